Context: an optimization exercise on an open-source flow, tuned for small area and a short achievable clock period. The choices shown serve that exercise and are no tape-out recipe.
Function was checked by simulation only, so behaviour that the tests miss may differ from the original.
Runs are listed by start time; runs that overlapped did not see each other's results, and the first one shown may already differ from the original design.
Not every run is shown, and edits may drop behaviour that the tests do not exercise.
No activity file was given, so power comes from the tool's default toggle rates.

==> flow/design.v <==
parameter NUM_OF_CORES = 4;
parameter NUM_OF_LANES = 4;
parameter NUM_OF_PORT = 8;
parameter NUM_OF_WB = 3;
parameter MEM_REQ_PER_CORE = 2;
parameter VECTOR_REG_DEPTH = 64; 
parameter VECTOR_REG_WIDTH = 32;
parameter SCALAR_REG_DEPTH = 32; 
parameter SCALAR_REG_WIDTH = 64;
parameter NUM_OF_VECTOR_REG = 8;
parameter PIPELINE_OPCODE_WIDTH = 32;
typedef bit [PIPELINE_OPCODE_WIDTH-1:0] opcode_t;
parameter LOAD_STORE_BUFFER_DEPTH = 64;
parameter REQUEST_COUNTER_WIDTH = 8;
parameter REQUEST_LENGHT_WIDTH = 8;
parameter TAG_BIT_WIDTH = 5; 
parameter SET_BIT_WIDTH = 5; 
parameter CACHE_BLOCK_SIZE = 8;
parameter MAX_ASSOCIATIVITY = 32;
parameter CACHE_SIZE = 2048;
typedef enum { ONE_WAY_ASSOCIATIVITY = 0,
               TWO_WAY_ASSOCIATIVITY = 1,
               FOUR_WAY_ASSOCIATIVITY = 2,
               EIGHT_WAY_ASSOCIATIVITY = 3,
               SIXTEEN_WAY_ASSOCIATIVITY = 4,
               THIRTYTWO_WAY_ASSOCIATIVITY = 5 } associativity_t;
parameter BYTE = 8;
parameter ADDR_FIELD_WIDTH = 16;
parameter DATA_FIELD_WIDTH = 64;
parameter ACCESS_ID_WIDTH = 8;
parameter CORE_ID_WIDTH = 4;
typedef enum { NULL_ACCESS, READ_REQ, WRITE_REQ, READ_RSP, WRITE_RSP, THREAD_ACTIVATE, THREAD_HALT} access_type_t;
typedef enum { NON_STRIDE, STRIDE, INDEX} stride_type_t;
typedef struct packed {
    bit vld;
    access_type_t access_type;
    bit [REQUEST_LENGHT_WIDTH-1:0] access_length;
    bit [ACCESS_ID_WIDTH-1:0] access_id;
    bit [CORE_ID_WIDTH-1:0] core_id;
    bit [ADDR_FIELD_WIDTH-1:0] addr;
    bit [(DATA_FIELD_WIDTH/BYTE)-1:0] byte_en;
    bit [VECTOR_REG_DEPTH-1:0] data;
} request_t;
typedef struct packed {
    bit vld;
    access_type_t access_type;
    bit [REQUEST_LENGHT_WIDTH-1:0] access_length;
    stride_type_t stride_type;
    bit [$clog2(NUM_OF_VECTOR_REG)-1:0] vec_reg_ptr;
    bit [ADDR_FIELD_WIDTH-1:0] addr;
    bit [VECTOR_REG_DEPTH-1:0] data;
} cntrl_req_t;
typedef enum bit [7:0] {
   NO_OP = 0,
   ADDVVD = 1, ADDVSD = 2,
   SUBVVD = 3, SUBVSD = 4, SUBSVD = 5, 
   MULVVD = 6, MULVSD = 7,
   DIVVVD = 8, DIVVSD = 9, DIVSVD = 10,
   LV = 11, LVI = 12, LVWS = 13, 
   SV = 14, SVI = 15, SVWS = 16,
   SEQVVD = 17, SNEVVD = 18, SGTVVD = 19, SLTVVD = 20, SGEVVD = 21, SLEVVD = 22,
   SEQVSD = 23, SNEVSD = 24, SGTVSD = 25, SLTVSD = 26, SGEVSD = 27, SLEVSD = 28,
   POP = 29, 
   CVM = 30, 
   MTC1 = 31, MFC1 = 32,
   MVTM = 33, MVFM = 34,
   PIPE_ACTIVATE =35, PIPE_HALT = 36, 
   MOV_IMM = 37, MOV_IMM_DATA = 38
 } vopcode_t;
 typedef enum {SADD, SSUB, SMUL, SDIV, 
               FADD, FSUB, FMUL, FDIV} function_opcode_t;
 typedef enum bit [7:0] { R0,  R1,  R2,  R3,  R4,  R5,  R6,  R7,
                          R8,  R9,  R10, R11, R12, R13, R14, R15,
                          R16, R17, R18, R19, R20, R21, R22, R23,
                          R24, R25, R26, R27, R28, R29, R30, R31 } s_register_t;
 typedef enum bit [7:0] { F0,  F1,  F2,  F3,  F4,  F5,  F6,  F7,
                          F8,  F9,  F10, F11, F12, F13, F14, F15,
                          F16, F17, F18, F19, F20, F21, F22, F23,
                          F24, F25, F26, F27, F28, F29, F30, F31 } f_register_t;
 typedef enum bit [7:0] { V0, V1, V2, V3, V4, V5, V6, V7, VLR, VM} v_register_t;
module arbiter_p #(parameter VECTOR_IN = 8)
                 (input clk,
                  input [VECTOR_IN-1:0] request_vector,
                  output reg [VECTOR_IN-1:0] grant
                 );
   logic found;
   always_comb begin
       grant = 0;
       found = 0;
       for(int i = 0; i < VECTOR_IN; i++) begin
          if((request_vector[i] == 1'b1) && !found) begin
             grant[i] = 1;
             found = 1;
          end
       end
   end
endmodule
module weight_logic # (parameter VECTOR_IN = 8)
                    (input clk, 
                     input reset,
                     input [VECTOR_IN-1:0] request_vector,
                     input [VECTOR_IN-1:0][VECTOR_IN-1:0] weight,
                     output reg [VECTOR_IN-1:0] grant
                    );
   logic [VECTOR_IN-1:0] num_of_grants;
   always_ff @(posedge clk or negedge reset) begin
      if(!reset) begin
         num_of_grants <= 0;
         grant <= 0;
      end
      else begin
         for(int i = 0; i<VECTOR_IN; i++) begin
            if(request_vector[i] && (weight[i] != num_of_grants+1)) begin
               num_of_grants <= num_of_grants+1;
            end
            else if(request_vector[i] && (weight[i] == num_of_grants+1)) begin
               num_of_grants <= 0;
               for(int i = 1; i < VECTOR_IN; i++) begin
                  grant[i] <= request_vector[i-1] | grant[i-1];
               end
            end
         end
      end
   end
endmodule
module warbiter_rr # (parameter VECTOR_IN = 8)
                   (input clk,
                    input reset,
                    input [VECTOR_IN-1:0] request_vector,
                    input [VECTOR_IN-1:0][VECTOR_IN-1:0] weight,
                    output reg [VECTOR_IN-1:0] grant
                   );
   logic [VECTOR_IN-1:0] request_vector_comb, masked_request_vector,
                         unmasked_grant, unmasked_grant_ff, masked_grant, next_mask_vector;
   logic masked;
   weight_logic # (.VECTOR_IN(VECTOR_IN))
                next_mask_generator (.clk(clk),
                                     .reset(reset),
                                     .request_vector(grant),
                                     .weight(weight),
                                     .grant(next_mask_vector)
                                    );
   always_comb begin
      request_vector_comb = 0;
      for(int i=0; i<VECTOR_IN; i++) begin
         if(weight[i] != 0)
            request_vector_comb[i] = request_vector[i];
      end
   end
    always_comb begin
       masked_request_vector = request_vector & next_mask_vector;
    end
   arbiter_p # (.VECTOR_IN(VECTOR_IN))
             masked_request_grant (.clk(clk),
                                   .request_vector(masked_request_vector),
                                   .grant(masked_grant)
                                  );
   arbiter_p # (.VECTOR_IN(VECTOR_IN))
             unmasked_request_grant (.clk(clk),
                                     .request_vector(request_vector_comb),
                                     .grant(unmasked_grant)
                                    );
    always_comb begin
       masked = (masked_grant == 4'h0) ? 0 : 1;
    end
always_ff@(posedge clk or negedge reset)
begin
   if(!reset)
      unmasked_grant_ff <= 0;
   else
      unmasked_grant_ff <= unmasked_grant;
end
    always_comb begin
       if(masked)
          grant = masked_grant;
       else
          grant = unmasked_grant_ff;
    end
endmodule
module crossbar_switch (input clk,
                        input reset,
                        input [NUM_OF_PORT-1:0] req_vld,
                        input [NUM_OF_PORT-1:0] req_write,
                        input [NUM_OF_PORT-1:0][REQUEST_LENGHT_WIDTH-1:0] req_length,
                        input [NUM_OF_PORT-1:0][$clog2(NUM_OF_VECTOR_REG)-1:0] req_vec_reg_ptr,
                        input [NUM_OF_PORT-1:0][ADDR_FIELD_WIDTH-1:0] req_addr,
                        input [NUM_OF_PORT-1:0][VECTOR_REG_WIDTH-1:0] req_data,
                        output reg [NUM_OF_VECTOR_REG-1:0][$clog2(VECTOR_REG_DEPTH)-1:0] vector_read_addr_port,
                        output reg [NUM_OF_VECTOR_REG-1:0] vector_write_port,
                        output reg [NUM_OF_VECTOR_REG-1:0][$clog2(VECTOR_REG_DEPTH)-1:0] vector_write_addr_port,
                        output reg [NUM_OF_VECTOR_REG-1:0][VECTOR_REG_WIDTH-1:0] write_data,
                        output reg [NUM_OF_PORT-1:0] reg_req_grant,
                        output reg [NUM_OF_PORT-1:0] rsp_vld,
                        output reg [NUM_OF_VECTOR_REG-1:0][$clog2(VECTOR_REG_DEPTH)-1:0] rsp_addr_port                    
                       );
    logic [NUM_OF_VECTOR_REG-1:0][NUM_OF_PORT-1:0] request, grant;
    logic [NUM_OF_VECTOR_REG-1:0][NUM_OF_PORT-1:0][NUM_OF_PORT-1:0] weight;
    logic [NUM_OF_VECTOR_REG-1:0][NUM_OF_PORT-1:0] grant_rev;
    logic [NUM_OF_PORT-1:0] rsp_vld_comb;
    logic [NUM_OF_PORT-1:0][$clog2(VECTOR_REG_DEPTH)-1:0] rsp_addr_port_ff;
    always_comb begin
        for(int i = 0; i<NUM_OF_PORT; i++) begin
           for(int j = 0; j<NUM_OF_VECTOR_REG; j++) begin
              if(req_vld[i] && (req_vec_reg_ptr[i] == j)) begin
                 request[j][i] = 1;
                 weight[j][i] = req_length[i];
              end
              else begin
                 request[j][i] = 0 ;
                 weight[j][i] = 0;
              end
           end
        end
    end
    generate for(genvar i=0; i<NUM_OF_VECTOR_REG; i++) begin : xbar_arbiter
    warbiter_rr #(.VECTOR_IN(NUM_OF_PORT))
                arb (.clk(clk),
                     .reset(reset),
                     .request_vector(request[i]),
                     .weight(weight[i]),
                     .grant(grant[i])
                    );
    end endgenerate
    always_comb begin
       for(int i=0; i<NUM_OF_VECTOR_REG; i++) begin
          for(int j=0; j<NUM_OF_PORT; j++) begin
             grant_rev[i][j] = grant[j][i];
          end
       end
    end
    always_comb begin
       for(int i = 0; i<NUM_OF_PORT; i++) begin
             reg_req_grant[i] =  |grant_rev[i];
             rsp_vld_comb[i] =  req_vld[i] && |grant_rev[i];
       end
    end
    always_ff@(posedge clk or negedge reset) begin
       if(!reset) begin
          for(int i = 0; i<NUM_OF_PORT; i++) begin
             rsp_vld[i] <= 0;
             rsp_addr_port_ff[i] <= 0;
          end
       end
       else begin
          rsp_vld <= rsp_vld_comb;
          for(int i=0; i<NUM_OF_VECTOR_REG; i++) begin
             for(int j=0; j<NUM_OF_PORT; j++) begin
                if(grant[i][j]) begin
                   rsp_addr_port_ff[j] <= i;
                end
             end
          end
       end
    end
    generate for(genvar i=0; i<NUM_OF_PORT; i++) begin
always_ff@(posedge clk or negedge reset)
begin
   if(!reset)
      rsp_addr_port[i] <= 0;
   else
      rsp_addr_port[i] <= rsp_addr_port_ff[i];
end
    end endgenerate
    always_ff @(posedge clk or negedge reset) begin
       if(!reset) begin
          for(int i = 0; i<NUM_OF_VECTOR_REG; i++) begin
             vector_read_addr_port[i] <= 0;
             vector_write_port[i] <= NO_OP;
             vector_write_addr_port[i] <= 0;
             write_data[i] <= 0;
          end
       end
       else begin
          for(int i = 0; i<NUM_OF_VECTOR_REG; i++) begin
             if(|grant[i]) begin
                vector_write_port[i] <= 0;
                for(int j = 0; j<NUM_OF_PORT; j++) begin
                   if(grant[i][j] && req_vld[j] && (req_vec_reg_ptr[j] == i)) begin
                      vector_read_addr_port[i] <= req_addr[j];
                      vector_write_port[i] <= req_write[j] ? 1 : 0;
                      vector_write_addr_port[i] <= req_addr[j];
                      write_data[i] <= req_data[j];
                   end
                end
             end
             else begin
                vector_write_port[i] <= 0;   
             end
          end
       end
    end
endmodule
module vreg_xbar (input clk,
                  input reset,
                  input [7:0] req_vld,
                  input [7:0] req_write,
                  input [63:0] req_len,
                  input [23:0] req_ptr,
                  input [47:0] req_addr,
                  input [NUM_OF_PORT*VECTOR_REG_WIDTH-1:0] req_data,
                  output [47:0] rd_addr,
                  output [7:0] wr_en,
                  output [47:0] wr_addr,
                  output [NUM_OF_VECTOR_REG*VECTOR_REG_WIDTH-1:0] wr_data,
                  output [7:0] grant,
                  output [7:0] rsp_vld,
                  output [23:0] rsp_reg
                 );
   logic [NUM_OF_PORT-1:0][ADDR_FIELD_WIDTH-1:0] req_addr_w;
   logic [NUM_OF_VECTOR_REG-1:0][$clog2(VECTOR_REG_DEPTH)-1:0] vector_read_addr_port, vector_write_addr_port;
   logic [NUM_OF_VECTOR_REG-1:0] vector_write_port;
   logic [NUM_OF_VECTOR_REG-1:0][VECTOR_REG_WIDTH-1:0] write_data;
   logic [NUM_OF_PORT-1:0] reg_req_grant, rsp_vld_w;
   logic [NUM_OF_VECTOR_REG-1:0][$clog2(VECTOR_REG_DEPTH)-1:0] rsp_addr_port;
   generate for(genvar p = 0; p < NUM_OF_PORT; p++) begin : port
      assign req_addr_w[p] = {10'h0, req_addr[p*6 +: 6]};
   end endgenerate
   crossbar_switch xbar (.clk(clk),
                         .reset(reset),
                         .req_vld(req_vld),
                         .req_write(req_write),
                         .req_length(req_len),
                         .req_vec_reg_ptr(req_ptr),
                         .req_addr(req_addr_w),
                         .req_data(req_data),
                         .vector_read_addr_port(vector_read_addr_port),
                         .vector_write_port(vector_write_port),
                         .vector_write_addr_port(vector_write_addr_port),
                         .write_data(write_data),
                         .reg_req_grant(reg_req_grant),
                         .rsp_vld(rsp_vld_w),
                         .rsp_addr_port(rsp_addr_port)
                        );
   generate for(genvar r = 0; r < 8; r++) begin : flat
      assign rd_addr[r*6 +: 6] = vector_read_addr_port[r];
      assign wr_addr[r*6 +: 6] = vector_write_addr_port[r];
      assign wr_data[r*VECTOR_REG_WIDTH +: VECTOR_REG_WIDTH] = write_data[r];
      assign rsp_reg[r*3 +: 3] = rsp_addr_port[r][2:0];
   end endgenerate
   assign wr_en = vector_write_port;
   assign grant = reg_req_grant;
   assign rsp_vld = rsp_vld_w;
endmodule
==> flow/run.sh <==
#!/bin/bash
# synth_recipe.tcl (not shown) runs the flow's synth.tcl, then flattens the netlist and writes it again
# the make line also repeats each setting of config.mk as NAME=value (left out here)
make -C /OpenROAD-flow-scripts/flow DESIGN_CONFIG=/design/flow/config.mk WORK_HOME=/design/flow/orfs CLKGATE_MAP_FILE= SYNTH_SCRIPT=/design/flow/synth_recipe.tcl finish
==> flow/config.mk <==
export PLATFORM = sky130hd
export DESIGN_NAME = vreg_xbar
export DESIGN_NICKNAME = vreg_xbar
export VERILOG_FILES = /design/flow/design.v
export SDC_FILE = /design/flow/constraint.sdc
export NUM_CORES = 4
export LEC_CHECK = 0
export CAP_MARGIN = 30
export CORE_MARGIN = 2
export CORE_UTILIZATION = 15
export PLACE_DENSITY = 0.3
export SETUP_SLACK_MARGIN = 0.3
export SLEW_MARGIN = 20
==> flow/constraint.sdc <==
create_clock -name core_clock -period 8.0 [get_ports {clk}]
set_input_delay 1.6000 -clock core_clock [delete_from_list [all_inputs] [get_ports {clk}]]
set_output_delay 1.6000 -clock core_clock [all_outputs]
set_load 0.01 [all_outputs]
==> results of run 1 <==
synth_stat cells (39+ instances only):
library cell / n
buf_1: 120
xnor3_1: 51
nand3_1: 190
nor2b_1: 53
a221oi_1: 89
o22a_1: 43
a221o_1: 49
clkbuf_1: 767
nor4_1: 78
dfrtp_1: 552
nor2_1: 1002
buf_4: 62
buf_2: 174
nand4b_1: 42
a21oi_1: 611
o21ai_0: 520
o221ai_1: 161
a21o_1: 39
a32oi_1: 55
o221a_2: 40
inv_1: 76
o22ai_1: 101
a211o_1: 74
o211ai_1: 153
nand4_1: 111
a22oi_1: 122
xor2_1: 48
xnor2_1: 175
or3_1: 66
and2_1: 67
a31oi_1: 124
o31ai_1: 64
a211oi_1: 338
and3_1: 96
mux2i_1: 336
nor3_1: 202
nand2_1: 654
nand2b_1: 47
per-layer routing:
layer / part of all wire / global-route usage / vias to the layer above
met5: 0.00039 / 0 / -
met2: 0.43 / 0.418 / 5104
met4: 0.066 / 0.163 / 34
met3: 0.085 / 0.0615 / 1124
met1: 0.42 / 0.363 / 40000
li1: - / - / 31600
layout by cell type, fill, tap and decap left out, drive strengths merged, types with 40 or more instances in the layout:
master,netlist,final
nand3,191,191
diode,0,106
nor3,207,207
and2,68,68
a221o,49,49
o21ai,534,534
xor2,49,49
a211o,74,74
nand2b,47,47
nor4,80,80
o22a,43,43
clkdlybuf4s50,0,763
o221ai,161,161
and3,96,96
nor2,1007,1007
a221oi,90,90
xnor3,51,51
o221a,40,40
inv,76,79
xnor2,176,176
nand4,112,112
o22ai,102,102
or3,66,66
clkbuf,771,132
nand2,654,654
a31oi,126,126
buf,368,533
a211oi,349,349
nor2b,53,53
o211ai,153,153
a22oi,123,123
mux2i,336,336
a32oi,56,56
dfrtp,552,552
a21oi,614,614
nand4b,43,43
o31ai,64,64
area by class of cell:
cell class	instances	area (µm²)	share of cell area
clock inverters	31	342	0.00437
flip-flops and latches	552	13800	0.177
multi-input cells	6450	42100	0.538
repair buffers	1300	12200	0.156
inverters	85	319	0.00408
clock buffers	130	2670	0.0341
diodes	106	265	0.00339
well taps	5265	6590	0.0842
worst max-delay path, cell delays in order:
cell             delay (ns)
clkdlybuf4s50_1        0.99
and4_1                 0.68
a22oi_1                0.35
and3_1                 0.37
a21o_1                 0.27
nor4_1                 0.79
nand2_1                0.42
clkdlybuf4s50_1        0.59
final timing paths:
path	endpoint	slack (ns)	cells past startpoint
max in group asynchronous	xbar.rsp_addr_port[8]$_DFF_PN0_	5.84	3
worst min-delay path	xbar.rsp_addr_port[0]$_DFF_PN0_	0.38	0
worst max-delay path	grant[2]	0.30	8
min in group asynchronous	async pin	0.73	1
worst min register to register	xbar.rsp_addr_port[0]$_DFF_PN0_	0.38	0
worst max register to register	flop	2.50	12
state kept, by name, indices dropped and copies added (netlist names):
name / cells
xbar.xbar_arbiter.arb.next_mask_generator.num_of_grants: 64
xbar.vector_write_addr_port: 30
xbar.xbar_arbiter.arb.unmasked_grant_ff: 64
xbar.vector_write_port: 8
xbar.vector_read_addr_port: 18
xbar.write_data: 256
xbar.rsp_vld: 8
xbar.rsp_addr_port: 24
xbar.rsp_addr_port_ff: 24
xbar.xbar_arbiter.arb.next_mask_generator.grant: 56
repair_timing:
action / in CTS / in global routing
pin swaps: 1 / 0
gates resized for setup: 0 / 2
setup endpoints to repair: 1 / 1
buffers inserted: 2 / 0
cell families after synthesis:
| group | Yosys count |
|---|---|
| compound gates | 2953 |
| simple gates | 2855 |
| buf+inv | 1224 |
| flops | 552 |
| mux | 352 |
| xor+xnor | 282 |
| fa+ha+maj | 8 |
where the power goes:
part	switching, mW	leakage (nW)	internal (mW)
clock network	1.90	1.47	2.48
logic	6.59	20.2	4.65
registers	1.66	6.74	3.92
total	10.1	28.4	11.0
per-stage QoR:
step | instance area, µm² | total power [mW] | hold WS [ns] | cells
global route | 78100 | 21.9 | 0.396 | 13900
detailed placement | 74900 | 16.6 | 0.365 | 13600
finish | 78200 | 21.2 | 0.377 | 13900
global placement | 74300 | 16.6 | 0.370 | 13600
floorplan | 60300 | 10.3 | 0.349 | 8226
CTS | 77900 | 21.1 | 0.377 | 13800
==> notes.md, run 1 <==
xor/xnor share of the synthesized area 0.0543; global-route total usage across every layer 0.278; clock buffer depth 4; Worst Clk Skew 0.127 ns; DIE AREA 0.407 mm²; first-pass GRT wire length 759000 µm; Slew @ Worst Pin 1.17 ns; vias in the first global route 71500; CTS Buf Count 94; Synth-to-Final Area Change 29.7%; crit path kind in2out; Buffers on Ports 809; Pins Over Slew Limit 0; post-layout util 0.196; HP Start xbar.rsp_addr_port_ff[0]$_DFFE_PN0N_; I/O pins slightly above 800; CP max FO 15; Clock Sink Count ~550; period utilization 0.962; Synth Register Bits 552; max_slew headroom 0.220; Via density between 5 and 6; Post-CTS Hold Fix Bufs 0; Netlist cell types 118; routed vias ~78000; Max-Cap Viols 0; Setup WS post-layout 0.302 ns; routability cong. 0.991; fillcell total about 45000; WL final approximately 600000 µm; status no timing/DRC/antenna violations; yosys warns 4; top cell type's share of synthesized area 0.229; pin count of the biggest net entering global routing around 100; pre-CTS setup slack between 0.15 and 0.2 ns; post-route ant nets 0; Crit path required time 6.40 ns; CP startpoint kind input port; initial core utilization 0.151; Hold Crit Class reg2reg; ys flop type dfrtp_1; Critical Path Sink Type primary output; Core ar. 0.400 mm²; leakage 28.4 nW; grt ovf 0; dpl hpwl 441000 µm; Peak Freq 130 MHz; endpoints failing hold 0; clk latency of the worst-skew pair 0.93 ns; post-synthesis sequential area ratio 0.229; fin crit period 7.70 ns; drt first pass iters 9; die height 638 µm; Post-route DRC 0; top cells by area, synth dfrtp_1, nor2_1, mux2i_1; Final TNS setup 0 ns; Die Width 638 µm; VDD IR max 0.000159 V; Arrival @ worst endpoint 6.10 ns; CTS root buf clkbuf_16; post-DR wirelength/cell 42.8 µm; Simple-Gate Fraction of Synth Area 0.232; area leader, netlist dfrtp_1; CTS tree done; Mapped Area between 0.06 and 0.07 mm²; Syn Inst Count a little over 8000; number of flops mapped to enable cells by yosys 0; # nets final 8901; P per Cell Area around 270 mW/mm²; CTS HTree Levels 3; crit path from req_ptr[23]; clock-pin slew on the worst setup and hold paths 0.05 ns; initial antenna violation count 191; RSZ-0062 raised after global routing false; post-synthesis mux area share 0.0587; Synth Area in Adders 0.00166; Mean Syn Cell Area ~7.3 µm²; Async S/R FF share, synth 1.00; layout cells sized above 1 0.110; syn_nets 8644; setup violators final 0; number of core rows 232; largest family of logic cells by synthesized area compound AO/OA/AOI/OAI gates; Compound-Gate Fraction of Synth Area 0.339; Starting DRT DRC Count ~11000
==> run 2: changes to the inputs <==
==> flow/design.v (replaced) <==
module vreg_xbar (input clk,
                  input reset,
                  input [7:0] req_vld,
                  input [7:0] req_write,
                  input [63:0] req_len,
                  input [23:0] req_ptr,
                  input [47:0] req_addr,
                  input [255:0] req_data,
                  output [47:0] rd_addr,
                  output [7:0] wr_en,
                  output [47:0] wr_addr,
                  output [255:0] wr_data,
                  output [7:0] grant,
                  output [7:0] rsp_vld,
                  output [23:0] rsp_reg
                 );
   wire [63:0] g;                 
   reg  [7:0]  gp;                
   generate for (genvar r = 0; r < 8; r++) begin : arb
      reg  [7:0] req, reqc, mreq, mg, ugff, gr, sel, len_sel;
      reg        anym, hit, anyg, match, pre;
      reg  [6:0] nm;              
      reg  [7:0] num;             
      reg  [2:0] ug_idx;          
      reg        ug_v;
      reg  [2:0] ug_idx_d;
      reg  [5:0] addr_q;
      reg        wen_q;
      reg  [31:0] data_q;
      always_comb begin
         for (int p = 0; p < 8; p++) begin
            req[p]  = req_vld[p] && (req_ptr[p*3 +: 3] == r);
            reqc[p] = req[p] && (req_len[p*8 +: 8] != 0);
            ugff[p] = ug_v && (ug_idx == p);
         end
         mreq = req & {nm, 1'b0};
         anym = |mreq;
         pre = 1'b0;
         for (int p = 0; p < 8; p++) begin
            mg[p] = mreq[p] & ~pre;
            pre = pre | mreq[p];
         end
         gr   = anym ? mg : ugff;
         sel  = anym ? mg : (ugff & req);
         hit  = |sel;
         anyg = anym | ug_v;
         len_sel = 0;
         for (int p = 0; p < 8; p++)
            len_sel = len_sel | ({8{sel[p]}} & req_len[p*8 +: 8]);
         match = hit && (num != 8'hff) && (len_sel == num + 8'd1);
         ug_idx_d = 0;
         for (int p = 7; p >= 0; p--)
            if (reqc[p]) ug_idx_d = p;
      end
      assign g[r*8 +: 8] = gr;
      always_ff @(posedge clk or negedge reset) begin
         if (!reset) begin
            nm <= 0;
            num <= 0;
            ug_idx <= 0;
            ug_v <= 0;
         end else begin
            ug_v <= |reqc;
            ug_idx <= ug_idx_d;
            if (anyg) begin
               if (match) begin
                  num <= 0;
                  nm <= {nm[5:0], 1'b0} | (anym ? 7'd0 : ugff[6:0]);
               end else
                  num <= num + 8'd1;
            end
         end
      end
      reg [5:0]  addr_d;
      reg [31:0] data_d;
      always_comb begin
         addr_d = {6{~hit}} & addr_q;
         data_d = {32{~hit}} & data_q;
         for (int p = 0; p < 8; p++) begin
            addr_d = addr_d | ({6{sel[p]}} & req_addr[p*6 +: 6]);
            data_d = data_d | ({32{sel[p]}} & req_data[p*32 +: 32]);
         end
      end
      always_ff @(posedge clk or negedge reset) begin
         if (!reset) begin
            addr_q <= 0;
            wen_q <= 0;
            data_q <= 0;
         end else begin
            wen_q <= |(sel & req_write);
            addr_q <= addr_d;
            data_q <= data_d;
         end
      end
      assign rd_addr[r*6 +: 6] = addr_q;
      assign wr_addr[r*6 +: 6] = addr_q;
      assign wr_en[r] = wen_q;
      assign wr_data[r*32 +: 32] = data_q;
   end endgenerate
   always_comb begin
      for (int p = 0; p < 8; p++) begin
         gp[p] = 0;
         for (int r = 0; r < 8; r++) gp[p] = gp[p] | g[r*8+p];
      end
   end
   assign grant = gp;
   reg [7:0]  rspv_q;
   reg [23:0] rsp_ff, rsp_q;
   always_ff @(posedge clk or negedge reset) begin
      if (!reset) begin
         rspv_q <= 0;
         rsp_ff <= 0;
         rsp_q <= 0;
      end else begin
         rspv_q <= req_vld & gp;
         rsp_q <= rsp_ff;
         for (int p = 0; p < 8; p++)
            for (int r = 0; r < 8; r++)
               if (g[r*8+p]) rsp_ff[p*3 +: 3] <= r;
      end
   end
   assign rsp_vld = rspv_q;
   assign rsp_reg = rsp_q;
endmodule
==> notes.md, run 2 <==
status no timing/DRC/antenna violations; top cells by area, synth dfrtp_1, a222oi_1, a22oi_1; Critical Path, Cell by Cell clkdlybuf4s50_1 -> and4_1 -> a22o_1 -> nor3_1 -> nand2_1 -> nor2_1 -> a21boi_0 -> nor3b_1 -> nand2_1 -> clkdlybuf4s50_1; leakage 21.5 nW; total chip power approximately 14 mW; first-pass GRT wire length 524000 µm; Reg-to-Reg End arb[2].nm[0]$_DFFE_PN0P_; Via density roughly 6; Final TNS setup 0 ns; post-DR wirelength/cell 43.9 µm; hold_ws between 0.3 and 0.4 ns; CP max FO 14; I/O pins 810; top cell type's share of synthesized area 0.311; placed cell count approximately 9000; WL final roughly 400000 µm; Pins Over Slew Limit 0; most frequent cells in the layout clkdlybuf4s50_1, a222oi_1, dfrtp_1; Non-Filler Instances 9171; grt ovf 0; clock-pin slew on the worst setup and hold paths 0.06 ns; max reg flops 256; Reg2Reg Launch Point arb[2].ug_v$_DFF_PN0_; global-route total usage across every layer 0.271; Worst setup endpoint grant[4]; Peak Freq approximately 130 MHz; Buffers on Ports about 810; yosys warns 1; synth cell count leaders clkbuf_1, a222oi_1, dfrtp_1, nand2_1, a22oi_1; DIE AREA 0.283 mm²; fin crit period roughly 7.5 ns; CTS tree done; cts repair resizes 0; routability cong. 0.947; die height 532 µm; setup violators final 0; # nets final 5764; layout cells sized above 1 0.0980; P per Cell Area 245 mW/mm²; largest stage delay on the critical path roughly 0.92 ns; initial antenna violation count 108; Mean Syn Cell Area 8.26 µm²; Slew @ Worst Pin 1.17 ns; Mapped Area 0.0418 mm²; period utilization 0.934; most common cell after layout, fill and taps aside clkdlybuf4s50_1; Hold Crit Class reg2reg; clk latency of the worst-skew pair 0.75 ns; Core ar. 0.277 mm²; Post-CTS Hold Fix Bufs 0; Async S/R FF share, synth 1.00; Netlist cell types 98; routed vias around 54000; clock buffer depth 3; Worst Clk Skew 0.0554 ns; dpl hpwl 282000 µm; number of flops mapped to enable cells by yosys 0; endpoints failing hold 0; pin count of the biggest net entering global routing 121; crit path from req_ptr[7]; area leader, netlist dfrtp_1; CTS Buf Count 81; drt first pass iters 14; Arrival @ worst endpoint 5.87 ns; Post-route DRC 0; Max-Cap Viols 0; Largest regs arb.data_q: 256 flops, arb.num: 64 flops, arb.nm: 56 flops; post-route ant nets 0; Worst path slowest cell clkdlybuf4s50_1; Clock Sink Count 520; CTS HTree Levels 3; Crit path max-delay family simple AND/OR/NAND/NOR gates; post-synthesis sequential area ratio 0.311; RSZ-0062 raised after global routing false; vias in the first global route 50800; Worst Path Buf+Inv 2; Levels on crit path 10; Synth Register Bits 520; CTS root buf clkbuf_16; crit path kind in2out; VDD IR max 0.000147 V; syn_nets approximately 5500; Syn Inst Count 5058; Reg with most FFs arb.data_q; max_slew headroom 0.217; Starting DRT DRC Count 11300; Crit path required time 6.40 ns; Synth-to-Final Area Change 35.1%; CP startpoint kind input port; number of core rows between 150 and 200; R2R Setup Slk 3.02 ns; Setup WS post-layout 0.529 ns; pre-CTS setup slack 0.626 ns; initial core utilization 0.151; Reg2Reg Depth 12; hold path depth 0; Critical Path Sink Type primary output; most frequent cell after synthesis clkbuf_1; buffer count from post-CTS setup fixing 0; Die Width around 530 µm; ys flop type dfrtp_1
==> run 2: changes by cell type after synthesis, sizes merged, moves of 174 or more <==
cell and delta:
o21ai -439, clkbuf -241, nand3 +193, a222oi +513
a21oi -443, mux2i -320, nor2 -823, a211oi -334
a22oi +305, nand2 -174
==> run 2: logic make-up after synthesis <==
family          Yosys count  synth area share
xor+xnor                 72            0.0151
compound gates         1848             0.365
fa+ha+maj                 8           0.00239
flops                   520             0.311
simple gates           1661             0.208
buf+inv                 913            0.0890
mux                      36           0.00922
==> run 2: worst min-delay path by stage <==
stage	start	endpoint	slack (ns)
after floorplan	rsp_ff[15]$_DFFE_PN0P_	rsp_q[15]$_DFF_PN0_	0.35
after global placement	rsp_ff[9]$_DFFE_PN0P_	rsp_q[9]$_DFF_PN0_	0.37
after detailed placement	rsp_ff[9]$_DFFE_PN0P_	rsp_q[9]$_DFF_PN0_	0.36
after CTS	rsp_ff[9]$_DFFE_PN0P_	rsp_q[9]$_DFF_PN0_	0.38
after global routing	rsp_ff[17]$_DFFE_PN0P_	rsp_q[17]$_DFF_PN0_	0.39
final	rsp_ff[17]$_DFFE_PN0P_	rsp_q[17]$_DFF_PN0_	0.37
==> run 2: final cells by class <==
type,instances,area (µm²)
multi-input cells,3625,25600
clock inverters,33,383
diodes,58,145
clock buffers,112,2350
repair buffers,1050,10100
flip-flops and latches,520,13000
inverters,68,255
well taps,3705,4640
fillers,30700,220000
==> run 2: metrics by stage <==
step	instance area, µm²	util
5_1_grt	56400	0.204
6_report	56500	0.204
2_1_floorplan	41800	-
3_3_place_gp	53400	0.193
4_1_cts	56300	0.203
3_5_place_dp	53500	0.193
==> run 2: worst reg2reg max path, stage by stage (launching register included) <==
cell and delay [ns]:
dfrtp_1 0.54, nand3_1 0.21, nor3_1 0.70, nand4_1 0.43
a21oi_4 0.24, buf_4 0.30, buf_4 0.77, a22oi_1 0.21
nand4_1 0.18, mux2i_1 0.21, o2111a_1 0.41, buf_4 0.29
mux2_2 0.36
==> run 2: power breakdown <==
part	switching (mW)	total, mW	internal (mW)	leakage, nW
registers	1.10	4.54	3.43	6.36
clock network	1.65	3.90	2.24	1.34
logic	3.03	5.42	2.40	13.8
total	5.78	13.9	8.08	21.5
==> run 2: layer usage <==
| layer | wire length, µm | GRT usage | vias to the layer above |
|---|---|---|---|
| li1 | - | - | 20900 |
| met1 | 162000 | 0.343 | 27700 |
| met2 | 180000 | 0.423 | 4315 |
| met3 | 41300 | 0.0794 | 863 |
| met4 | 19800 | 0.119 | 36 |
| met5 | 273 | 0.00101 | - |
==> run 3: changes to the inputs <==
--- a/flow/design.v
+++ b/flow/design.v
@@ -14,11 +14,37 @@
                   output [7:0] rsp_vld,
                   output [23:0] rsp_reg
                  );
+   wire [63:0] mask;              
+   wire [63:0] ugff;              
+   reg  [63:0] t, nt_pre;         
+   reg  [7:0]  nanym;             
+   reg  [7:0]  win, ugw;
+   reg  [63:0] dec;               
+   always_comb begin
+      for (int r = 0; r < 8; r++) begin
+         for (int q = 0; q < 8; q++) begin
+            dec[r*8+q] = req_vld[q] && (req_ptr[q*3 +: 3] == r);
+            t[r*8+q] = dec[r*8+q] && mask[r*8+q];
+         end
+         nt_pre[r*8] = 1'b1;
+         for (int q = 1; q < 8; q++)
+            nt_pre[r*8+q] = nt_pre[r*8+q-1] && !t[r*8+q-1];
+         nanym[r] = nt_pre[r*8+7] && !t[r*8+7];
+      end
+      for (int p = 0; p < 8; p++) begin
+         win[p] = 1'b0;
+         ugw[p] = 1'b0;
+         for (int r = 0; r < 8; r++) begin
+            win[p] = win[p] | (t[r*8+p] && nt_pre[r*8+p]);
+            ugw[p] = ugw[p] | (ugff[r*8+p] && nanym[r]);
+         end
+      end
+   end
+   assign grant = win | ugw;
    wire [63:0] g;                 
-   reg  [7:0]  gp;                
    generate for (genvar r = 0; r < 8; r++) begin : arb
-      reg  [7:0] req, reqc, mreq, mg, ugff, gr, sel, len_sel;
-      reg        anym, hit, anyg, match, pre;
+      reg  [7:0] req, reqc, mg, uf, sel, len_sel;
+      reg        hit, anyg, match;
       reg  [6:0] nm;              
       reg  [7:0] num;             
       reg  [2:0] ug_idx;          
@@ -27,23 +53,17 @@
       reg  [5:0] addr_q;
       reg        wen_q;
       reg  [31:0] data_q;
+      assign mask[r*8 +: 8] = {nm, 1'b0};
       always_comb begin
          for (int p = 0; p < 8; p++) begin
-            req[p]  = req_vld[p] && (req_ptr[p*3 +: 3] == r);
+            req[p]  = dec[r*8+p];
             reqc[p] = req[p] && (req_len[p*8 +: 8] != 0);
-            ugff[p] = ug_v && (ug_idx == p);
+            uf[p]   = ug_v && (ug_idx == p);
+            mg[p]   = t[r*8+p] && nt_pre[r*8+p];
          end
-         mreq = req & {nm, 1'b0};
-         anym = |mreq;
-         pre = 1'b0;
-         for (int p = 0; p < 8; p++) begin
-            mg[p] = mreq[p] & ~pre;
-            pre = pre | mreq[p];
-         end
-         gr   = anym ? mg : ugff;
-         sel  = anym ? mg : (ugff & req);
+         sel  = !nanym[r] ? mg : (uf & req);
          hit  = |sel;
-         anyg = anym | ug_v;
+         anyg = !nanym[r] | ug_v;
          len_sel = 0;
          for (int p = 0; p < 8; p++)
             len_sel = len_sel | ({8{sel[p]}} & req_len[p*8 +: 8]);
@@ -52,7 +72,8 @@
          for (int p = 7; p >= 0; p--)
             if (reqc[p]) ug_idx_d = p;
       end
-      assign g[r*8 +: 8] = gr;
+      assign ugff[r*8 +: 8] = uf;
+      assign g[r*8 +: 8] = !nanym[r] ? mg : uf;
       always_ff @(posedge clk or negedge reset) begin
          if (!reset) begin
             nm <= 0;
@@ -65,7 +86,7 @@
             if (anyg) begin
                if (match) begin
                   num <= 0;
-                  nm <= {nm[5:0], 1'b0} | (anym ? 7'd0 : ugff[6:0]);
+                  nm <= {nm[5:0], 1'b0} | (!nanym[r] ? 7'd0 : uf[6:0]);
                end else
                   num <= num + 8'd1;
             end
@@ -97,13 +118,6 @@
       assign wr_en[r] = wen_q;
       assign wr_data[r*32 +: 32] = data_q;
    end endgenerate
-   always_comb begin
-      for (int p = 0; p < 8; p++) begin
-         gp[p] = 0;
-         for (int r = 0; r < 8; r++) gp[p] = gp[p] | g[r*8+p];
-      end
-   end
-   assign grant = gp;
    reg [7:0]  rspv_q;
    reg [23:0] rsp_ff, rsp_q;
    always_ff @(posedge clk or negedge reset) begin
@@ -112,7 +126,7 @@
          rsp_ff <= 0;
          rsp_q <= 0;
       end else begin
-         rspv_q <= req_vld & gp;
+         rspv_q <= req_vld & grant;
          rsp_q <= rsp_ff;
          for (int p = 0; p < 8; p++)
             for (int r = 0; r < 8; r++)
==> flow/flow/run.sh (new file) <==
#!/bin/bash
# Own layout flow: the standard ORFS flow (standard synthesis unchanged), with the
# port buffers made from the smallest buffer cell instead of the resizer's default pick.
set -euo pipefail
export BUFFER_PORTS_ARGS="-buffer_cell sky130_fd_sc_hd__buf_1"
bash standard.sh > standard_flow.log 2>&1
==> flow/standard.sh (new file) <==
#!/bin/bash
# synth_recipe.tcl (not shown) runs the flow's synth.tcl, then flattens the netlist and writes it again
# the make line also repeats each setting of config.mk as NAME=value (left out here)
make -C /OpenROAD-flow-scripts/flow DESIGN_CONFIG=/design/flow/config.mk WORK_HOME=/design/flow/orfs CLKGATE_MAP_FILE= SYNTH_SCRIPT=/design/flow/synth_recipe.tcl "${@:-finish}"
--- a/flow/config.mk
+++ b/flow/config.mk
@@ -6,8 +6,11 @@
 export NUM_CORES = 4
 export LEC_CHECK = 0
 export CAP_MARGIN = 30
+export CELL_PAD_IN_SITES_DETAIL_PLACEMENT = 1
+export CELL_PAD_IN_SITES_GLOBAL_PLACEMENT = 2
 export CORE_MARGIN = 2
-export CORE_UTILIZATION = 15
-export PLACE_DENSITY = 0.3
-export SETUP_SLACK_MARGIN = 0.3
+export CORE_UTILIZATION = 25
+export CTS_BUF_LIST = sky130_fd_sc_hd__clkbuf_8
+export PLACE_DENSITY = 0.35
+export SETUP_SLACK_MARGIN = 3.5
 export SLEW_MARGIN = 20
removed: flow/run.sh
==> notes.md, run 3 <==
Arrival @ worst endpoint 3.79 ns; Pins Over Slew Limit 0; fillcell total 20000; Largest regs arb.data_q: 256 flops, arb.num: 64 flops, arb.nm: 56 flops; number of flops mapped to enable cells by yosys 0; pin count of the biggest net entering global routing 128; routability cong. between 0.9 and 1; Design Area, Final between 0.05 and 0.06 mm²; post-route ant nets 0; Buffers on Ports 809; Critical Path Sink Type primary output; I/O pins ~800; Via density about 7; Slew @ Worst Pin 1.16 ns; endpoints failing hold 0; hold_ws 0.376 ns; CTS HTree Levels 3; status no timing/DRC/antenna violations; CTS tree done; Crit path required time 6.40 ns; HP Start rsp_ff[0]$_DFFE_PN0P_; top cells by area, synth dfrtp_1, a222oi_1, nand2_1; Non-Filler Instances 8233; fin crit period 5.39 ns; post-synthesis sequential area ratio 0.306; global-route total usage across every layer 0.411; Starting DRT DRC Count 10400; CP startpoint kind input port; initial antenna violation count 78; setup violators final 0; max reg flops 256; drt first pass iters 12; # nets final 6282; RSZ-0062 raised after global routing true; leakage roughly 22 nW; CTS Buf Count 114; routed vias roughly 57000; placed cell count 7664; Reg2Reg Launch Point arb[7].ug_v$_DFF_PN0_; synth cell count leaders nand2_1, dfrtp_1, a222oi_1, clkbuf_1, nand3_1; Post-CTS Hold Fix Bufs 0; syn_nets between 5000 and 6000; grt ovf 0; Final TNS setup 0 ns; crit path from req_vld[2]; ys flop type dfrtp_1; clock-pin slew on the worst setup and hold paths 0.06 ns; Max-Cap Viols 0; yosys warns 1; top cell type's share of synthesized area 0.306; Synth Register Bits 520; VDD IR max 0.000141 V; dpl hpwl approximately 250000 µm; post-DR wirelength/cell 45.9 µm; CP max FO 6; Netlist cell types between 100 and 150; layout cells sized above 1 0.183; most common cell after layout, fill and taps aside nand2_1; Syn Inst Count around 5300; Reg with most FFs arb.data_q; most frequent cell after synthesis nand2_1; Worst Clk Skew 0.0820 ns; Die Width 417 µm; Mean Syn Cell Area between 8 and 9 µm²; Mapped Area about 0.043 mm²; DIE AREA approximately 0.17 mm²; Core ar. 0.169 mm²; Synth-to-Final Area Change 27.5%; period utilization 0.674; most frequent cells in the layout nand2_1, buf_1, dfrtp_1; first-pass GRT wire length 498000 µm; Hold Crit Class reg2reg; clock buffer depth 3; area leader, netlist dfrtp_1; Clock Sink Count 520; Async S/R FF share, synth 1.00; WL final approximately 380000 µm; P per Cell Area around 240 mW/mm²; clk latency of the worst-skew pair around 0.96 ns; initial core utilization 0.251; Peak Freq 185 MHz; CTS root buf clkbuf_8; die height about 420 µm; crit path kind in2out; dpl cell area 0.0472 mm²; number of core rows 151; Post-route DRC 0; max_slew headroom 0.229; vias in the first global route 56100
==> run 3: cell types whose count changed in the layout (fill, tap and decap cells not counted), sizes merged, moves of 24 or more <==
cell / before / now
buf: 242 / 1260
a221oi: 34 / 82
a21o: 145 / 26
clkbuf: 112 / 196
nand4: 129 / 210
o21ai: 95 / 127
nand2: 480 / 829
inv: 70 / 115
nand3: 384 / 302
a22oi: 428 / 288
clkdlybuf4s50: 807 / 0
a21oi: 171 / 195
==> run 3: cells by family (layout without fill, tap and decap cells) <==
group / after synthesis / after routing / synth area share
muxes: 32 / 32 / 0.00803
buffers and inverters: 936 / 1597 / 0.0963
adders and majority gates: 8 / 8 / 0.00235
xor gates and xnor gates: 80 / 80 / 0.0168
AOI/OAI and AO/OA: 1686 / 1689 / 0.330
other: 0 / 56 / 0
DFF: 520 / 520 / 0.306
and+or+nand+nor: 2030 / 2033 / 0.241
==> run 3: final timing paths <==
path / cells past startpoint / slack, ns / end
worst max-delay path: 12 / 2.61 / grant[1]
worst min-delay path: 0 / 0.38 / rsp_q[0]$_DFF_PN0_
worst max register to register: 11 / 3.21 / arb[7].nm[3]$_DFFE_PN0P_
worst min register to register: 0 / 0.38 / rsp_q[0]$_DFF_PN0_
max in group asynchronous: 3 / 5.60 / arb[1].data_q[7]$_DFF_PN0_
min in group asynchronous: 1 / 0.74 / arb[5].ug_idx[0]$_DFF_PN0_
==> run 3: routing by layer <==
| metal | wire, µm | vias up | GRT usage |
|---|---|---|---|
| met1 | 147000 | 29400 | 0.520 |
| met5 | 152 | - | 0 |
| met2 | 164000 | 4185 | 0.621 |
| met4 | 25500 | 24 | 0.236 |
| li1 | - | 22000 | - |
| met3 | 41400 | 1148 | 0.119 |
==> run 3: where the power goes <==
group | leakage, nW | switching [mW] | internal, mW
sequential | 6.38 | 1.11 | 3.51
combinational | 13.8 | 3.13 | 1.68
clock | 1.43 | 1.60 | 1.93
total | 21.6 | 5.84 | 7.13
==> run 3: timing repair <==
item                       CTS  global route
buffers inserted           188            89
setup endpoints to repair  398           201
pin swaps                  104            84
resized for setup          308           139
cloned                       6            16
==> run 3: worst max-delay path, stage by stage <==
cell	delay, ns
buf_12	0.12
nand4b_1	0.22
buf_4	0.17
or2_4	0.13
nand4_1	0.23
nor2_4	0.22
nand2_2	0.08
or4_4	0.50
nor3b_4	0.17
and3_4	0.19
inv_4	0.06
buf_6	0.09
==> run 3: metrics by stage <==
step	util	power [mW]	setup slack [ns]
2_1_floorplan	-	6.72	2.98
3_3_place_gp	0.278	8.97	1.17
3_5_place_dp	0.279	8.96	1.18
4_1_cts	0.310	12.8	2.69
5_1_grt	0.320	13.5	2.61
6_report	0.320	13.0	2.61
==> run 3: final cells by class <==
class                   count  area (µm²)  area share
inverters                  83         314     0.00579
diodes                     56         140     0.00258
repair buffers           1303        7850       0.145
well taps                2218        2780      0.0512
flip-flops and latches    520       13000       0.240
clock buffers             153        2110      0.0388
multi-input cells        3842       27600       0.508
clock inverters            58         468     0.00863
==> run 4: changes to the inputs <==
--- a/flow/design.v
+++ b/flow/design.v
@@ -46,7 +46,7 @@
       reg  [7:0] req, reqc, mg, uf, sel, len_sel;
       reg        hit, anyg, match;
       reg  [6:0] nm;              
-      reg  [7:0] num;             
+      reg  [7:0] c;               
       reg  [2:0] ug_idx;          
       reg        ug_v;
       reg  [2:0] ug_idx_d;
@@ -67,7 +67,7 @@
          len_sel = 0;
          for (int p = 0; p < 8; p++)
             len_sel = len_sel | ({8{sel[p]}} & req_len[p*8 +: 8]);
-         match = hit && (num != 8'hff) && (len_sel == num + 8'd1);
+         match = hit && (c != 8'd0) && (len_sel == c);
          ug_idx_d = 0;
          for (int p = 7; p >= 0; p--)
             if (reqc[p]) ug_idx_d = p;
@@ -77,7 +77,7 @@
       always_ff @(posedge clk or negedge reset) begin
          if (!reset) begin
             nm <= 0;
-            num <= 0;
+            c <= 8'd1;
             ug_idx <= 0;
             ug_v <= 0;
          end else begin
@@ -85,10 +85,10 @@
             ug_idx <= ug_idx_d;
             if (anyg) begin
                if (match) begin
-                  num <= 0;
+                  c <= 8'd1;
                   nm <= {nm[5:0], 1'b0} | (!nanym[r] ? 7'd0 : uf[6:0]);
                end else
-                  num <= num + 8'd1;
+                  c <= c + 8'd1;
             end
          end
       end
--- a/flow/config.mk
+++ b/flow/config.mk
@@ -12,5 +12,6 @@
 export CORE_UTILIZATION = 25
 export CTS_BUF_LIST = sky130_fd_sc_hd__clkbuf_8
 export PLACE_DENSITY = 0.35
-export SETUP_SLACK_MARGIN = 3.5
+export SETUP_SLACK_MARGIN = 4.0
 export SLEW_MARGIN = 20
+export TNS_END_PERCENT = 0
==> notes.md, run 4 <==
Post-route DRC 0; Hold Crit Class reg2reg; Via density 6.82; Crit path required time 6.40 ns; Synth-to-Final Area Change 23.6%; Async S/R FF share, synth 1.00; CTS tree done; HP Start rsp_ff[6]$_DFFE_PN0P_; fillcell total 19500; Peak Freq 188 MHz; Worst path slowest cell a31oi_4; area leader, netlist dfrtp_1; I/O pins between 800 and 900; syn_nets 5527; CP max FO 10; total chip power 12.4 mW; CTS Buf Count 113; first-pass GRT wire length 469000 µm; dpl hpwl 247000 µm; vias in the first global route about 53000; CP startpoint kind input port; CTS root buf clkbuf_8; Mean Syn Cell Area 8.14 µm²; drt first pass iters 12; Worst Clk Skew between 0.06 and 0.07 ns; Reg-to-Reg End arb[6].nm[1]$_DFFE_PN0P_; CTS HTree Levels 3; most frequent cell after synthesis nand2_1; ys flop type dfrtp_1; GRT met2 Usage 0.611; VDD IR max 0.000127 V; most common cell after layout, fill and taps aside buf_1; most frequent cells in the layout buf_1, nand2_1, dfrtp_1; Critical Path, Cell by Cell buf_6 -> buf_6 -> and4b_4 -> a32o_2 -> nor3_4 -> buf_4 -> and3_2 -> a31oi_4 -> nand2_2 -> nor2_4 -> nand2_4 -> buf_2; number of flops mapped to enable cells by yosys 0; number of core rows 149; Critical Path Sink Type primary output; grt ovf 0; crit path kind in2out; Syn Inst Count 5101; post-route ant nets 0; R2R Setup Slk 3.04 ns; largest family of logic cells by synthesized area compound AO/OA/AOI/OAI gates; pin count of the biggest net entering global routing 111; GR peak layer met2; Die Width 412 µm; placed cell count 7487; post-layout util 0.311; Simple-Gate Fraction of Synth Area 0.223; initial core utilization 0.252; clock buffer depth 3; Slew @ Worst Pin approximately 1.1 ns; Non-Filler Instances 7863; top cell type's share of synthesized area 0.308; layout cells sized above 1 0.165; CP dominant cell by count buf_6; # nets final 5967; M3 GR Usage 0.107; leakage just over 20 nW; met1 usage 0.511; WL final 349000 µm; Post-CTS Hold Fix Bufs 0; clock-pin slew on the worst setup and hold paths 0.06 ns; synth cell count leaders nand2_1, dfrtp_1, a222oi_1, clkbuf_1, a22oi_1; Reg2Reg Depth 10; Reg2Reg Launch Point arb[6].ug_idx[0]$_DFF_PN0_; xor/xnor share of the synthesized area 0.0171; period utilization 0.664; hold_ws 0.377 ns; largest stage delay on the critical path 0.35 ns; Pins Over Slew Limit 0; Compound-Gate Fraction of Synth Area 0.335; max_slew headroom 0.249; post-DR wirelength/cell between 40 and 50 µm; die height 412 µm; Arrival @ worst endpoint roughly 3.7 ns; Clock Sink Count 520; Core ar. 0.165 mm²; Starting DRT DRC Count 9632; Synth Area in Adders 0.00482; yosys warns 1; Largest regs arb.data_q: 256 flops, arb.c: 64 flops, arb.nm: 56 flops; DIE AREA 0.169 mm²; max reg flops between 200 and 300; Buffers on Ports 809; Synth Register Bits 520; P per Cell Area around 240 mW/mm²; post-synthesis mux area share 0.0161; top cells by area, synth dfrtp_1, a222oi_1, a22oi_1; setup violators final 0; Netlist cell types 102; Final TNS setup 0 ns; WHS Endpoint rsp_q[6]$_DFF_PN0_; initial antenna violation count a little over 80; RSZ-0062 raised after global routing true; post-synthesis sequential area ratio 0.314; hold path depth 0; clk latency of the worst-skew pair 0.95 ns; endpoints failing hold 0; Max-Cap Viols 0; routed vias 53600; Mapped Area around 0.042 mm²; global-route total usage across every layer 0.395; status no timing/DRC/antenna violations; routability cong. 0.997; fin crit period roughly 5.3 ns; Reg with most FFs arb.data_q
run 4: cell count changes after synthesis, sizes merged, moves of 24 or more:
| cell | delta |
|---|---|
| nand4 | -60 |
| a22oi | +113 |
| nand3 | +26 |
| a21o | +30 |
| a221oi | +24 |
| o21ai | -53 |
| a222oi | -25 |
| nand2 | -151 |
| a221o | -72 |
| clkbuf | -26 |
| and2 | +26 |
run 4: cells by family (layout without fill, tap and decap cells):
group | Yosys count | count (layout)
other cells | 0 | 38
mux | 62 | 62
flops | 520 | 520
simple gates | 1814 | 1814
buf+inv | 913 | 1448
fa+ha+maj | 16 | 16
xor+xnor | 81 | 81
compound gates | 1695 | 1695
run 4: through the flow:
| stage | setup slack, ns | area [µm²] |
|---|---|---|
| 2_1_floorplan | 3.13 | 41900 |
| 3_3_place_gp | 1.25 | 46300 |
| 3_5_place_dp | 1.20 | 46400 |
| 4_1_cts | 2.75 | 51100 |
| 5_1_grt | 2.67 | 51300 |
| 6_report | 2.69 | 51300 |
run 4: how the worst max path moves through the flow:
stage	from	endpoint	slack, ns	cells past startpoint
after global routing	req_ptr[12]	grant[4]	2.67	11
after floorplan	req_ptr[12]	arb[1].nm[0]$_DFFE_PN0P_	3.13	15
after global placement	req_vld[1]	grant[1]	1.25	10
final	req_ptr[7]	grant[4]	2.69	12
after detailed placement	req_ptr[5]	arb[0].nm[3]$_DFFE_PN0P_	1.20	11
after CTS	req_ptr[17]	grant[1]	2.75	11
run 4: final cells by class:
type                       instances  area (µm²)  share of cell area
tap                             2189        2740              0.0534
antenna                           38        95.1             0.00185
clock buffer                     155        2130              0.0416
sequential                       520       13000               0.254
clock inverter                    55         345             0.00673
inverter                          78         293             0.00570
multi-input combinational       3668       26500               0.517
timing repair buffer            1160        6170               0.120
run 4: what timing repair did:
item                       CTS  global route
cloned                       1             0
buffers inserted           115            10
setup endpoints to repair  451           425
resized for setup          323            22
pin swaps                   67            13
run 4: power breakdown:
| group | internal [mW] | leakage, nW | total [mW] | switching [mW] |
|---|---|---|---|---|
| logic | 1.50 | 12.7 | 4.34 | 2.84 |
| clock network | 1.81 | 1.38 | 3.39 | 1.58 |
| registers | 3.56 | 6.44 | 4.70 | 1.14 |
run 4: worst max-delay path: cells and delay by family:
family | cells | cell delay (ns)
buffers and inverters | 4 | 0.60
AND/OR/NAND/NOR | 6 | 0.95
AO/OA/AOI/OAI | 2 | 0.54
run 4: layer usage:
layer  part of all wire  vias up  routed length [µm]
li1                   -    21000                   -
met2               0.44     3747              153000
met4              0.052       64               18200
met5             0.0012        -                 424
met3               0.10      905               35100
met1               0.41    27900              142000
==> run 5: changes to the inputs <==
==> flow/flow/run.sh (replaced) <==
#!/bin/bash
# Own layout flow: the standard ORFS flow (standard synthesis unchanged), with
#  - port buffers made from the smallest buffer cell instead of the resizer's default pick,
#  - clock tree built from clkbuf_8 in larger sink clusters, without dummy balancing loads.
set -euo pipefail
export BUFFER_PORTS_ARGS="-buffer_cell sky130_fd_sc_hd__buf_1"
export CTS_ARGS="-sink_clustering_enable -repair_clock_nets -sink_clustering_size 12 -sink_clustering_max_diameter 60 -buf_list sky130_fd_sc_hd__clkbuf_8 -dont_use_dummy_load"
bash standard.sh > standard_flow.log 2>&1
==> notes.md, run 5 <==
Async S/R FF share, synth 1.00; post-route ant nets 0; routed vias 53200; global-route total usage across every layer 0.394; status no timing/DRC/antenna violations; yosys warns 1; hold path depth 0; synth cell count leaders nand2_1, dfrtp_1, a222oi_1, clkbuf_1, a22oi_1; # nets final 5968; dpl cell area 0.0464 mm²; Post-route DRC 0; Peak Freq 189 MHz; most common cell after layout, fill and taps aside buf_1; die height about 400 µm; fin crit period 5.30 ns; Design Area, Final 0.0504 mm²; clk latency of the worst-skew pair 0.89 ns; post-DR wirelength/cell 45.0 µm; vias in the first global route around 53000; drt first pass iters 14; WL final about 350000 µm; syn_nets 5527; top cells by area, synth dfrtp_1, a222oi_1, a22oi_1; most frequent cell after synthesis nand2_1; Syn Inst Count about 5100; CP startpoint kind input port; Largest regs arb.data_q: 256 flops, arb.c: 64 flops, arb.nm: 56 flops; pin count of the biggest net entering global routing roughly 110; Synth Area in Adders 0.00482; I/O pins slightly above 800; first-pass GRT wire length 468000 µm; CTS Buf Count 96; CTS root buf clkbuf_8; Clock Sink Count 520; largest family of logic cells by synthesized area compound AO/OA/AOI/OAI gates; Synth Register Bits 520; clock buffer depth 3; Synth-to-Final Area Change 21.3%; pre-CTS setup slack 1.20 ns; period utilization 0.663; grt ovf 0; Reg2Reg Depth 10; Buffers on Ports 809; Non-Filler Instances 7765; setup violators final 0; Mean Syn Cell Area 8.14 µm²; ys flop type dfrtp_1; Mapped Area 0.0415 mm²; area leader, netlist dfrtp_1; clock-pin slew on the worst setup and hold paths about 0.060 ns; routability cong. 0.997; Max-Cap Viols 0; number of core rows about 150; max_slew headroom 0.255; Die Width between 400 and 500 µm; Arrival @ worst endpoint 3.70 ns; Worst Clk Skew 0.100 ns; RSZ-0062 raised after global routing true; Via density about 7; post-synthesis mux area share 0.0161; Starting DRT DRC Count 9707; post-synthesis sequential area ratio 0.314; Pins Over Slew Limit 0; crit path kind in2out; VDD IR max 0.000125 V; CTS HTree Levels 3; layout cells sized above 1 0.157; Core ar. 0.165 mm²; top cell type's share of synthesized area 0.308; number of flops mapped to enable cells by yosys 0; placed cell count 7487; Netlist cell types between 100 and 150; xor/xnor share of the synthesized area 0.0171; endpoints failing hold 0; Reg with most FFs arb.data_q; Compound-Gate Fraction of Synth Area 0.335; hold_ws 0.374 ns; DIE AREA 0.169 mm²; Final TNS setup 0 ns; max reg flops ~260; total chip power between 10 and 15 mW; Setup WS post-layout 2.70 ns; initial antenna violation count 84; Critical Path Sink Type primary output; CP max FO 9; dpl hpwl around 250000 µm; post-layout util 0.305; initial core utilization 0.252; Slew @ Worst Pin between 1 and 1.5 ns; Hold Crit Class reg2reg; most frequent cells in the layout buf_1, nand2_1, dfrtp_1; Simple-Gate Fraction of Synth Area 0.223; Crit path required time 6.40 ns; CTS tree done; Post-CTS Hold Fix Bufs 0; leakage 20.0 nW; P per Cell Area around 230 mW/mm²
[run 5: timing repair]
item                                    4_1_cts  5_1_grt
gates cloned                                  1        1
resized for setup                           315       42
buffers inserted                            118       23
pin swaps                                    63       30
endpoints found under the setup margin      453      435
[run 5: routing by layer]
layer / track usage / up-vias / share of wire
li1: - / 20900 / -
met1: 0.510 / 27700 / 0.40
met2: 0.612 / 3669 / 0.44
met3: 0.105 / 813 / 0.10
met4: 0.175 / 68 / 0.050
met5: 0 / - / 0.0012
[run 5: power breakdown]
group	internal [mW]	switching [mW]
Clock	1.04	1.29
Sequential	3.56	1.15
Combinational	1.51	2.86
[run 5: cell type report]
cell class	instances	area (µm²)
fill	19500	115000
multi-input combinational	3669	26600
sequential	520	13000
timing repair buffer	1177	6300
tap	2189	2740
clock buffer	96	1320
inverter	78	293
antenna	36	90.1
[run 5: final timing paths]
path                                                 start                           to  slack (ns)
worst max-delay path                           req_ptr[21]                     grant[1]        2.70
worst min register to register       rsp_ff[6]$_DFFE_PN0P_           rsp_q[6]$_DFF_PN0_        0.37
worst max register to register  arb[6].ug_idx[1]$_DFF_PN0_     arb[6].nm[1]$_DFFE_PN0P_        3.12
min in group asynchronous                            reset        rsp_ff[3]$_DFFE_PN0P_        0.78
max in group asynchronous                            reset  arb[4].data_q[27]$_DFF_PN0_        5.58
worst min-delay path                 rsp_ff[6]$_DFFE_PN0P_           rsp_q[6]$_DFF_PN0_        0.37
[run 5: cell families (layout without fill, tap and decap cells)]
logic type	count (synthesis)	after routing
compound gates	1695	1695
xor+xnor	81	81
fa+ha+maj	16	16
buf+inv	913	1351
flops	520	520
mux	62	62
other cells	0	36
simple gates	1814	1815
[run 5: worst max-delay path: stages]
cell and delay (ns):
buf_1 0.08, buf_6 0.14, buf_12 0.13, nor4b_4 0.23, buf_4 0.19, a22oi_2 0.12
and3_4 0.21, nand2_2 0.10, nor3_4 0.07, nor4b_4 0.48, nand2_2 0.17, buf_6 0.16
==> run 6: changes to the inputs <==
--- a/flow/design.v
+++ b/flow/design.v
@@ -46,7 +46,7 @@
       reg  [7:0] req, reqc, mg, uf, sel, len_sel;
       reg        hit, anyg, match;
       reg  [6:0] nm;              
-      reg  [7:0] c;               
+      reg  [7:0] num;             
       reg  [2:0] ug_idx;          
       reg        ug_v;
       reg  [2:0] ug_idx_d;
@@ -67,7 +67,7 @@
          len_sel = 0;
          for (int p = 0; p < 8; p++)
             len_sel = len_sel | ({8{sel[p]}} & req_len[p*8 +: 8]);
-         match = hit && (c != 8'd0) && (len_sel == c);
+         match = hit && (num != 8'hff) && (len_sel == num + 8'd1);
          ug_idx_d = 0;
          for (int p = 7; p >= 0; p--)
             if (reqc[p]) ug_idx_d = p;
@@ -77,7 +77,7 @@
       always_ff @(posedge clk or negedge reset) begin
          if (!reset) begin
             nm <= 0;
-            c <= 8'd1;
+            num <= 0;
             ug_idx <= 0;
             ug_v <= 0;
          end else begin
@@ -85,10 +85,10 @@
             ug_idx <= ug_idx_d;
             if (anyg) begin
                if (match) begin
-                  c <= 8'd1;
+                  num <= 0;
                   nm <= {nm[5:0], 1'b0} | (!nanym[r] ? 7'd0 : uf[6:0]);
                end else
-                  c <= c + 8'd1;
+                  num <= num + 8'd1;
             end
          end
       end
==> flow/flow/run.sh (replaced) <==
#!/bin/bash
# Own layout flow: the standard ORFS flow (standard synthesis unchanged), with
#  - port buffers made from the smallest buffer cell instead of the resizer's default pick,
#  - clock tree built from clkbuf_8 in 12-sink clusters, without dummy balancing loads.
set -euo pipefail
export BUFFER_PORTS_ARGS="-buffer_cell sky130_fd_sc_hd__buf_1"
export CTS_ARGS="-sink_clustering_enable -repair_clock_nets -sink_clustering_size 12 -sink_clustering_max_diameter 60 -buf_list sky130_fd_sc_hd__clkbuf_8 -dont_use_dummy_load"
bash standard.sh > standard_flow.log 2>&1
==> notes.md, run 6 <==
CTS tree done; Worst path slowest cell or4_4; RSZ-0062 raised after global routing true; I/O pins roughly 800; Post-route DRC 0; CP dominant cell by count buf_6; crit path kind in2out; Seq. cell area 0.0130 mm²; Reg2Reg Launch Point arb[7].ug_idx[2]$_DFF_PN0_; post-DR wirelength/cell 45.4 µm; fillcell total 20100; Mean Syn Cell Area 8.04 µm²; Arrival @ worst endpoint 3.76 ns; Largest regs arb.data_q: 256 flops, arb.num: 64 flops, arb.nm: 56 flops; Clock Sink Count 520; Buffers on Ports 809; layout cells sized above 1 0.142; Non-Filler Instances 7992; first-pass GRT wire length just under 500000 µm; VDD IR max 0.000127 V; hold path depth 0; # nets final 6130; area leader, netlist dfrtp_1; routed vias about 55000; synth cell count leaders nand2_1, dfrtp_1, a222oi_1, clkbuf_1, nand3_1; Die Width around 420 µm; WHS Endpoint rsp_q[15]$_DFF_PN0_; Netlist cell types 116; number of flops mapped to enable cells by yosys 0; R2R Setup Slk 3.39 ns; leakage roughly 20 nW; max reg flops 256; Peak Freq roughly 190 MHz; global-route total usage across every layer 0.399; CTS root buf clkbuf_8; CP max FO 7; Critical Path, Cell by Cell buf_8 -> buf_8 -> nand4b_1 -> buf_6 -> buf_6 -> or2_4 -> nand4_1 -> nor2_4 -> nand2_2 -> or4_4 -> nor3b_4 -> and3_4 -> inv_4 -> buf_6; Design Area, Final 0.0508 mm²; Crit path max-delay family simple AND/OR/NAND/NOR gates; syn_nets 5710; Via density between 6 and 7; DIE AREA 0.174 mm²; routability cong. 0.977; Max-Cap Viols 0; CP startpoint kind input port; clk latency of the worst-skew pair 0.92 ns; grt ovf 0; Reg with most FFs arb.data_q; Mapped Area 0.0425 mm²; die height 417 µm; P per Cell Area 227 mW/mm²; post-synthesis sequential area ratio 0.306; pre-CTS setup slack 1.26 ns; max_slew headroom 0.224; clock buffer depth 3; status no timing/DRC/antenna violations; hold_ws 0.344 ns; endpoints failing hold 0; vias in the first global route 54900; Final TNS setup 0 ns; number of core rows 151; initial antenna violation count 87; yosys warns 1; placed cell count 7684; pin count of the biggest net entering global routing 117; area of the multi-input gates 0.0270 mm²; Synth Register Bits 520; most frequent cells in the layout nand2_1, buf_1, dfrtp_1; Hold Crit Class reg2reg; WL final between 300000 and 400000 µm; clock-pin slew on the worst setup and hold paths 0.07 ns; Synth-to-Final Area Change 19.4%; Crit path required time 6.40 ns; post-route ant nets 0; dpl cell area 0.0469 mm²; Pins Over Slew Limit 0; most common cell after layout, fill and taps aside nand2_1; dpl hpwl 243000 µm; Reg2Reg Depth 11; Syn Inst Count 5292; Reg-to-Reg End arb[7].nm[3]$_DFFE_PN0P_; period utilization 0.670; Worst Path Buf+Inv 6; Critical Path Sink Type primary output; top cell type's share of synthesized area 0.306; initial core utilization 0.251; Setup WS post-layout 2.64 ns; top cells by area, synth dfrtp_1, a222oi_1, nand2_1; Starting DRT DRC Count 9326; crit path from req_ptr[6]; Worst Clk Skew 0.128 ns; Slew @ Worst Pin 1.16 ns; fin crit period ~5.4 ns; ys flop type dfrtp_1; drt first pass iters 13; Core ar. 0.169 mm²; most frequent cell after synthesis nand2_1; largest stage delay on the critical path 0.49 ns; CTS HTree Levels 3; setup violators final 0; HP Start rsp_ff[15]$_DFFE_PN0P_; CTS Buf Count 96; Async S/R FF share, synth 1.00
## run 6: cell types whose count changed after synthesis, moves of 25 or more
cell | before | now
a21o_1 | 56 | 26
a22oi_1 | 400 | 285
nand2_1 | 678 | 828
buf_4 | 61 | 90
nand4_1 | 147 | 206
nand3_1 | 327 | 299
and2_1 | 78 | 53
a221oi_1 | 106 | 79
a222oi_1 | 482 | 507
buf_1 | 219 | 153
a221o_1 | 90 | 162
o21ai_0 | 71 | 99
## run 6: area by class of cell
type / instances / share of cell area
multi-input combinational: 3838 / 0.532
sequential: 520 / 0.256
timing repair buffer: 1173 / 0.122
tap: 2218 / 0.0546
clock buffer: 96 / 0.0260
inverter: 83 / 0.00618
antenna: 64 / 0.00315
## run 6: stage by stage
stage,total power [mW],util
2_1_floorplan,6.67,-
3_3_place_gp,8.87,0.277
3_5_place_dp,8.86,0.277
4_1_cts,11.4,0.295
5_1_grt,12.0,0.300
6_report,11.5,0.300
## run 6: cell families (layout without fill, tap and decap cells)
| group | after synthesis | in the layout | synth area share |
|---|---|---|---|
| compound gates | 1686 | 1686 | 0.330 |
| xor+xnor | 80 | 80 | 0.0168 |
| fa+ha+maj | 8 | 8 | 0.00235 |
| buf+inv | 936 | 1352 | 0.0963 |
| flops | 520 | 520 | 0.306 |
| mux | 32 | 32 | 0.00803 |
| other cells | 0 | 64 | 0 |
| simple gates | 2030 | 2032 | 0.241 |
## run 6: timing repair
action / 4_1_cts / 5_1_grt
resized for setup: 234 / 94
setup buffers: 98 / 42
endpoints found under the setup margin: 448 / 436
pin swaps: 53 / 48
cloned: 3 / 3
hold buffers: 0 / 0
## run 6: worst max path at each step
stage | end | slack [ns] | cells past startpoint
floorplan | grant[1] | 2.96 | 11
global placement | grant[4] | 0.65 | 9
detailed placement | arb[3].nm[1]$_DFFE_PN0P_ | 1.26 | 12
CTS | grant[1] | 2.62 | 14
global route | grant[1] | 2.60 | 14
finish | grant[1] | 2.64 | 14
## run 6: worst register-to-register path, delay by kind of cell, from the launching register on
kind,cells,cell delay (ns)
AOI/OAI and AO/OA,4,1.54
and+or+nand+nor,5,1.81
DFF,1,0.56
muxes,1,0.48
xor gates and xnor gates,1,0.08
## run 6: power by group
part | switching, mW | internal, mW | leakage [nW]
clock network | 1.32 | 1.05 | 0.691
registers | 1.09 | 3.51 | 6.38
logic | 2.97 | 1.59 | 12.7
total | 5.39 | 6.15 | 19.8
## run 6: per-layer routing
layer  share of wire  global-route usage
met5         0.00083             0.00306
met4           0.066               0.246
met3           0.099               0.108
met2            0.44               0.607
met1            0.39               0.499
==> run 7: changes to the inputs <==
==> flow/flow/run.sh (replaced) <==
#!/bin/bash
# Own layout flow: the standard ORFS flow (standard synthesis unchanged), with
#  - port buffers made from the smallest buffer cell instead of the resizer's default pick,
#  - clock tree built from clkbuf_4 in 8-sink clusters, without dummy balancing loads.
set -euo pipefail
export BUFFER_PORTS_ARGS="-buffer_cell sky130_fd_sc_hd__buf_1"
export CTS_ARGS="-sink_clustering_enable -repair_clock_nets -sink_clustering_size 8 -sink_clustering_max_diameter 40 -buf_list sky130_fd_sc_hd__clkbuf_4 -dont_use_dummy_load"
bash standard.sh > standard_flow.log 2>&1
--- a/flow/config.mk
+++ b/flow/config.mk
@@ -10,7 +10,7 @@
 export CELL_PAD_IN_SITES_GLOBAL_PLACEMENT = 2
 export CORE_MARGIN = 2
 export CORE_UTILIZATION = 25
-export CTS_BUF_LIST = sky130_fd_sc_hd__clkbuf_8
+export CTS_BUF_LIST = sky130_fd_sc_hd__clkbuf_4
 export PLACE_DENSITY = 0.35
 export SETUP_SLACK_MARGIN = 4.0
 export SLEW_MARGIN = 20
==> notes.md, run 7 <==
status no timing/DRC/antenna violations; total chip power 11.3 mW; Netlist cell types 116; Die Width ~420 µm; period utilization 0.669; pin count of the biggest net entering global routing 117; WL final 363000 µm; I/O pins 810; setup violators final 0; routability cong. between 0.9 and 1; synth cell count leaders nand2_1, dfrtp_1, a222oi_1, clkbuf_1, nand3_1; # nets final 6177; Slew @ Worst Pin 1.18 ns; clk latency of the worst-skew pair approximately 1.3 ns; initial antenna violation count 92; CP max FO 9; Buffers on Ports 809; clock-pin slew on the worst setup and hold paths roughly 0.09 ns; top cell type's share of synthesized area 0.306; VDD IR max 0.000147 V; max_slew headroom 0.213; Post-CTS Hold Fix Bufs 0; Reg with most FFs arb.data_q; Max-Cap Viols 0; leakage approximately 20 nW; most frequent cells in the layout nand2_1, buf_1, dfrtp_1; global-route total usage across every layer 0.400; Async S/R FF share, synth 1.00; vias in the first global route 55300; fin crit period 5.35 ns; Mean Syn Cell Area 8.04 µm²; most frequent cell after synthesis nand2_1; Via density 6.90; Arrival @ worst endpoint 3.75 ns; initial core utilization 0.251; Largest regs arb.data_q: 256 flops, arb.num: 64 flops, arb.nm: 56 flops; Crit path required time ~6.4 ns; grt ovf 0; routed vias 55400; top cells by area, synth dfrtp_1, a222oi_1, nand2_1; CTS HTree Levels 4; Hold Crit Class reg2reg; Pins Over Slew Limit 0; most common cell after layout, fill and taps aside nand2_1; post-route ant nets 0; max reg flops 256; Mapped Area approximately 0.043 mm²; Syn Inst Count 5292; CP startpoint kind input port; Critical Path Sink Type primary output; yosys warns 1; P per Cell Area 224 mW/mm²; area leader, netlist dfrtp_1; first-pass GRT wire length approximately 480000 µm; ys flop type dfrtp_1; Synth Register Bits 520; post-synthesis sequential area ratio 0.306; Clock Sink Count 520; Core ar. approximately 0.17 mm²; placed cell count 7684; number of flops mapped to enable cells by yosys 0; die height 417 µm; Peak Freq 187 MHz; endpoints failing hold 0; syn_nets approximately 5700; CTS root buf clkbuf_4; Starting DRT DRC Count 9219; layout cells sized above 1 0.148; post-DR wirelength/cell 45.2 µm; clock buffer depth 3; number of core rows 151; CTS Buf Count 154; crit path kind in2out; Post-route DRC 0; CTS tree done; hold_ws 0.343 ns; Worst Clk Skew 0.106 ns; DIE AREA 0.174 mm²; drt first pass iters 12; Final TNS setup 0 ns; Synth-to-Final Area Change 18.8%; Non-Filler Instances approximately 8000; dpl hpwl roughly 240000 µm; RSZ-0062 raised after global routing true
run 7: changes by cell type in the layout (fill, tap and decap cells not counted), moves of 3 or more:
cell      before  now
buf_6         31   25
clkbuf_8      96    0
buf_12        10   13
nor2_4        22   19
buf_4        328  321
clkbuf_4       7  160
run 7: final cells by class:
cell class	instances	area (µm²)
Antenna cell	63	158
Clock buffer	154	1160
Tap cell	2218	2780
Multi-Input combinational cell	3837	27000
Fill cell	20200	119000
Timing Repair Buffer	1163	6130
Inverter	83	314
Sequential cell	520	13000
run 7: logic make-up after synthesis:
logic type | Yosys count | share of synthesized area
compound gates | 1686 | 0.330
buf+inv | 936 | 0.0963
flops | 520 | 0.306
simple gates | 2030 | 0.241
fa+ha+maj | 8 | 0.00235
xor+xnor | 80 | 0.0168
mux | 32 | 0.00803
run 7: worst paths after layout:
path,from,end,slack (ns),cells after the start
max in group asynchronous,reset,arb[0].addr_q[1]$_DFF_PN0_,5.96,3
min,rsp_ff[15]$_DFFE_PN0P_,rsp_q[15]$_DFF_PN0_,0.34,0
min reg2reg,rsp_ff[15]$_DFFE_PN0P_,rsp_q[15]$_DFF_PN0_,0.34,0
max,req_vld[3],grant[2],2.65,11
min in group asynchronous,reset,rsp_q[0]$_DFF_PN0_,0.35,1
max reg2reg,arb[3].nm[1]$_DFFE_PN0P_,arb[3].nm[4]$_DFFE_PN0P_,3.22,12
run 7: repair_timing:
action,CTS,global route
setup buffers,98,30
setup endpoints to repair,437,408
resized for setup,230,89
endpoints found under the hold margin,0,0
pin swaps,51,44
cloned,2,2
run 7: report_power, final:
| group | total [mW] | internal, mW | switching [mW] | leakage, nW |
|---|---|---|---|---|
| Combinational | 4.54 | 1.58 | 2.96 | 12.7 |
| Sequential | 4.60 | 3.51 | 1.08 | 6.38 |
| Clock | 2.19 | 0.865 | 1.32 | 0.709 |
run 7: through the flow:
step                setup slack, ns  utilization  instance area, µm²
floorplan                      2.96            -               42700
global placement              0.652        0.277               46800
detailed placement             1.26        0.277               46900
CTS                            2.62        0.294               49800
global route                   2.56        0.298               50500
finish                         2.65        0.299               50600
run 7: metal layers:
metal,vias up,track usage,part of all wire
met3,1087,0.112,0.10
met1,28600,0.500,0.39
met4,32,0.245,0.066
met2,3993,0.609,0.44
li1,21700,-,-
met5,-,0,0.00070
run 7: worst max-delay path, cell delays in order:
cell,delay [ns]
buf_1,0.07
buf_4,0.18
and4_4,0.36
a22oi_2,0.15
buf_4,0.19
and4_2,0.34
nor3_2,0.25
nand4_1,0.20
nor2_4,0.23
inv_2,0.05
buf_6,0.11
==> run 8: changes to the inputs <==
--- a/flow/design.v
+++ b/flow/design.v
@@ -46,7 +46,7 @@
       reg  [7:0] req, reqc, mg, uf, sel, len_sel;
       reg        hit, anyg, match;
       reg  [6:0] nm;              
-      reg  [7:0] num;             
+      reg  [7:0] c;               
       reg  [2:0] ug_idx;          
       reg        ug_v;
       reg  [2:0] ug_idx_d;
@@ -67,7 +67,7 @@
          len_sel = 0;
          for (int p = 0; p < 8; p++)
             len_sel = len_sel | ({8{sel[p]}} & req_len[p*8 +: 8]);
-         match = hit && (num != 8'hff) && (len_sel == num + 8'd1);
+         match = hit && (c != 8'd0) && (len_sel == c);
          ug_idx_d = 0;
          for (int p = 7; p >= 0; p--)
             if (reqc[p]) ug_idx_d = p;
@@ -77,7 +77,7 @@
       always_ff @(posedge clk or negedge reset) begin
          if (!reset) begin
             nm <= 0;
-            num <= 0;
+            c <= 8'd1;
             ug_idx <= 0;
             ug_v <= 0;
          end else begin
@@ -85,10 +85,10 @@
             ug_idx <= ug_idx_d;
             if (anyg) begin
                if (match) begin
-                  num <= 0;
+                  c <= 8'd1;
                   nm <= {nm[5:0], 1'b0} | (!nanym[r] ? 7'd0 : uf[6:0]);
                end else
-                  num <= num + 8'd1;
+                  c <= c + 8'd1;
             end
          end
       end
--- a/flow/config.mk
+++ b/flow/config.mk
@@ -9,9 +9,9 @@
 export CELL_PAD_IN_SITES_DETAIL_PLACEMENT = 1
 export CELL_PAD_IN_SITES_GLOBAL_PLACEMENT = 2
 export CORE_MARGIN = 2
-export CORE_UTILIZATION = 25
+export CORE_UTILIZATION = 30
 export CTS_BUF_LIST = sky130_fd_sc_hd__clkbuf_4
-export PLACE_DENSITY = 0.35
+export PLACE_DENSITY = 0.4
 export SETUP_SLACK_MARGIN = 4.0
 export SLEW_MARGIN = 20
 export TNS_END_PERCENT = 0
==> notes.md, run 8 <==
WL final 322000 µm; Worst Path Buf+Inv 27; post-synthesis sequential area ratio 0.314; Worst setup endpoint rsp_ff[1]$_DFFE_PN0P_; RSZ-0062 raised after global routing true; clk latency of the worst-skew pair 1.20 ns; Reg2Reg Depth 34; Buffers on Ports 809; R2R Setup Slk 3.14 ns; max reg flops 256; first-pass GRT wire length 438000 µm; leakage 19.9 nW; post-route ant nets 0; synth cell count leaders nand2_1, dfrtp_1, a222oi_1, clkbuf_1, a22oi_1; Compound-Gate Fraction of Synth Area 0.335; Reg2Reg Launch Point arb[7].nm[3]$_DFFE_PN0P_; DIE AREA 0.141 mm²; initial core utilization 0.302; Worst path slowest cell nor4_4; vias in the first global route 52800; CP startpoint kind input port; global-route total usage across every layer 0.436; Largest regs arb.data_q: 256 flops, arb.c: 64 flops, arb.nm: 56 flops; CP dominant cell by count buf_4; Final TNS setup 0 ns; syn_nets ~5500; crit path kind in2reg; die height 376 µm; P per Cell Area 222 mW/mm²; Levels on crit path 35; clock buffer depth 3; largest stage delay on the critical path approximately 0.36 ns; Core ar. roughly 0.14 mm²; Netlist cell types 102; routed vias 54000; VDD IR max 0.000115 V; Design Area, Final 0.0495 mm²; most common cell after layout, fill and taps aside buf_1; met1 usage 0.550; max_slew headroom 0.205; setup violators final 0; CTS tree done; pre-CTS setup slack roughly 1.1 ns; Max-Cap Viols 0; initial antenna violation count 67; Reg with most FFs arb.data_q; GRT met2 Usage 0.658; period utilization 0.658; post-synthesis mux area share 0.0161; ys flop type dfrtp_1; Syn Inst Count 5101; dpl cell area 0.0457 mm²; # nets final about 6000; top cells by area, synth dfrtp_1, a222oi_1, a22oi_1; CTS root buf clkbuf_4; largest family of logic cells by synthesized area compound AO/OA/AOI/OAI gates; clock-pin slew on the worst setup and hold paths 0.09 ns; CTS HTree Levels 4; number of core rows 136; Synth Register Bits 520; post-DR wirelength/cell 43.5 µm; Peak Freq around 190 MHz; Via density 7.30; dpl hpwl roughly 230000 µm; Clock Sink Count between 500 and 600; area leader, netlist dfrtp_1; CP max FO 6; Arrival @ worst endpoint 6.29 ns; endpoints failing hold 0; Worst Clk Skew 0.158 ns; Synth Area in Adders 0.00482; fin crit period 5.27 ns; Simple-Gate Fraction of Synth Area 0.223; M3 GR Usage 0.133; Starting DRT DRC Count 11100; Hold Crit Class reg2reg; pin count of the biggest net entering global routing about 110; Mean Syn Cell Area slightly above 8 µm²; number of flops mapped to enable cells by yosys 0; yosys warns 1; Slew @ Worst Pin roughly 1.2 ns; drt first pass iters 12; Crit path max-delay family buffers and inverters; CTS Buf Count 137; Reg-to-Reg End rsp_ff[1]$_DFFE_PN0P_; layout cells sized above 1 0.160; GR peak layer met2; status no timing/DRC/antenna violations; crit path from req_ptr[6]; Pins Over Slew Limit 0; Crit path required time between 9 and 10 ns; I/O pins 810; most frequent cell after synthesis nand2_1; Post-route DRC 0; Mapped Area 0.0415 mm²; routability cong. 1.03; xor/xnor share of the synthesized area 0.0171; most frequent cells in the layout buf_1, nand2_1, dfrtp_1; grt ovf 0; Synth-to-Final Area Change 19.2%; top cell type's share of synthesized area 0.308; Async S/R FF share, synth 1.00; Die Width around 380 µm; Setup WS post-layout 2.73 ns; Critical Path Sink Type flop
run 8: cell count changes after synthesis, moves of 29 or more:
cell | before | now
a21o_1 | 26 | 56
a221o_1 | 162 | 90
a22oi_1 | 285 | 400
buf_1 | 153 | 219
buf_4 | 90 | 61
nand2_1 | 828 | 678
nand4_1 | 206 | 147
run 8: logic make-up after synthesis:
logic type                 count (synthesis)
and+or+nand+nor                         1814
AOI/OAI and AO/OA                       1695
buffers and inverters                    913
DFF                                      520
xor gates and xnor gates                  81
muxes                                     62
adders and majority gates                 16
run 8: through the flow:
stage | utilization | hold slack, ns | cells | power (mW)
after floorplan | - | 0.346 | 5101 | 6.59
after detailed placement | 0.333 | 0.366 | 7072 | 8.63
after CTS | 0.356 | 0.379 | 7337 | 10.9
after global routing | 0.360 | 0.381 | 7391 | 11.5
after global placement | 0.331 | 0.361 | 7056 | 8.60
final | 0.360 | 0.377 | 7402 | 11.0
run 8: worst min path at each step:
stage                                 startpoint  slack (ns)                          to  cells after the start
final                     rsp_ff[22]$_DFFE_PN0P_        0.38         rsp_q[22]$_DFF_PN0_                      0
after global routing      rsp_ff[22]$_DFFE_PN0P_        0.38         rsp_q[22]$_DFF_PN0_                      0
after CTS                                  reset        0.38  arb[2].ug_idx[0]$_DFF_PN0_                      1
after detailed placement   rsp_ff[1]$_DFFE_PN0P_        0.37          rsp_q[1]$_DFF_PN0_                      0
after global placement    rsp_ff[12]$_DFFE_PN0P_        0.36         rsp_q[12]$_DFF_PN0_                      0
after floorplan            rsp_ff[9]$_DFFE_PN0P_        0.35          rsp_q[9]$_DFF_PN0_                      0
run 8: worst register-to-register path, delay by kind of cell (launching register included):
kind	cells	cell delay (ns)
buf+inv	24	2.92
flops	1	0.43
compound gates	4	0.57
simple gates	6	0.87
run 8: cell type report:
| type | count | area (µm²) |
|---|---|---|
| Inverter | 78 | 293 |
| Antenna cell | 31 | 77.6 |
| Clock buffer | 137 | 1030 |
| Sequential cell | 520 | 13000 |
| Timing Repair Buffer | 1174 | 6290 |
| Multi-Input combinational cell | 3668 | 26500 |
| Fill cell | 16400 | 88000 |
| Tap cell | 1794 | 2240 |
run 8: where the power goes:
group	internal, mW	switching (mW)	leakage (nW)	total (mW)
registers	3.56	1.11	6.44	4.67
logic	1.53	2.79	12.9	4.32
clock network	0.774	1.23	0.630	2.00
run 8: repair_timing:
action	4_1_cts	5_1_grt
hold endpoints to repair	0	0
cloned	1	1
pin swaps	71	37
hold buffers	0	0
setup buffers	127	25
gates resized for setup	295	48
setup endpoints to repair	442	358
run 8: metal layers:
layer,part of all wire,vias to the layer above
li1,-,21000
met1,0.38,27400
met4,0.067,64
met3,0.12,1042
met5,0.0014,-
met2,0.43,4434
==> run 9: changes to the inputs <==
--- a/flow/config.mk
+++ b/flow/config.mk
@@ -9,9 +9,9 @@
 export CELL_PAD_IN_SITES_DETAIL_PLACEMENT = 1
 export CELL_PAD_IN_SITES_GLOBAL_PLACEMENT = 2
 export CORE_MARGIN = 2
-export CORE_UTILIZATION = 30
+export CORE_UTILIZATION = 25
 export CTS_BUF_LIST = sky130_fd_sc_hd__clkbuf_4
-export PLACE_DENSITY = 0.4
+export PLACE_DENSITY = 0.35
 export SETUP_SLACK_MARGIN = 4.0
 export SLEW_MARGIN = 20
 export TNS_END_PERCENT = 0
==> notes.md, run 9 <==
status no timing/DRC/antenna violations; leakage 20.1 nW; hold_ws between 0.3 and 0.4 ns; top cells by area, synth dfrtp_1, a222oi_1, a22oi_1; DIE AREA 0.169 mm²; largest stage delay on the critical path 0.27 ns; Critical Path Sink Type flop; initial antenna violation count 81; post-DR wirelength/cell 44.6 µm; max_slew headroom 0.243; global-route total usage across every layer 0.397; Via density 6.86; number of flops mapped to enable cells by yosys 0; CTS Buf Count 150; Pins Over Slew Limit 0; most frequent cells in the layout buf_1, nand2_1, dfrtp_1; hold path depth 0; CTS root buf clkbuf_4; clock buffer depth 3; layout cells sized above 1 0.170; number of core rows 149; Reg2Reg Depth 10; Slew @ Worst Pin approximately 1.1 ns; top cell type's share of synthesized area 0.308; Post-route DRC 0; CP startpoint kind input port; Buffers on Ports between 800 and 900; die height 412 µm; yosys warns 1; Design Area, Final 0.0504 mm²; Core ar. 0.165 mm²; RSZ-0062 raised after global routing true; initial core utilization 0.252; Reg2Reg Launch Point arb[6].ug_idx[0]$_DFF_PN0_; Async S/R FF share, synth 1.00; Die Width 412 µm; clock-pin slew on the worst setup and hold paths roughly 0.080 ns; Synth Area in Adders 0.00482; routability cong. approximately 1.0; routed vias 53900; CP max FO 10; Mean Syn Cell Area about 8.1 µm²; Mapped Area roughly 0.042 mm²; P per Cell Area 223 mW/mm²; # nets final 6047; ys flop type dfrtp_1; xor/xnor share of the synthesized area 0.0171; Syn Inst Count a little over 5000; most common cell after layout, fill and taps aside buf_1; Arrival @ worst endpoint 6.46 ns; vias in the first global route 53500; endpoints failing hold 0; area leader, netlist dfrtp_1; CTS HTree Levels 4; WL final 350000 µm; HP Start rsp_ff[6]$_DFFE_PN0P_; Final TNS setup 0 ns; post-synthesis mux area share 0.0161; Starting DRT DRC Count roughly 9900; Synth Register Bits 520; Hold Crit Class reg2reg; largest family of logic cells by synthesized area compound AO/OA/AOI/OAI gates; first-pass GRT wire length 471000 µm; crit path from req_ptr[4]; Max-Cap Viols 0; dpl cell area 0.0464 mm²; syn_nets 5527; crit path kind in2reg; I/O pins 810; period utilization 0.662; fillcell total ~20000; Simple-Gate Fraction of Synth Area 0.223; setup violators final 0; clk latency of the worst-skew pair 1.30 ns; CP dominant cell by count buf_4; drt first pass iters 14; Clock Sink Count 520; Largest regs arb.data_q: 256 flops, arb.c: 64 flops, arb.nm: 56 flops; CTS tree done; fin crit period around 5.3 ns; dpl hpwl 247000 µm; grt ovf 0; Netlist cell types 102; pin count of the biggest net entering global routing 111; synth cell count leaders nand2_1, dfrtp_1, a222oi_1, clkbuf_1, a22oi_1; Peak Freq 189 MHz; Synth-to-Final Area Change 21.3%; post-route ant nets 0; Worst Clk Skew 0.145 ns; Worst path slowest cell a22oi_2; VDD IR max 0.000166 V; max reg flops ~260; post-synthesis sequential area ratio 0.314; Reg with most FFs arb.data_q; Compound-Gate Fraction of Synth Area 0.335; most frequent cell after synthesis nand2_1; Crit path required time slightly above 9 ns
run 9: power by group:
group,switching (mW),internal (mW)
Combinational,2.87,1.52
Sequential,1.14,3.56
Clock,1.29,0.844
Total,5.30,5.92
run 9: routing by layer:
| metal | global-route usage | part of all wire | wire, µm | vias up |
|---|---|---|---|---|
| li1 | - | - | - | 21100 |
| met1 | 0.514 | 0.41 | 143000 | 28200 |
| met2 | 0.611 | 0.44 | 154000 | 3656 |
| met3 | 0.108 | 0.099 | 34800 | 859 |
| met4 | 0.185 | 0.051 | 17900 | 52 |
| met5 | 0.000565 | 0.0010 | 351 | - |
run 9: layout make-up:
type	count	area, µm²	area share
well taps	2189	2740	0.0543
diodes	46	115	0.00228
inverters	78	293	0.00581
clock buffers	150	1130	0.0223
flip-flops and latches	520	13000	0.258
multi-input cells	3668	26600	0.528
repair buffers	1203	6480	0.129
run 9: worst paths after layout:
check                                              end  slack (ns)
hold reg to reg                     rsp_q[6]$_DFF_PN0_        0.38
min in group asynchronous           rsp_q[7]$_DFF_PN0_        0.44
hold / removal                      rsp_q[6]$_DFF_PN0_        0.38
max in group asynchronous  arb[4].data_q[27]$_DFF_PN0_        5.96
setup reg to reg              arb[6].nm[3]$_DFFE_PN0P_        2.80
setup / recovery                rsp_ff[19]$_DFFE_PN0P_        2.70
run 9: cell families (layout without fill, tap and decap cells):
| logic type | after synthesis | count (layout) |
|---|---|---|
| multiplexers | 62 | 62 |
| AND/OR/NAND/NOR | 1814 | 1814 |
| adder cells (fa/ha/maj) | 16 | 16 |
| buffers and inverters | 913 | 1431 |
| flip-flops | 520 | 520 |
| AO/OA/AOI/OAI | 1695 | 1695 |
| other | 0 | 46 |
| XOR/XNOR | 81 | 81 |
run 9: critical path, delay by kind of cell:
kind / cells / cell delay (ns)
and+or+nand+nor: 3 / 0.40
AOI/OAI and AO/OA: 4 / 0.79
buffers and inverters: 29 / 3.63
run 9: metrics by stage:
step | total power, mW | util | worst slack, ns | instances
2_1_floorplan | 6.59 | - | 3.13 | 5101
3_3_place_gp | 8.80 | 0.280 | 1.25 | 7480
3_5_place_dp | 8.79 | 0.281 | 1.20 | 7487
4_1_cts | 11.2 | 0.303 | 2.79 | 7790
5_1_grt | 11.8 | 0.305 | 2.69 | 7826
6_report | 11.2 | 0.305 | 2.70 | 7854
run 9: repair_timing:
item	4_1_cts	5_1_grt
endpoints found under the setup margin	438	340
gates cloned	1	1
buffers inserted	152	15
pin swaps	79	32
resized for setup	346	23
hold buffers	0	0

[static timing again, ports no longer ideal]
The flow's constraints put no driver on any port. The routed layouts listed below were extracted and timed again, unchanged, in two steps. Step 1 assumes that a clkbuf_16 drives the clock port and a buf_2 every other input. Step 2 also shifts input and output timing later by t, the mid clock arrival at the registers, as if the neighbouring blocks saw the same clock. Slacks: ideal ports / drivers / drivers and shift; pairs: ideal ports / drivers.
run	t, ns	slack for setup (ns)	hold slack, ns	slew at the worst register clock pin (ns)	pins driven straight from the clock port
run 1	0.972	0.302 / 0.279 / 0.279	0.377 / 0.377 / 0.377	0.07 / 0.07	1
run 2	0.826	0.529 / 0.499 / 0.499	0.375 / 0.375 / 0.375	0.07 / 0.07	1
run 3	1.008	2.607 / 2.378 / 1.813	0.376 / 0.376 / 0.376	0.08 / 0.08	1
run 4	1.012	2.685 / 2.602 / 1.876	0.377 / 0.377 / 0.377	0.08 / 0.08	1
run 5	0.938	2.700 / 2.653 / 1.915	0.374 / 0.374 / 0.374	0.09 / 0.09	1
run 6	0.950	2.639 / 2.597 / 1.798	0.344 / 0.344 / 0.344	0.09 / 0.09	1
run 7	1.317	2.646 / 2.609 / 1.526	0.343 / 0.279 / 0.343	0.09 / 0.09	1
run 8	1.196	2.733 / 2.678 / 1.565	0.377 / 0.377 / 0.377	0.10 / 0.10	1
run 9	1.320	2.703 / 2.678 / 1.399	0.377 / 0.377 / 0.377	0.10 / 0.10	1
After both steps setup and hold are still met in every run listed. For run 9, which loses most, drivers alone change the setup slack by -0.025 ns; drivers and shift together by -1.304 ns.
